This design comes from an exercise in tuning for small area on the open sky130 flow, not from production work. At most, simulation tests tie the RTL to the original design; equivalence was not proved. Runs are listed by start time; runs that overlapped did not see each other's results, and the first one shown may already differ from the original design. Not every run is shown, and edits may drop behaviour that the tests do not exercise. For runs 1 to 3, only the layout was checked, not whether the RTL still works. No driver is modelled on the clock port, so clocking that relies on it looks cheaper here than on a real chip. Power is estimated from default activity; no workload was simulated.

File: flow/run.sh
#!/bin/bash
# synth_recipe.tcl (not shown) runs the flow's synth.tcl, then flattens the netlist and writes it again
# the make line also repeats each setting of config.mk as NAME=value (left out here)
make -C /OpenROAD-flow-scripts/flow DESIGN_CONFIG=/design/flow/config.mk WORK_HOME=/design/flow/orfs CLKGATE_MAP_FILE= SYNTH_SCRIPT=/design/flow/synth_recipe.tcl finish
File: flow/config.mk
export PLATFORM = sky130hd
export DESIGN_NAME = digital_voting_system_top
export DESIGN_NICKNAME = digital_voting_system_top
export VERILOG_FILES = /design/flow/design.v
export SDC_FILE = /design/flow/constraint.sdc
export NUM_CORES = 4
export LEC_CHECK = 0
export CAP_MARGIN = 20
export CORE_MARGIN = 2
export CORE_UTILIZATION = 40
export SLEW_MARGIN = 20
File: flow/constraint.sdc
create_clock -name core_clock -period 7.0 [get_ports {master_clk}]
set_input_delay 1.4000 -clock core_clock [delete_from_list [all_inputs] [get_ports {master_clk}]]
set_output_delay 1.4000 -clock core_clock [all_outputs]
set_load 0.01 [all_outputs]
File: flow/design.v
module voter_authentication(
    input wire clk,
    input wire reset,
    input wire [7:0] voter_id_input,
    input wire authenticate_voter,
    input wire system_enable,
    output reg authenticated,
    output reg already_voted,
    output reg valid_voter
);
    wire [7:0] registered_voters [0:15];
    reg voted [0:15];
    integer i;
    genvar g;
    generate
        for (g = 0; g < 16; g = g + 1) begin : g_ids
            assign registered_voters[g] = 8'h10 + g;
        end
    endgenerate
    always @(posedge clk or posedge reset) begin
        if (reset) begin
            authenticated <= 0;
            already_voted <= 0;
            valid_voter <= 0;
            for (i = 0; i < 16; i = i + 1)
                voted[i] <= 0;
        end else if (system_enable && authenticate_voter) begin
            valid_voter <= 0;
            already_voted <= 0;
            authenticated <= 0;
            for (i = 0; i < 16; i = i + 1) begin
                if (voter_id_input == registered_voters[i]) begin
                    valid_voter <= 1;
                    if (voted[i]) begin
                        already_voted <= 1;
                        authenticated <= 0;
                    end else begin
                        authenticated <= 1;
                        already_voted <= 0;
                        voted[i] <= 1;
                    end
                end
            end
        end
    end
endmodule
module vote_counter(
    input wire clk,
    input wire reset,
    input wire valid_vote,
    input wire [3:0] candidate,
    input wire result_request,
    output reg [15:0] total_votes_cast,
    output reg [3:0] winning_candidate_id,
    output reg [15:0] winning_candidate_votes,
    output reg results_available
);
    reg [15:0] votes [0:3];
    reg [15:0] best_votes;
    reg [3:0] best_id;
    integer i, j;
    always @(*) begin
        best_id = 0;
        best_votes = votes[0];
        for (j = 1; j < 4; j = j + 1) begin
            if (votes[j] > best_votes) begin
                best_votes = votes[j];
                best_id = j[3:0];
            end
        end
    end
    always @(posedge clk or posedge reset) begin
        if (reset) begin
            total_votes_cast <= 0;
            for (i = 0; i < 4; i = i + 1)
                votes[i] <= 0;
            winning_candidate_id <= 0;
            winning_candidate_votes <= 0;
            results_available <= 0;
        end else begin
            if (valid_vote && candidate < 4) begin
                votes[candidate] <= votes[candidate] + 1;
                total_votes_cast <= total_votes_cast + 1;
            end
            if (result_request) begin
                winning_candidate_id <= best_id;
                winning_candidate_votes <= best_votes;
                results_available <= 1;
            end else begin
                results_available <= 0;
            end
        end
    end
endmodule
module voting_system_controller(
    input wire clk,
    input wire reset,
    input wire [7:0] voter_id_input,
    input wire [3:0] candidate_selection,
    input wire submit_vote,
    input wire authenticate_voter,
    input wire display_results_request,
    input wire system_enable,
    output reg [7:0] system_status,
    output reg [7:0] current_voter_id,
    output reg [3:0] current_candidate,
    output reg vote_accepted,
    output reg vote_rejected,
    output reg system_ready,
    output wire [15:0] total_votes_cast,
    output wire [3:0] winning_candidate_id,
    output wire [15:0] winning_candidate_votes,
    output wire results_available,
    output reg [7:0] error_code
);
    wire authenticated, already_voted, valid_voter;
    reg allow_vote;
    reg result_request_pulse;
    voter_authentication auth (
        .clk(clk),
        .reset(reset),
        .voter_id_input(voter_id_input),
        .authenticate_voter(authenticate_voter),
        .system_enable(system_enable),
        .authenticated(authenticated),
        .already_voted(already_voted),
        .valid_voter(valid_voter)
    );
    vote_counter vcount (
        .clk(clk),
        .reset(reset),
        .valid_vote(allow_vote),
        .candidate(candidate_selection),
        .result_request(display_results_request),
        .total_votes_cast(total_votes_cast),
        .winning_candidate_id(winning_candidate_id),
        .winning_candidate_votes(winning_candidate_votes),
        .results_available(results_available)
    );
    always @(posedge clk or posedge reset) begin
        if (reset) begin
            system_status <= 0;
            current_voter_id <= 0;
            current_candidate <= 0;
            vote_accepted <= 0;
            vote_rejected <= 0;
            system_ready <= 0;
            error_code <= 0;
            allow_vote <= 0;
        end else begin
            system_ready <= system_enable;
            if (system_enable) begin
                if (authenticate_voter) begin
                    current_voter_id <= voter_id_input;
                    if (!valid_voter) begin
                        system_status <= 0;
                        error_code <= 8'h01;  
                        vote_accepted <= 0;
                        vote_rejected <= 1;
                        allow_vote <= 0;
                    end else if (already_voted) begin
                        system_status <= 0;
                        error_code <= 8'h02;  
                        vote_accepted <= 0;
                        vote_rejected <= 1;
                        allow_vote <= 0;
                    end else if (authenticated) begin
                        system_status <= 8'h01;
                        error_code <= 0;
                        vote_accepted <= 0;
                        vote_rejected <= 0;
                        allow_vote <= 0;
                    end
                end
                if (system_status == 8'h01 && submit_vote) begin
                    current_candidate <= candidate_selection;
                    if (candidate_selection < 4) begin
                        vote_accepted <= 1;
                        vote_rejected <= 0;
                        allow_vote <= 1;
                        error_code <= 0;
                    end else begin
                        vote_accepted <= 0;
                        vote_rejected <= 1;
                        error_code <= 8'h03;  
                        allow_vote <= 0;
                    end
                end else begin
                    vote_accepted <= 0;
                    vote_rejected <= 0;
                    allow_vote <= 0;
                end
            end else begin
                system_status <= 0;
                system_ready <= 0;
            end
        end
    end
endmodule
module digital_voting_system_top (
    input wire master_clk,
    input wire reset,
    input wire [7:0] voter_id_input,
    input wire [3:0] candidate_selection,
    input wire submit_vote,
    input wire authenticate_voter,
    input wire display_results_request,
    input wire system_enable,
    output wire [7:0] system_status,
    output wire [7:0] current_voter_id,
    output wire [3:0] current_candidate,
    output wire vote_accepted,
    output wire vote_rejected,
    output wire system_ready,
    output wire [15:0] total_votes_cast,
    output wire [3:0] winning_candidate_id,
    output wire [15:0] winning_candidate_votes,
    output wire results_available,
    output wire [7:0] error_code
);
    voting_system_controller voting_sys (
        .clk(master_clk),
        .reset(reset),
        .voter_id_input(voter_id_input),
        .candidate_selection(candidate_selection),
        .submit_vote(submit_vote),
        .authenticate_voter(authenticate_voter),
        .display_results_request(display_results_request),
        .system_enable(system_enable),
        .system_status(system_status),
        .current_voter_id(current_voter_id),
        .current_candidate(current_candidate),
        .vote_accepted(vote_accepted),
        .vote_rejected(vote_rejected),
        .system_ready(system_ready),
        .total_votes_cast(total_votes_cast),
        .winning_candidate_id(winning_candidate_id),
        .winning_candidate_votes(winning_candidate_votes),
        .results_available(results_available),
        .error_code(error_code)
    );
endmodule
==> results.json, run 1 <==
{
  "status": "complete, no violations",
  "gr-total-overflow": 0,
  "num-fill-cells": 1855,
  "ir_drop_uv": 146,
  "dieArea_um2": 21300,
  "synth-simple-area-share_pct": 13.8,
  "yosys.area.top_type": "dfrtp_1",
  "cp-end-kind": "flip-flop",
  "synthMuxAreaShare_pct": 12.2,
  "crit_buf_inv": 4,
  "vias": 6095,
  "worstHoldPathCells": 1,
  "first_global_vias": 6093,
  "r2r_start": "voting_sys.vcount.votes[0][14]",
  "fin_crit_ns": 6.21,
  "path_common_cell": "ha_1",
  "clk-insertion-delay-late_ns": 0.42,
  "cp.arrival_ns": 6.51,
  "drc": 0,
  "worstHoldStart": "voting_sys.auth.voted[9]",
  "synth_seq_area_share_pct": 42.3,
  "clock_path_buffers": 2,
  "seq_power_share_pct": 44.3,
  "combPwrFrac_pct": 8.1,
  "post_synth_num_cell_types": 67,
  "first_iter_violations": 348,
  "path_class": "flip-flop to flip-flop",
  "worstSetupPathDepth": 21,
  "synth_edf_count": 0,
  "tns_ns": 0,
  "initial_core_util_pct": 41.0,
  "cts_resized": 0,
  "cts_tree": "built",
  "die_height_um": 146,
  "syn_avg_cell_area_um2": 10.2,
  "wl_per_cell_um": 17.2,
  "synthAdderAreaFrac_pct": 7.78,
  "cp_max_fo": 19,
  "nets": 921,
  "tightestPinTransition_ns": 1.01,
  "clockPowerShare_pct": 47.7,
  "cp_data_required_time_ns": 7.30,
  "cp_top_family": "compound AO/OA/AOI/OAI gates",
  "synth-main-ff-cell": "dfrtp_1",
  "hp-class": "flip-flop to flip-flop",
  "p_leak_nw": 4.20,
  "synth_top_family_by_area": "compound AO/OA/AOI/OAI gates",
  "stdcell_count": 1131,
  "clockRootBuffer": "clkbuf_16",
  "slew_viol_final": 0,
  "swShare_pct": 24.3,
  "antenna_found_initial": 0,
  "n_antenna_cell": 0,
  "antenna_left": 0,
  "grt_pass1_wl_um": 32700,
  "coreArea_um2": 19600,
  "rr_endpoint": "voting_sys.vcount.winning_candidate_votes[5]",
  "final_cell_area_um2": 9520,
  "maxSlewHeadroom_pct": 32.5,
  "rows": 51,
  "post_dp_cell_area_um2": 8940,
  "syn-cell-area_um2": 8040,
  "drive_gt1_share_pct": 13.0,
  "switchingPower_w": 0.000452,
  "seqCellArea_um2": 3400,
  "crit_chain": "inv_1, ha_1, nand4_1, a2111o_1, a31oi_4, mux2_2, inv_1, ha_1, o211ai_1, a22oi_1, nand2_1, a311oi_4, buf_4, mux2_2, ha_1, nand4_1, nor4_1, o32ai_1, buf_4, a31oi_1, o221a_2",
  "drv_cap": 0,
  "viasPerCell": 5.39,
  "synth_compound_area_share_pct": 13.9,
  "max_stage_delay_ns": 0.82,
  "die_x_um": 146,
  "ys_ff_latch": 136,
  "worst_setup_path_start_kind": "flip-flop",
  "track_usage_pct": 19.0,
  "synth_xor_area_share_pct": 3.69,
  "synth_area_leaders": "dfrtp_1 42%, ha_1 7.8%, nand2_1 3.5%",
  "drt_wl_total_um": 19500,
  "fin_crit_sh_pct": 88.8,
  "clock_skew_ns": 0.00885,
  "ios": 86,
  "r2r.worst_path.cells": 21,
  "holdPathEnd": "voting_sys.auth.voted[9]",
  "synthCells": 790,
  "p_int_w": 0.00141,
  "yosysWarnings": 5,
  "dp.cells": 1099,
  "cellPowerDensity_nw_per_um2": 195,
  "syn_to_final_growth_pct": 18.4,
  "fmax_ghz": 0.161,
  "cts_buffers": 17,
  "setup_viol": 0,
  "gp_congestion": 0.901,
  "cts_setup_buffers": 0,
  "r2r_setup_slack_ns": 0.79,
  "clkTransAtPathRegs_ns": 0.06,
  "drtPass1Iterations": 5,
  "port_buffers": 70,
  "holdBufCountCts": 0,
  "hold_violations": 0,
  "multi_input_area_um2": 4210,
  "cts_sinks": 136,
  "rsz0062_at_grt": "no",
  "cp_slowest_cell": "o32ai_1",
  "grt_max_degree": 82,
  "dp_hpwl_um": 13700,
  "cts-htree-levels": 4,
  "async_reset_ff_share_pct": 100,
  "synth_top_area_share_pct": 42.3
}
flip-flops by register name, indices dropped and copies added, names as in the netlist, 2 cells and up:
register	cells
voting_sys.vcount.winning_candidate_votes	16
voting_sys.vcount.winning_candidate_id	2
voting_sys.error_code	2
voting_sys.auth.voted	16
voting_sys.vcount.votes	64
voting_sys.current_candidate	4
voting_sys.current_voter_id	8
voting_sys.vcount.total_votes_cast	16
cell usage after synthesis (10+ instances only):
cell        n
a21oi_1    39
o21ai_0    44
mux4_1     10
nand4_1    22
nand2_1    74
mux2_2     22
o221a_2    15
clkbuf_1   21
ha_1       50
buf_4      18
dfrtp_1   136
xnor2_1    16
a31oi_1    21
a21o_1     12
xor2_1     16
inv_1      58
nor2_1     70
nand3_1    16
mux2i_1    20
worst max-delay path by stage:
stage | slack [ns] | endpoint | start
after floorplan | 1.77 | voting_sys.vcount.winning_candidate_votes[0] | voting_sys.vcount.votes[1][1]
after CTS | 0.81 | voting_sys.vcount.winning_candidate_votes[5] | voting_sys.vcount.votes[0][7]
final | 0.79 | voting_sys.vcount.winning_candidate_votes[5] | voting_sys.vcount.votes[0][14]
after global placement | 0.96 | voting_sys.vcount.winning_candidate_votes[5] | voting_sys.vcount.votes[0][5]
after detailed placement | 0.86 | voting_sys.vcount.winning_candidate_votes[5] | voting_sys.vcount.votes[0][1]
after global routing | 0.35 | voting_sys.vcount.winning_candidate_votes[5] | voting_sys.vcount.votes[0][1]
power by group through the flow:
stage	Sequential (W)	Clock, W	Combinational, W
global placement	0.000835	0	0.000151
floorplan	0.000842	0	0.0000856
CTS	0.000822	0.000909	0.000152
detailed placement	0.000836	0	0.000151
global route	0.000825	0.000942	0.000165
finish	0.000822	0.000886	0.000150
cell type report:
type / count / share of cell area (%)
Timing Repair Buffer: 79 / 8.07
Clock inverter: 14 / 1.58
Tap cell: 265 / 3.48
Inverter: 58 / 2.34
Multi-Input combinational cell: 561 / 44.3
Clock buffer: 18 / 4.51
Sequential cell: 136 / 35.8
through the flow:
step	hold WS, ns	total power, W	util [%]	setup WS (ns)
2_1_floorplan	0.427	0.000928	-	1.77
3_3_place_gp	0.443	0.000986	45.6	0.964
3_5_place_dp	0.446	0.000988	45.6	0.857
4_1_cts	0.461	0.00188	48.6	0.813
5_1_grt	0.466	0.00193	48.6	0.349
6_report	0.458	0.00186	48.6	0.787
cell usage in the layout, fill, tap and decap left out, drive strengths merged, types with 22 or more instances in the layout:
master | synthesis | final
a21oi | 39 | 39
a31oi | 22 | 22
clkdlybuf4s50 | 0 | 70
dfrtp | 136 | 136
ha | 50 | 50
inv | 58 | 61
mux2 | 31 | 31
nand2 | 74 | 74
nand4 | 23 | 23
nor2 | 71 | 71
o21ai | 49 | 49
kinds of logic after synthesis:
family,after synthesis
AND/OR/NAND/NOR,228
AO/OA/AOI/OAI,168
flip-flops,136
buffers and inverters,107
multiplexers,67
adder cells (fa/ha/maj),50
XOR/XNOR,33
other,1
metal layers:
metal / vias up / GRT usage, % / routed length, µm / part of all wire [%]
met1: 2948 / 28.0 / 9280 / 48
met3: 13 / 4.64 / 1360 / 7.0
met5: - / 0 / 0 / 0
met4: 0 / 3.97 / 176 / 0.90
met2: 187 / 28.6 / 8630 / 44
li1: 2947 / - / - / -
==> inputs of run 2 (changes only) <==
==> flow/design.v (replaced) <==
module voter_authentication(
    input wire clk,
    input wire reset,
    input wire [7:0] voter_id_input,
    input wire authenticate_voter,
    input wire system_enable,
    input wire [7:0] current_voter_id,
    output wire authenticated,
    output reg already_voted,
    output wire valid_voter
);
    reg [15:0] voted;
    wire id_ok = (voter_id_input[7:4] == 4'h1);
    wire do_auth = system_enable & authenticate_voter;
    assign valid_voter = (current_voter_id[7:4] == 4'h1);
    assign authenticated = valid_voter & ~already_voted;
    always @(posedge clk or posedge reset) begin
        if (reset) begin
            already_voted <= 1'b0;
            voted <= 16'd0;
        end else if (do_auth) begin
            already_voted <= id_ok & voted[voter_id_input[3:0]];
            if (id_ok)
                voted[voter_id_input[3:0]] <= 1'b1;
        end
    end
endmodule
module vote_counter(
    input wire clk,
    input wire reset,
    input wire valid_vote,
    input wire [3:0] candidate,
    input wire result_request,
    output reg [15:0] total_votes_cast,
    output reg [3:0] winning_candidate_id,
    output reg [15:0] winning_candidate_votes,
    output reg results_available
);
    reg [15:0] v0, v1, v2, v3;
    function [15:0] inc16(input [15:0] q, input en);
        integer k;
        reg t;
        begin
            t = en;
            for (k = 0; k < 16; k = k + 1) begin
                inc16[k] = q[k] ^ t;
                t = t & q[k];
            end
        end
    endfunction
    wire vote = valid_vote & ~candidate[3] & ~candidate[2];
    reg [3:0] alive;
    reg [15:0] best_votes;
    reg [1:0] best_id;
    integer b;
    always @(*) begin
        alive = 4'b1111;
        for (b = 15; b >= 0; b = b - 1) begin
            best_votes[b] = (alive[0] & v0[b]) | (alive[1] & v1[b]) |
                            (alive[2] & v2[b]) | (alive[3] & v3[b]);
            if (best_votes[b])
                alive = alive & {v3[b], v2[b], v1[b], v0[b]};
        end
        best_id = alive[0] ? 2'd0 : alive[1] ? 2'd1 : alive[2] ? 2'd2 : 2'd3;
    end
    always @(posedge clk or posedge reset) begin
        if (reset) begin
            total_votes_cast <= 0;
            v0 <= 0; v1 <= 0; v2 <= 0; v3 <= 0;
            winning_candidate_id <= 0;
            winning_candidate_votes <= 0;
            results_available <= 0;
        end else begin
            total_votes_cast <= inc16(total_votes_cast, vote);
            v0 <= inc16(v0, vote & (candidate[1:0] == 2'd0));
            v1 <= inc16(v1, vote & (candidate[1:0] == 2'd1));
            v2 <= inc16(v2, vote & (candidate[1:0] == 2'd2));
            v3 <= inc16(v3, vote & (candidate[1:0] == 2'd3));
            results_available <= result_request;
            if (result_request) begin
                winning_candidate_id <= {2'b00, best_id};
                winning_candidate_votes <= best_votes;
            end
        end
    end
endmodule
module voting_system_controller(
    input wire clk,
    input wire reset,
    input wire [7:0] voter_id_input,
    input wire [3:0] candidate_selection,
    input wire submit_vote,
    input wire authenticate_voter,
    input wire display_results_request,
    input wire system_enable,
    output wire [7:0] system_status,
    output reg [7:0] current_voter_id,
    output reg [3:0] current_candidate,
    output reg vote_accepted,
    output reg vote_rejected,
    output reg system_ready,
    output wire [15:0] total_votes_cast,
    output wire [3:0] winning_candidate_id,
    output wire [15:0] winning_candidate_votes,
    output wire results_available,
    output wire [7:0] error_code
);
    wire authenticated, already_voted, valid_voter;
    reg status;
    reg [1:0] err;
    assign system_status = {7'd0, status};
    assign error_code = {6'd0, err};
    voter_authentication auth (
        .clk(clk),
        .reset(reset),
        .voter_id_input(voter_id_input),
        .authenticate_voter(authenticate_voter),
        .system_enable(system_enable),
        .current_voter_id(current_voter_id),
        .authenticated(authenticated),
        .already_voted(already_voted),
        .valid_voter(valid_voter)
    );
    vote_counter vcount (
        .clk(clk),
        .reset(reset),
        .valid_vote(vote_accepted),
        .candidate(candidate_selection),
        .result_request(display_results_request),
        .total_votes_cast(total_votes_cast),
        .winning_candidate_id(winning_candidate_id),
        .winning_candidate_votes(winning_candidate_votes),
        .results_available(results_available)
    );
    wire cand_ok = ~candidate_selection[3] & ~candidate_selection[2];
    always @(posedge clk or posedge reset) begin
        if (reset) begin
            status <= 0;
            current_voter_id <= 0;
            current_candidate <= 0;
            vote_accepted <= 0;
            vote_rejected <= 0;
            system_ready <= 0;
            err <= 0;
        end else begin
            system_ready <= system_enable;
            if (system_enable) begin
                if (authenticate_voter) begin
                    current_voter_id <= voter_id_input;
                    status <= authenticated;
                    err <= !valid_voter ? 2'd1 : already_voted ? 2'd2 : 2'd0;
                end
                if (status && submit_vote) begin
                    current_candidate <= candidate_selection;
                    vote_accepted <= cand_ok;
                    vote_rejected <= ~cand_ok;
                    err <= cand_ok ? 2'd0 : 2'd3;
                end else begin
                    vote_accepted <= 0;
                    vote_rejected <= 0;
                end
            end else begin
                status <= 0;
            end
        end
    end
endmodule
module digital_voting_system_top (
    input wire master_clk,
    input wire reset,
    input wire [7:0] voter_id_input,
    input wire [3:0] candidate_selection,
    input wire submit_vote,
    input wire authenticate_voter,
    input wire display_results_request,
    input wire system_enable,
    output wire [7:0] system_status,
    output wire [7:0] current_voter_id,
    output wire [3:0] current_candidate,
    output wire vote_accepted,
    output wire vote_rejected,
    output wire system_ready,
    output wire [15:0] total_votes_cast,
    output wire [3:0] winning_candidate_id,
    output wire [15:0] winning_candidate_votes,
    output wire results_available,
    output wire [7:0] error_code
);
    voting_system_controller voting_sys (
        .clk(master_clk),
        .reset(reset),
        .voter_id_input(voter_id_input),
        .candidate_selection(candidate_selection),
        .submit_vote(submit_vote),
        .authenticate_voter(authenticate_voter),
        .display_results_request(display_results_request),
        .system_enable(system_enable),
        .system_status(system_status),
        .current_voter_id(current_voter_id),
        .current_candidate(current_candidate),
        .vote_accepted(vote_accepted),
        .vote_rejected(vote_rejected),
        .system_ready(system_ready),
        .total_votes_cast(total_votes_cast),
        .winning_candidate_id(winning_candidate_id),
        .winning_candidate_votes(winning_candidate_votes),
        .results_available(results_available),
        .error_code(error_code)
    );
endmodule
==> run 2 against run 1 <==
Effect of this change: the layout now fails its checks (negative setup slack); via count rose by 12%; utilization rose by 9.3 points; global-route usage grew 2.1 points; area after synthesis shrank 3.0%; clock skew is 0.0016 ns higher; wire length rose by 10%; cell count rose by 8.8%; critical endpoint is now voting_sys.vcount.winning_candidate_id[1]; largest power group unchanged.
==> results.json, run 2 <==
{
  "antenna_found_initial": 0,
  "r2r_start": "voting_sys.vcount.v1[15]",
  "synth_xor_area_share_pct": 0.786,
  "dieArea_um2": 20600,
  "first_global_vias": 7069,
  "synth-main-ff-cell": "dfrtp_1",
  "crit_buf_inv": 4,
  "tightestPinTransition_ns": 0.944,
  "clkTransAtPathRegs_ns": 0.07,
  "cts_tree": "built",
  "track_usage_pct": 21.1,
  "synth_compound_area_share_pct": 22.6,
  "rsz0062_at_grt": "yes",
  "synthTopCellsByCount": "134 x dfrtp_1, 79 x ha_1, 53 x nor2_1",
  "drive_gt1_share_pct": 34.1,
  "cp_slowest_cell": "or4b_4",
  "fmax_ghz": 0.134,
  "drt_wl_total_um": 21400,
  "syn-cell-area_um2": 7800,
  "cellPowerDensity_nw_per_um2": 170,
  "clock_skew_ns": 0.0104,
  "clk-insertion-delay-late_ns": 0.43,
  "synth_seq_area_share_pct": 43.0,
  "drtPass1Iterations": 6,
  "synth_top_area_share_pct": 43.0,
  "final_cell_area_um2": 11100,
  "ios": 86,
  "synth-simple-area-share_pct": 13.0,
  "wl_per_cell_um": 17.4,
  "grt_pass1_wl_um": 34400,
  "path_class": "flip-flop to flip-flop",
  "synth_area_leaders": "dfrtp_1 43%, ha_1 13%, nor2_1 2.6%",
  "power_w": 0.00189,
  "worst_setup_path_start_kind": "flip-flop",
  "drv_cap": 0,
  "worst_slack_ns": -0.472,
  "coreArea_um2": 19300,
  "path_common_cell": "buf_4",
  "post_dp_cell_area_um2": 9430,
  "status": "finished with violations",
  "cp_max_fo": 7,
  "grt_max_degree": 75,
  "nets": 1050,
  "cts_buffers": 17,
  "first_iter_violations": 409,
  "yosys.area.top_type": "dfrtp_1",
  "maxSlewHeadroom_pct": 37.1,
  "die_x_um": 144,
  "check-failures": "negative setup slack",
  "syn_to_final_growth_pct": 42.9,
  "synth_edf_count": 0,
  "vias": 6855,
  "gr-total-overflow": 0,
  "async_reset_ff_share_pct": 100,
  "synthMuxAreaShare_pct": 2.87,
  "startpoint": "voting_sys.vcount.v1[15]",
  "seqCellArea_um2": 3360,
  "viasPerCell": 5.57,
  "post_synth_num_cell_types": 94,
  "fin_util_pct": 57.8,
  "cp_top_family": "compound AO/OA/AOI/OAI gates",
  "ir_drop_uv": 171,
  "port_buffers": 70,
  "ys_ff_latch": 134,
  "initial_core_util_pct": 40.5,
  "p_leak_nw": 5.43,
  "yosysWarnings": 3,
  "cts_sinks": 134,
  "die_height_um": 144,
  "synthCells": 722,
  "gp_congestion": 0.910,
  "final_common_cell": "buf_4",
  "slew_viol_final": 0,
  "antenna_left": 0,
  "tns_ns": -1.72,
  "n_antenna_cell": 0,
  "cts-htree-levels": 4,
  "worstHoldStart": "voting_sys.auth.voted[15]",
  "hp-class": "flip-flop to flip-flop",
  "cp-end-kind": "flip-flop",
  "holdBufCountCts": 0,
  "dp_hpwl_um": 14200,
  "fin_crit_sh_pct": 107,
  "most-common-layout-cells": "149 x buf_4, 132 x dfrtp_1, 79 x ha_1, 70 x clkdlybuf4s50_1, 48 x nor2_1",
  "fin_crit_ns": 7.47,
  "setup_viol": 5,
  "syn_avg_cell_area_um2": 10.8,
  "multi_input_area_um2": 4780,
  "synthAdderAreaFrac_pct": 13.3,
  "clock_path_buffers": 2,
  "max_stage_delay_ns": 0.54,
  "rows": 51,
  "hold_violations": 0,
  "cp_data_required_time_ns": 7.34,
  "cp.arrival_ns": 7.81,
  "num-fill-cells": 1607,
  "synth_most_common_cell": "dfrtp_1",
  "drc": 0,
  "synth_top_family_by_area": "compound AO/OA/AOI/OAI gates",
  "clockRootBuffer": "clkbuf_16"
}
-- run 2: cell count changes after synthesis, moves of 14 or more --
cell	change
mux2i_1	-19
ha_1	+29
nand4_1	-15
xnor2_1	-14
inv_1	-18
nor2_1	-17
o21ai_0	-22
o221a_2	-15
nand2_1	-35
-- run 2: power breakdown --
part           internal (W)  switching [W]
sequential         0.000802      0.0000172
clock              0.000535       0.000382
combinational     0.0000784      0.0000778
total               0.00142       0.000477
-- run 2: logic make-up (layout without fill, tap and decap cells) --
kind of cell,after synthesis,count (layout)
buffers and inverters,72,302
multiplexers,15,15
flip-flops,134,134
other,1,15
adder cells (fa/ha/maj),84,84
AND/OR/NAND/NOR,196,196
XOR/XNOR,7,7
AO/OA/AOI/OAI,213,213
-- run 2: layer usage --
metal / wire length, µm / GRT usage (%) / vias up
met5: 0 / 0 / -
met2: 11200 / 38.1 / 193
met3: 629 / 3.47 / 53
met4: 642 / 9.96 / 0
li1: - / - / 3173
met1: 8900 / 24.5 / 3436
-- run 2: path summary, 6_finish.rpt --
kind | endpoint | slack, ns | depth (start not counted)
min in group asynchronous | voting_sys.vcount.total_votes_cast[8] | 1.41 | 2
max in group asynchronous | voting_sys.vcount.v1[3] | 4.24 | 3
worst min register to register | voting_sys.auth.voted[15] | 0.45 | 1
worst max register to register | voting_sys.vcount.winning_candidate_id[1] | -0.47 | 30
worst max-delay path | voting_sys.vcount.winning_candidate_id[1] | -0.47 | 30
worst min-delay path | voting_sys.auth.voted[15] | 0.45 | 1
-- run 2: stage by stage --
| step | hold WS, ns | instances | worst slack, ns |
|---|---|---|---|
| after floorplan | 0.423 | 736 | 0.120 |
| after global placement | 0.435 | 1138 | -0.355 |
| after detailed placement | 0.443 | 1138 | -0.487 |
| after CTS | 0.458 | 1214 | -0.174 |
| after global routing | 0.473 | 1231 | -0.862 |
| final | 0.453 | 1231 | -0.472 |
-- run 2: area by class of cell --
cell class | instances | area share [%]
sequential | 134 | 30.1
clock inverter | 14 | 1.49
timing repair buffer | 228 | 17.2
clock buffer | 18 | 3.85
multi-input combinational | 530 | 42.9
inverter | 42 | 1.46
tap | 265 | 2.97
-- run 2: worst reg2reg max path, delay by kind of cell (launching register included) --
kind,cells,cell delay [ns]
AOI/OAI and AO/OA,21,4.94
buffers and inverters,4,0.49
DFF,1,0.40
and+or+nand+nor,5,1.54
-- run 2: repair_timing --
item / in CTS / in global routing
gates resized for setup: 90 / 36
pin swaps: 70 / 41
hold endpoints to repair: 0 / 0
setup endpoints to repair: 3 / 5
setup buffers: 45 / 17
cloned: 0 / 0
==> inputs of run 3 (changes only) <==
==> flow/flow/run.sh (new file) <==
#!/bin/bash
# Own layout flow: the standard synthesis, then an area-oriented re-mapping of
# the combinational logic (flip-flops, half adders and tie cells are kept as
# the standard synthesis made them), then the standard ORFS layout steps with
# small port buffers and a clock tree without dummy loads.
set -euo pipefail
W=$(pwd)
F=$W/flow
R=$W/orfs/results/${FLOW_PLATFORM}/digital_voting_system_top/base
LIB=$FLOW_HOME/platforms/${FLOW_PLATFORM}/lib/sky130_fd_sc_hd__tt_025C_1v80.lib

bash standard.sh synth > $W/synth.log 2>&1

cp $R/1_2_yosys.v $W/standard_1_2_yosys.v
REMAP_LIB=$LIB REMAP_TOP=$FLOW_TOP REMAP_IN=$W/standard_1_2_yosys.v \
REMAP_OUT=$W/remap.v REMAP_ABC=$F/abc_area.script \
    yosys -c $F/remap.tcl > $W/remap.log 2>&1
cp $W/remap.v $R/1_2_yosys.v
rm -f $R/1_synth.odb $R/1_synth.sdc

export BUFFER_PORTS_ARGS="-buffer_cell sky130_fd_sc_hd__buf_1"
export CTS_ARGS="-sink_clustering_enable -repair_clock_nets -dont_use_dummy_load"
bash standard.sh > $W/layout.log 2>&1
==> flow/flow/abc_area.script (new file) <==
strash
&get -n
&st
&dch
&nf -R 1000
&put
topo
==> flow/flow/remap.tcl (new file) <==
yosys -import
set lib $::env(REMAP_LIB)
set top $::env(REMAP_TOP)
read_liberty -wb -ignore_miss_func $lib
read_verilog $::env(REMAP_IN)
hierarchy -top $top
# keep sequential cells, adders and ties as they are
setattr -mod -set keep_hierarchy 1 =sky130_fd_sc_hd__df* =sky130_fd_sc_hd__ha_* =sky130_fd_sc_hd__fa_* =sky130_fd_sc_hd__conb_*
flatten -wb
opt_clean -purge
tee -o $::env(REMAP_OUT).pre.stat stat -liberty $lib
abc -script $::env(REMAP_ABC) -liberty $lib -dont_use sky130_fd_sc_hd__probe_p_8 -dont_use sky130_fd_sc_hd__probec_p_8 -dont_use sky130_fd_sc_hd__lpflow_*
opt_clean -purge
hilomap -singleton -hicell sky130_fd_sc_hd__conb_1 HI -locell sky130_fd_sc_hd__conb_1 LO
splitnets
opt_clean -purge
tee -o $::env(REMAP_OUT).stat stat -liberty $lib
select -module $top
write_verilog -noattr -noexpr -nohex -nodec -selected $::env(REMAP_OUT)
==> flow/standard.sh (new file) <==
#!/bin/bash
# synth_recipe.tcl (not shown) runs the flow's synth.tcl, then flattens the netlist and writes it again
# the make line also repeats each setting of config.mk as NAME=value (left out here)
make -C /OpenROAD-flow-scripts/flow DESIGN_CONFIG=/design/flow/config.mk WORK_HOME=/design/flow/orfs CLKGATE_MAP_FILE= SYNTH_SCRIPT=/design/flow/synth_recipe.tcl "${@:-finish}"
removed: flow/run.sh
==> run 3 against run 2 <==
Effect of this change: combinational power down 6%; wire length down 19%; maximum frequency down 13%; largest power group is now registers; via count down 18%; still fails the layout checks on negative setup slack; sequential power up 2%; setup slack worse by 1.1 ns.
==> results.json, run 3 <==
{
  "status": "finished with violations",
  "check-failures": "negative setup slack",
  "multi_input_area_um2": 3740,
  "antenna_left": 0,
  "tightestPinTransition_ns": 0.853,
  "cts-htree-levels": 4,
  "gr-total-overflow": 0,
  "cp_data_required_time_ns": 7.30,
  "p_leak_nw": 5.10,
  "seqCellArea_um2": 3350,
  "slew_viol_final": 0,
  "grt_pass1_wl_um": 26700,
  "initial_core_util_pct": 40.8,
  "cts_tree": "built",
  "final_common_cell": "buf_4",
  "drt_wl_total_um": 17300,
  "fin_util_pct": 60.9,
  "antenna_found_initial": 0,
  "cp.arrival_ns": 8.84,
  "stdcell_count": 1089,
  "drv_cap": 0,
  "cts_buffers": 17,
  "drtPass1Iterations": 4,
  "path_class": "flip-flop to flip-flop",
  "n_antenna_cell": 0,
  "syn_to_final_growth_pct": 49.3,
  "cts_sinks": 134,
  "worst_setup_path_start_kind": "flip-flop",
  "grt_max_degree": 87,
  "clock_path_buffers": 2,
  "nets": 972,
  "syn_avg_cell_area_um2": 11.0,
  "fin_crit_ns": 8.55,
  "ir_drop_uv": 147,
  "syn-cell-area_um2": 6460,
  "fmax_ghz": 0.117,
  "num-fill-cells": 1225,
  "viasPerCell": 5.19,
  "cellPowerDensity_nw_per_um2": 174,
  "dp_hpwl_um": 10600,
  "track_usage_pct": 19.9,
  "first_iter_violations": 323,
  "die_x_um": 131,
  "path_common_cell": "and2_4",
  "rows": 46,
  "clk-insertion-delay-late_ns": 0.42,
  "hold_violations": 0,
  "die_height_um": 131,
  "vias": 5654,
  "cp_max_fo": 3,
  "maxSlewHeadroom_pct": 43.1,
  "final_cell_area_um2": 9640,
  "clkTransAtPathRegs_ns": 0.05,
  "post_dp_cell_area_um2": 8000,
  "drc": 0,
  "dp.cells": 994,
  "first_global_vias": 5674,
  "worst_slack_ns": -1.55,
  "most-common-layout-cells": "163 x buf_4, 134 x dfrtp_1, 79 x ha_1, 69 x buf_1, 51 x nand2_1",
  "setup_viol": 6,
  "clockRootBuffer": "clkbuf_16",
  "cp_slowest_cell": "dfrtp_1",
  "hp-class": "flip-flop to flip-flop",
  "cp-end-kind": "flip-flop",
  "wl_per_cell_um": 15.9,
  "dieArea_um2": 17200,
  "drive_gt1_share_pct": 38.8,
  "ios": 86,
  "yosysWarnings": 3,
  "gp_congestion": 0.871,
  "rsz0062_at_grt": "yes",
  "max_stage_delay_ns": 0.40,
  "clock_skew_ns": 0.0129,
  "fin_crit_sh_pct": 122,
  "synthCells": 585,
  "coreArea_um2": 15800,
  "port_buffers": 70
}
[run 3: where the power goes]
part / switching, W / leakage [nW] / total, W / internal, W
clock network: 0.000282 / 0.209 / 0.000700 / 0.000418
registers: 0.0000220 / 1.80 / 0.000834 / 0.000812
logic: 0.0000908 / 3.09 / 0.000147 / 0.0000564
[run 3: layout make-up]
type                       count  share of cell area (%)
clock buffer                  17                    4.41
inverter                      22                    1.01
multi-input combinational    443                    38.8
sequential                   134                    34.8
tap                          216                    2.80
timing repair buffer         257                    18.2
[run 3: final timing paths]
path | from | endpoint | slack, ns | cells past startpoint
worst min-delay path | voting_sys.auth.voted[7] | voting_sys.auth.voted[7] | 0.45 | 1
worst max-delay path | voting_sys.vcount.v1[14] | voting_sys.vcount.winning_candidate_id[0] | -1.55 | 58
max in group asynchronous | reset | voting_sys.vcount.v2[7] | 4.84 | 3
min in group asynchronous | reset | voting_sys.vcount.v2[4] | 1.03 | 2
worst min register to register | voting_sys.auth.voted[7] | voting_sys.auth.voted[7] | 0.45 | 1
worst max register to register | voting_sys.vcount.v1[14] | voting_sys.vcount.winning_candidate_id[0] | -1.55 | 58
[run 3: worst max-delay path: cells and delay by family (launching register included)]
family | cells | cell delay (ns)
AO/OA/AOI/OAI | 17 | 2.71
AND/OR/NAND/NOR | 35 | 4.54
buffers and inverters | 6 | 0.76
flip-flops | 1 | 0.40
[run 3: timing repair]
item                                    4_1_cts  5_1_grt
setup buffers                                60       20
gates resized for setup                      76       78
pin swaps                                    63       34
hold buffers                                  0        0
endpoints found under the setup margin        5        6
[run 3: through the flow]
| step | setup WS, ns | hold WS [ns] | total power (W) | TNS, ns |
|---|---|---|---|---|
| 2_1_floorplan | -0.702 | 0.423 | 0.000921 | -1.80 |
| 3_3_place_gp | -1.11 | 0.437 | 0.000977 | -3.57 |
| 3_5_place_dp | -1.32 | 0.439 | 0.000983 | -4.48 |
| 4_1_cts | -0.955 | 0.450 | 0.00169 | -3.80 |
| 5_1_grt | -2.03 | 0.464 | 0.00175 | -9.89 |
| 6_report | -1.55 | 0.451 | 0.00168 | -7.19 |
[run 3: metal layers]
metal / wire [µm] / track usage, % / vias to the layer above
li1: - / - / 2669
met1: 7330 / 25.6 / 2787
met2: 8700 / 32.4 / 161
met3: 840 / 4.95 / 37
met4: 457 / 7.76 / 0
met5: 0 / 0 / -
==> inputs of run 4 (changes only) <==
--- a/flow/design.v
+++ b/flow/design.v
@@ -51,16 +51,19 @@
     wire vote = valid_vote & ~candidate[3] & ~candidate[2];
-    reg [3:0] alive;
-    reg [15:0] best_votes;
-    reg [1:0] best_id;
-    integer b;
-    always @(*) begin
-        alive = 4'b1111;
-        for (b = 15; b >= 0; b = b - 1) begin
-            best_votes[b] = (alive[0] & v0[b]) | (alive[1] & v1[b]) |
-                            (alive[2] & v2[b]) | (alive[3] & v3[b]);
-            if (best_votes[b])
-                alive = alive & {v3[b], v2[b], v1[b], v0[b]};
-        end
-        best_id = alive[0] ? 2'd0 : alive[1] ? 2'd1 : alive[2] ? 2'd2 : 2'd3;
-    end
+    function ge16(input [15:0] a, input [15:0] b);
+        integer k;
+        reg c;
+        begin
+            c = 1'b1;
+            for (k = 0; k < 16; k = k + 1)
+                c = (a[k] & ~b[k]) | ((a[k] | ~b[k]) & c);
+            ge16 = c;
+        end
+    endfunction
+    wire g01 = ge16(v0, v1);
+    wire g23 = ge16(v2, v3);
+    wire [15:0] m01 = g01 ? v0 : v1;
+    wire [15:0] m23 = g23 ? v2 : v3;
+    wire g = ge16(m01, m23);
+    wire [15:0] best_votes = g ? m01 : m23;
+    wire [1:0] best_id = g ? {1'b0, ~g01} : {1'b1, ~g23};
     always @(posedge clk or posedge reset) begin
==> flow/flow/abc_area.script (replaced) <==
strash
dch
map -D 5000
topo
stime -c
buffer -c
upsize -c -D 5000
dnsize -c -D 5000
--- a/flow/config.mk
+++ b/flow/config.mk
@@ -10,2 +10,3 @@
 export CORE_UTILIZATION = 40
+export CTS_BUF_LIST = sky130_fd_sc_hd__clkbuf_4 sky130_fd_sc_hd__clkbuf_8
 export SLEW_MARGIN = 20
==> run 4 against run 3 <==
Effect of this change: now clean on timing, DRC and antenna; wire length shrank 26%; die area barely moved; global-route usage fell by 3.7 points; clock power is 1% lower; register-to-register slack better by 3.8 ns; non-clock buffer count is 184 lower; first-iteration DRC count fell by 11%; highest routed layer unchanged.
==> results.json, run 4 <==
{
  "drc": 0,
  "first_global_vias": 4616,
  "swShare_pct": 25.0,
  "cp_top_family": "simple AND/OR/NAND/NOR gates",
  "cts_buffers": 17,
  "clock_skew_ns": 0.0192,
  "grt_max_degree": 84,
  "n_antenna_cell": 0,
  "cellPowerDensity_nw_per_um2": 228,
  "max_stage_delay_ns": 0.68,
  "clk-insertion-delay-late_ns": 0.42,
  "busiest_layer": "met2",
  "combPwrFrac_pct": 10.7,
  "die_height_um": 131,
  "cp_max_fo": 14,
  "port_buffers": 70,
  "rsz0062_at_grt": "no",
  "hp-class": "flip-flop to flip-flop",
  "cp_data_required_time_ns": 7.31,
  "yosysWarnings": 3,
  "status": "complete, no violations",
  "power_w": 0.00170,
  "tns_ns": 0,
  "most-common-layout-cells": "134 x dfrtp_1, 83 x nand2_1, 79 x ha_1, 75 x inv_1, 70 x buf_1",
  "drv_cap": 0,
  "first_iter_violations": 287,
  "coreArea_um2": 15800,
  "cts_sinks": 134,
  "p_int_w": 0.00128,
  "wl_per_cell_um": 13.4,
  "fmax_ghz": 0.210,
  "initial_core_util_pct": 40.8,
  "pre_cts_ws_ns": 2.18,
  "tightestPinTransition_ns": 0.890,
  "cts_tree": "built",
  "drt_wl_total_um": 12800,
  "worst_slack_ns": 2.24,
  "grtUsageMet3_pct": 4.97,
  "grt_pass1_wl_um": 21500,
  "path_common_cell": "nor2_1",
  "cts-htree-levels": 4,
  "syn_to_final_growth_pct": 15.6,
  "cts_setup_buffers": 0,
  "setup_viol": 0,
  "fin_crit_sh_pct": 68.0,
  "rows": 46,
  "slew_viol_final": 0,
  "use_met2_pct": 25.1,
  "ios": 86,
  "synthCells": 644,
  "path_class": "flip-flop to flip-flop",
  "drtPass1Iterations": 4,
  "clkTransAtPathRegs_ns": 0.06,
  "cp_slowest_cell": "nor2_1",
  "cts_resized": 0,
  "gr-total-overflow": 0,
  "final_cell_area_um2": 7460,
  "grt.met1_usage_pct": 21.2,
  "crit_chain": "inv_1, nor2_1, nor3_1, o21ai_0, o21ai_0, o21ai_0, nand3_1, a41oi_1, nor2_1, buf_4, clkinv_1, nor2_1, a21oi_1, inv_1, nor2_1, inv_1, o211ai_1, a21oi_1, o311ai_0, nand4_1, nand2_1, nor2_1, inv_1, o211ai_1",
  "cp.arrival_ns": 5.07,
  "switchingPower_w": 0.000426,
  "syn-cell-area_um2": 6450,
  "die_x_um": 131,
  "viasPerCell": 5.01,
  "track_usage_pct": 16.2,
  "clockPowerShare_pct": 40.6,
  "p_leak_nw": 3.92,
  "dp_hpwl_um": 9640,
  "gp_congestion": 0.858,
  "post_dp_cell_area_um2": 7030,
  "seq_power_share_pct": 48.7,
  "clock_path_buffers": 2,
  "worst_setup_path_start_kind": "flip-flop",
  "crit_buf_inv": 6,
  "holdBufCountCts": 0,
  "nets": 839,
  "vias": 4790,
  "cp-end-kind": "flip-flop",
  "antenna_left": 0,
  "maxSlewHeadroom_pct": 40.5,
  "ir_drop_uv": 177,
  "dieArea_um2": 17200,
  "r2r_setup_slack_ns": 2.24,
  "syn_avg_cell_area_um2": 10.0,
  "drive_gt1_share_pct": 3.51,
  "hold_violations": 0,
  "timing.hold.ws_ns": 0.459,
  "final_common_cell": "dfrtp_1",
  "clockRootBuffer": "clkbuf_16",
  "fin_crit_ns": 4.76,
  "antenna_found_initial": 0
}
## run 4: changes by cell type in the layout (fill, tap and decap cells not counted), sizes merged, moves of 7 or more
cell    delta
inv       +72
o22ai      +7
buf      -183
and2      -13
o21bai    +10
clkinv    -17
a31oi     -11
a22oi     +13
o21ai     +37
mux2      -10
a21o      -16
nor2b      -7
## run 4: routing by layer
metal  wire length [µm]  up-vias  part of all wire, %
met1               6020     2249                   47
met5                  0        -                    0
met2               5850      121                   46
met4                192        0                  1.5
met3                719       17                  5.6
li1                   -     2403                    -
## run 4: final timing paths
path,start,to,cells past startpoint
worst max register to register,voting_sys.vcount.v0[1],voting_sys.vcount.winning_candidate_votes[12],24
worst min-delay path,voting_sys.auth.voted[2],voting_sys.auth.voted[2],2
max in group asynchronous,reset,voting_sys.vcount.winning_candidate_votes[14],3
worst min register to register,voting_sys.auth.voted[2],voting_sys.auth.voted[2],2
min in group asynchronous,reset,voting_sys.vcount.v0[1],2
worst max-delay path,voting_sys.vcount.v0[1],voting_sys.vcount.winning_candidate_votes[12],24
## run 4: area by class of cell
| class | instances | area [µm²] |
|---|---|---|
| inverters | 77 | 294 |
| repair buffers | 73 | 285 |
| fillers | 1534 | 8370 |
| flip-flops and latches | 134 | 3350 |
| well taps | 216 | 270 |
| multi-input cells | 439 | 2830 |
| clock buffers | 17 | 425 |
## run 4: worst reg2reg max path: cells and delay by family, from the launching register on
kind / cells / cell delay, ns
and+or+nand+nor: 9 / 2.00
buffers and inverters: 6 / 1.11
DFF: 1 / 0.37
AOI/OAI and AO/OA: 9 / 1.15
## run 4: power by group through the flow
stage / Combinational [W] / Sequential (W) / Clock [W]
after floorplan: 0.000107 / 0.000850 / 0
after global placement: 0.000180 / 0.000841 / 0
after detailed placement: 0.000182 / 0.000842 / 0
after CTS: 0.000183 / 0.000830 / 0.000718
after global routing: 0.000208 / 0.000833 / 0.000753
final: 0.000183 / 0.000830 / 0.000691
## run 4: through the flow
stage               std cells  utilization, %
finish                    956            47.1
global route              956            47.1
CTS                       956            47.1
detailed placement        939            44.4
global placement          939            44.4
floorplan                 658               -
==> inputs of run 5 (changes only) <==
--- a/flow/config.mk
+++ b/flow/config.mk
@@ -10,3 +10,2 @@
 export CORE_UTILIZATION = 40
-export CTS_BUF_LIST = sky130_fd_sc_hd__clkbuf_4 sky130_fd_sc_hd__clkbuf_8
 export SLEW_MARGIN = 20
==> run 5 against run 4 <==
Effect of this change: utilization did not move; setup slack unchanged; combinational power hardly changed; largest cell class unchanged; critical path depth unchanged; die area stayed put; highest routed layer unchanged; via count is the same; area after synthesis stayed put; cell count unchanged; still clean on timing, DRC and antenna.
==> results.json, run 5 <==
{
  "slew_viol_final": 0,
  "r2r_start": "voting_sys.vcount.v0[1]",
  "path_class": "flip-flop to flip-flop",
  "num-fill-cells": 1534,
  "cts-htree-levels": 4,
  "yosysWarnings": 3,
  "dieArea_um2": 17200,
  "grt_pass1_wl_um": 21500,
  "fin_util_pct": 47.1,
  "worstHoldPathCells": 2,
  "tns_ns": 0,
  "status": "complete, no violations",
  "fin_crit_ns": 4.76,
  "clkTransAtPathRegs_ns": 0.06,
  "syn_to_final_growth_pct": 15.6,
  "gr-total-overflow": 0,
  "dp_hpwl_um": 9640,
  "rows": 46,
  "holdBufCountCts": 0,
  "r2r_setup_slack_ns": 2.24,
  "die_height_um": 131,
  "drt_wl_total_um": 12800,
  "setup_viol": 0,
  "syn_avg_cell_area_um2": 10.0,
  "clockRootBuffer": "clkbuf_16",
  "clock_path_buffers": 2,
  "crit_end": "voting_sys.vcount.winning_candidate_votes[12]",
  "first_global_vias": 4616,
  "final_common_cell": "dfrtp_1",
  "cp_data_required_time_ns": 7.31,
  "track_usage_pct": 16.2,
  "maxSlewHeadroom_pct": 40.5,
  "ir_drop_uv": 177,
  "most-common-layout-cells": "134 x dfrtp_1, 83 x nand2_1, 79 x ha_1, 75 x inv_1, 70 x buf_1",
  "drv_cap": 0,
  "viasPerCell": 5.01,
  "gp_congestion": 0.858,
  "drtPass1Iterations": 4,
  "cts_resized": 0,
  "coreArea_um2": 15800,
  "syn-cell-area_um2": 6450,
  "antenna_left": 0,
  "cp-end-kind": "flip-flop",
  "clock_skew_ns": 0.0192,
  "clk-insertion-delay-late_ns": 0.42,
  "drc": 0,
  "port_buffers": 70,
  "ios": 86,
  "wl_per_cell_um": 13.4,
  "r2r.worst_path.cells": 24,
  "hp-class": "flip-flop to flip-flop",
  "dp.cells": 939,
  "rsz0062_at_grt": "no",
  "cts_setup_buffers": 0,
  "timing.hold.ws_ns": 0.459,
  "tightestPinTransition_ns": 0.890,
  "nets": 839,
  "n_antenna_cell": 0,
  "worst_setup_path_start_kind": "flip-flop",
  "cts_sinks": 134,
  "multi_input_area_um2": 2830,
  "cts_buffers": 17,
  "power_w": 0.00170,
  "drive_gt1_share_pct": 3.51,
  "antenna_found_initial": 0,
  "die_x_um": 131,
  "rr_endpoint": "voting_sys.vcount.winning_candidate_votes[12]",
  "cp.arrival_ns": 5.07,
  "fmax_ghz": 0.210,
  "cellPowerDensity_nw_per_um2": 228,
  "vias": 4790,
  "first_iter_violations": 287,
  "p_leak_nw": 3.92,
  "stdcell_count": 956,
  "cts_tree": "built",
  "cp_max_fo": 14,
  "synthCells": 644,
  "seqCellArea_um2": 3350,
  "grt_max_degree": 84,
  "hold_violations": 0,
  "fin_crit_sh_pct": 68.0,
  "startpoint": "voting_sys.vcount.v0[1]",
  "worstHoldStart": "voting_sys.auth.voted[2]",
  "initial_core_util_pct": 40.8
}
-- run 5: report_power, final --
group          switching (W)  internal [W]
sequential         0.0000213      0.000809
clock               0.000273      0.000418
combinational       0.000131     0.0000516
-- run 5: area by class of cell --
type                            count  area share, %
Clock buffer                       17           5.70
Inverter                           77           3.94
Multi-Input combinational cell    439           38.0
Sequential cell                   134           44.9
Tap cell                          216           3.62
Timing Repair Buffer               73           3.82
-- run 5: critical path, stage by stage, from the launching register on --
cell      delay (ns)
dfrtp_1         0.37
inv_1           0.11
nor2_1          0.05
nor3_1          0.13
o21ai_0         0.10
o21ai_0         0.09
o21ai_0         0.12
nand3_1         0.12
a41oi_1         0.13
nor2_1          0.47
buf_4           0.30
clkinv_1        0.25
nor2_1          0.15
a21oi_1         0.05
inv_1           0.10
nor2_1          0.05
inv_1           0.09
o211ai_1        0.09
a21oi_1         0.13
o311ai_0        0.21
nand4_1         0.13
nand2_1         0.22
nor2_1          0.68
inv_1           0.26
o211ai_1        0.23
-- run 5: worst min-delay path by stage --
stage | end | slack [ns]
floorplan | voting_sys.auth.voted[9] | 0.42
global placement | voting_sys.auth.voted[10] | 0.44
detailed placement | voting_sys.auth.voted[2] | 0.45
CTS | voting_sys.auth.voted[2] | 0.46
global route | voting_sys.vcount.total_votes_cast[15] | 0.48
finish | voting_sys.auth.voted[2] | 0.46
-- run 5: metrics by stage --
step / cell area, µm² / setup slack (ns)
3_3_place_gp: 7030 / 2.24
5_1_grt: 7460 / 1.66
4_1_cts: 7460 / 2.35
6_report: 7460 / 2.24
2_1_floorplan: 6500 / 2.02
3_5_place_dp: 7030 / 2.18
-- run 5: metal layers --
| metal | vias to the layer above | GRT usage, % | wire [µm] | part of all wire, % |
|---|---|---|---|---|
| met5 | - | 0 | 0 | 0 |
| met4 | 0 | 6.70 | 192 | 1.5 |
| met3 | 17 | 4.97 | 719 | 5.6 |
| met2 | 121 | 25.1 | 5850 | 46 |
| met1 | 2249 | 21.2 | 6020 | 47 |
| li1 | 2403 | - | - | - |
==> inputs of run 6 (changes only) <==
--- a/flow/flow/run.sh
+++ b/flow/flow/run.sh
@@ -21,3 +21,3 @@
 export BUFFER_PORTS_ARGS="-buffer_cell sky130_fd_sc_hd__buf_1"
-export CTS_ARGS="-sink_clustering_enable -repair_clock_nets -dont_use_dummy_load"
+export CTS_ARGS="-sink_clustering_enable -repair_clock_nets -dont_use_dummy_load -buf_list {sky130_fd_sc_hd__clkbuf_4 sky130_fd_sc_hd__clkbuf_8} -root_buf sky130_fd_sc_hd__clkbuf_8"
 bash standard.sh > $W/layout.log 2>&1
==> run 6 against run 5 <==
Effect of this change: power down 14%; sequential power hardly changed; wire length fell by 0.34%; final area decreased by 2.6%; maximum frequency shrank 0.53%; die area unchanged; cell count unchanged; sequential share of layout area up 1.2 points; critical path depth unchanged; utilization shrank 1.2 points; critical endpoint unchanged; largest cell class unchanged; largest power group unchanged.
==> results.json, run 6 <==
{
  "cp_max_fo": 14,
  "gp_congestion": 0.858,
  "nets": 839,
  "vias": 4801,
  "track_usage_pct": 16.0,
  "fin_crit_ns": 4.78,
  "seqCellArea_um2": 3350,
  "cp.arrival_ns": 5.11,
  "cp_data_required_time_ns": 7.32,
  "hold_violations": 0,
  "coreArea_um2": 15800,
  "cts_buffers": 17,
  "drv_cap": 0,
  "drc": 0,
  "clock_path_buffers": 2,
  "cts_resized": 0,
  "gr-total-overflow": 0,
  "tightestPinTransition_ns": 0.896,
  "post_dp_cell_area_um2": 7030,
  "worstHoldStart": "voting_sys.auth.voted[2]",
  "drtPass1Iterations": 5,
  "ir_drop_uv": 156,
  "cts_setup_buffers": 0,
  "clock_skew_ns": 0.0263,
  "dp_hpwl_um": 9640,
  "wl_per_cell_um": 13.3,
  "max_stage_delay_ns": 0.68,
  "power_w": 0.00147,
  "first_global_vias": 4589,
  "final_cell_area_um2": 7270,
  "worst_setup_path_start_kind": "flip-flop",
  "hp-class": "flip-flop to flip-flop",
  "num-fill-cells": 1557,
  "yosysWarnings": 3,
  "rows": 46,
  "grt_max_degree": 84,
  "timing.hold.ws_ns": 0.464,
  "cp-end-kind": "flip-flop",
  "holdBufCountCts": 0,
  "multi_input_area_um2": 2830,
  "pre_cts_ws_ns": 2.18,
  "final_common_cell": "dfrtp_1",
  "ios": 86,
  "startpoint": "voting_sys.vcount.v0[1]",
  "syn-cell-area_um2": 6450,
  "tns_ns": 0,
  "cellPowerDensity_nw_per_um2": 202,
  "grt_pass1_wl_um": 21500,
  "slew_viol_final": 0,
  "first_iter_violations": 373,
  "clkTransAtPathRegs_ns": 0.08,
  "syn_avg_cell_area_um2": 10.0,
  "setup_viol": 0,
  "most-common-layout-cells": "134 x dfrtp_1, 83 x nand2_1, 79 x ha_1, 75 x inv_1, 70 x buf_1",
  "initial_core_util_pct": 40.8,
  "r2r_start": "voting_sys.vcount.v0[1]",
  "die_x_um": 131,
  "status": "complete, no violations",
  "cts-htree-levels": 4,
  "synthCells": 644,
  "cts_sinks": 134,
  "fmax_ghz": 0.209,
  "clockRootBuffer": "clkbuf_8",
  "path_common_cell": "nor2_1",
  "path_class": "flip-flop to flip-flop",
  "port_buffers": 70,
  "fin_crit_sh_pct": 68.3,
  "crit_chain": "inv_1, nor2_1, nor3_1, o21ai_0, o21ai_0, o21ai_0, nand3_1, a41oi_1, nor2_1, buf_4, clkinv_1, nor2_1, a21oi_1, inv_1, nor2_1, inv_1, o211ai_1, a21oi_1, o311ai_0, nand4_1, nand2_1, nor2_1, inv_1, o211ai_1",
  "clk-insertion-delay-late_ns": 0.43,
  "rsz0062_at_grt": "no",
  "maxSlewHeadroom_pct": 40.1,
  "dieArea_um2": 17200,
  "n_antenna_cell": 0,
  "cts_tree": "built",
  "antenna_found_initial": 0,
  "die_height_um": 131,
  "drt_wl_total_um": 12700,
  "drive_gt1_share_pct": 3.51,
  "viasPerCell": 5.02,
  "p_leak_nw": 3.83,
  "cp_slowest_cell": "nor2_1",
  "syn_to_final_growth_pct": 12.7,
  "worst_slack_ns": 2.22,
  "antenna_left": 0
}
==> run 6: routing by layer <==
metal	routed length, µm	track usage, %	part of all wire, %	vias to the layer above
li1	-	-	-	2403
met1	6060	21.5	48	2263
met2	5810	25.1	46	128
met3	734	5.33	5.8	7
met4	124	4.26	0.97	0
met5	0	0	0	-
==> run 6: final cells by class <==
type	count	area share [%]
clock buffer	17	3.22
inverter	77	4.04
multi-input combinational	439	39.0
sequential	134	46.1
tap	216	3.72
timing repair buffer	73	3.92
==> run 6: final timing paths <==
path	cells past startpoint	slack, ns	end
max in group asynchronous	3	4.72	voting_sys.vcount.winning_candidate_id[1]
worst min-delay path	2	0.46	voting_sys.auth.voted[2]
worst max register to register	24	2.22	voting_sys.vcount.winning_candidate_votes[12]
worst max-delay path	24	2.22	voting_sys.vcount.winning_candidate_votes[12]
min in group asynchronous	2	1.11	voting_sys.vcount.v0[1]
worst min register to register	2	0.46	voting_sys.auth.voted[2]
==> run 6: report_power, final <==
part	internal [W]	leakage, nW	switching [W]	total, W
registers	0.000807	1.81	0.0000214	0.000828
clock network	0.000213	0.122	0.000244	0.000457
logic	0.0000517	1.90	0.000131	0.000182
total	0.00107	3.83	0.000396	0.00147
==> run 6: stage by stage <==
step / utilization, % / std cells
after floorplan: - / 658
after global placement: 44.4 / 939
after detailed placement: 44.4 / 939
after CTS: 45.9 / 956
after global routing: 45.9 / 956
final: 45.9 / 956
==> run 6: worst max-delay path: cells and delay by family, from the launching register on <==
family	cells	cell delay, ns
AO/OA/AOI/OAI	9	1.15
buffers and inverters	6	1.11
flip-flops	1	0.38
AND/OR/NAND/NOR	9	2.01
==> inputs of run 7 (changes only) <==
--- a/flow/flow/run.sh
+++ b/flow/flow/run.sh
@@ -21,3 +21,3 @@
 export BUFFER_PORTS_ARGS="-buffer_cell sky130_fd_sc_hd__buf_1"
-export CTS_ARGS="-sink_clustering_enable -repair_clock_nets -dont_use_dummy_load -buf_list {sky130_fd_sc_hd__clkbuf_4 sky130_fd_sc_hd__clkbuf_8} -root_buf sky130_fd_sc_hd__clkbuf_8"
+export CTS_ARGS="-sink_clustering_enable -repair_clock_nets -dont_use_dummy_load -buf_list {sky130_fd_sc_hd__clkbuf_2 sky130_fd_sc_hd__clkbuf_4} -root_buf sky130_fd_sc_hd__clkbuf_4 -sink_clustering_size 20"
 bash standard.sh > $W/layout.log 2>&1
==> run 7 against run 6 <==
Effect of this change: critical endpoint unchanged; combinational power barely moved; critical path depth did not move; largest power group unchanged; die area did not move; sequential share of layout area rose by 0.67 points; still clean on timing, DRC and antenna; first-iteration DRC count rose by 4.8%; wire length fell by 0.29%.
==> results.json, run 7 <==
{
  "fmax_ghz": 0.209,
  "cts_sinks": 134,
  "worst_setup_path_start_kind": "flip-flop",
  "final_common_cell": "dfrtp_1",
  "cp.arrival_ns": 5.18,
  "gp_congestion": 0.858,
  "clock_skew_ns": 0.0442,
  "ir_drop_uv": 126,
  "status": "complete, no violations",
  "cp-end-kind": "flip-flop",
  "path_class": "flip-flop to flip-flop",
  "ios": 86,
  "path_common_cell": "nor2_1",
  "vias": 4806,
  "antenna_found_initial": 1,
  "clock_path_buffers": 2,
  "rr_endpoint": "voting_sys.vcount.winning_candidate_votes[12]",
  "hold_violations": 0,
  "drv_cap": 0,
  "crit_chain": "inv_1, nor2_1, nor3_1, o21ai_0, o21ai_0, o21ai_0, nand3_1, a41oi_1, nor2_1, buf_4, clkinv_1, nor2_1, a21oi_1, inv_1, nor2_1, inv_1, o211ai_1, a21oi_1, o311ai_0, nand4_1, nand2_1, nor2_1, inv_1, o211ai_1",
  "syn-cell-area_um2": 6450,
  "r2r.worst_path.cells": 24,
  "tns_ns": 0,
  "drtPass1Iterations": 5,
  "drt_wl_total_um": 12700,
  "grt_max_degree": 84,
  "cts_setup_buffers": 0,
  "clockRootBuffer": "clkbuf_4",
  "nets": 839,
  "slew_viol_final": 0,
  "viasPerCell": 5.02,
  "clkTransAtPathRegs_ns": 0.12,
  "setup_viol": 0,
  "max_stage_delay_ns": 0.67,
  "worstSetupPathDepth": 24,
  "dp.cells": 939,
  "drive_gt1_share_pct": 3.51,
  "stdcell_count": 957,
  "startpoint": "voting_sys.vcount.v0[1]",
  "die_height_um": 131,
  "power_w": 0.00135,
  "final_cell_area_um2": 7170,
  "r2r_setup_slack_ns": 2.22,
  "rows": 46,
  "drc": 0,
  "worstHoldPathCells": 2,
  "worstHoldStart": "voting_sys.auth.voted[2]",
  "port_buffers": 70,
  "cp_data_required_time_ns": 7.40,
  "tightestPinTransition_ns": 0.883,
  "cts_resized": 0,
  "hp-class": "flip-flop to flip-flop",
  "yosysWarnings": 3,
  "cp_slowest_cell": "nor2_1",
  "coreArea_um2": 15800,
  "post_dp_cell_area_um2": 7030,
  "holdBufCountCts": 0,
  "grt_pass1_wl_um": 21500,
  "dp_hpwl_um": 9640,
  "syn_to_final_growth_pct": 11.1,
  "wl_per_cell_um": 13.3,
  "crit_buf_inv": 6,
  "cts_buffers": 17,
  "clk-insertion-delay-late_ns": 0.52,
  "cts_tree": "built",
  "syn_avg_cell_area_um2": 10.0,
  "rsz0062_at_grt": "no",
  "gr-total-overflow": 0,
  "cellPowerDensity_nw_per_um2": 188,
  "cts-htree-levels": 4,
  "first_iter_violations": 391,
  "cp_max_fo": 14,
  "most-common-layout-cells": "134 x dfrtp_1, 83 x nand2_1, 79 x ha_1, 75 x inv_1, 70 x buf_1",
  "antenna_left": 0,
  "first_global_vias": 4595,
  "fin_util_pct": 45.3,
  "fin_crit_sh_pct": 68.3,
  "crit_end": "voting_sys.vcount.winning_candidate_votes[12]",
  "fin_crit_ns": 4.78,
  "dieArea_um2": 17200,
  "initial_core_util_pct": 40.8,
  "r2r_start": "voting_sys.vcount.v0[1]",
  "synthCells": 644,
  "die_x_um": 131,
  "cp_top_family": "simple AND/OR/NAND/NOR gates",
  "maxSlewHeadroom_pct": 41.0,
  "p_leak_nw": 3.79,
  "track_usage_pct": 16.0
}
run 7: final cells by class:
type / instances / area (µm²)
timing repair buffer: 73 / 285
tap: 216 / 270
fill: 1565 / 8660
multi-input combinational: 439 / 2830
clock buffer: 17 / 128
sequential: 134 / 3350
antenna: 1 / 2.50
inverter: 77 / 294
run 7: metrics by stage:
step                hold slack [ns]  setup slack [ns]
detailed placement            0.449              2.18
finish                        0.473              2.22
CTS                           0.477              2.30
global placement              0.445              2.24
floorplan                     0.424              2.02
global route                  0.494              1.58
run 7: how the worst min path moves through the flow:
stage	to	slack, ns
global placement	voting_sys.auth.voted[10]	0.44
global route	voting_sys.vcount.total_votes_cast[15]	0.49
CTS	voting_sys.auth.voted[2]	0.48
detailed placement	voting_sys.auth.voted[2]	0.45
floorplan	voting_sys.auth.voted[9]	0.42
finish	voting_sys.auth.voted[2]	0.47
run 7: worst min-delay path, cell delays in order, from the launching register on:
cell and delay [ns]:
dfrtp_1 0.34, inv_1 0.05, o21ai_0 0.06
run 7: metal layers:
layer  wire length, µm  track usage [%]  vias up
met5                 0                0        -
met4               126             4.63        0
met1              6110             21.5     2278
met3               695             5.46        7
li1                  -                -     2401
met2              5760             24.7      120
run 7: power breakdown:
group,switching [W],internal [W],total (W)
clock network,0.000228,0.000111,0.000339
logic,0.000130,0.0000516,0.000182
registers,0.0000214,0.000806,0.000827
total,0.000379,0.000968,0.00135
==> inputs of run 8 (changes only) <==
--- a/flow/flow/run.sh
+++ b/flow/flow/run.sh
@@ -21,3 +21,3 @@
 export BUFFER_PORTS_ARGS="-buffer_cell sky130_fd_sc_hd__buf_1"
-export CTS_ARGS="-sink_clustering_enable -repair_clock_nets -dont_use_dummy_load -buf_list {sky130_fd_sc_hd__clkbuf_2 sky130_fd_sc_hd__clkbuf_4} -root_buf sky130_fd_sc_hd__clkbuf_4 -sink_clustering_size 20"
+export CTS_ARGS="-sink_clustering_enable -repair_clock_nets -dont_use_dummy_load -buf_list {sky130_fd_sc_hd__clkbuf_4} -root_buf sky130_fd_sc_hd__clkbuf_8"
 bash standard.sh > $W/layout.log 2>&1
==> run 8 against run 7 <==
Effect of this change: final area barely moved; first-iteration DRC count fell by 11%; area after synthesis did not move; still clean; hold slack barely moved; sequential share of layout area barely moved; non-clock buffer count did not move; count of clock-buffer cells in the layout did not move; global-route usage barely moved; wire length fell by 0.32%.
==> results.json, run 8 <==
{
  "gp_congestion": 0.858,
  "final_cell_area_um2": 7170,
  "worst_setup_path_start_kind": "flip-flop",
  "dr_wl_met2_um": 5730,
  "clock_path_buffers": 2,
  "highest_layer": "met4",
  "clkTransAtPathRegs_ns": 0.12,
  "grt_max_degree": 84,
  "cp.arrival_ns": 5.10,
  "clock_skew_ns": 0.0436,
  "rows": 46,
  "drc": 0,
  "fin_crit_ns": 4.80,
  "final_common_cell": "dfrtp_1",
  "power_w": 0.00136,
  "cp_max_fo": 14,
  "syn_to_final_growth_pct": 11.1,
  "timing.hold.ws_ns": 0.473,
  "cts_setup_buffers": 0,
  "clk-insertion-delay-late_ns": 0.42,
  "drt-met1-wl_um": 6140,
  "cp-end-kind": "flip-flop",
  "die_x_um": 131,
  "yosysWarnings": 3,
  "grt_pass1_wl_um": 21500,
  "dp.cells": 939,
  "stdcell_count": 956,
  "tns_ns": 0,
  "dieArea_um2": 17200,
  "clockRootBuffer": "clkbuf_8",
  "n_antenna_cell": 0,
  "cts-htree-levels": 4,
  "antenna_found_initial": 0,
  "dp_hpwl_um": 9640,
  "cts_resized": 0,
  "first_global_vias": 4595,
  "p_leak_nw": 3.79,
  "port_buffers": 70,
  "synthCells": 644,
  "vias": 4780,
  "drtPass1Iterations": 5,
  "cellPowerDensity_nw_per_um2": 189,
  "syn_avg_cell_area_um2": 10.0,
  "cts_buffers": 17,
  "most-common-layout-cells": "134 x dfrtp_1, 83 x nand2_1, 79 x ha_1, 75 x inv_1, 70 x buf_1",
  "cts_tree": "built",
  "rsz0062_at_grt": "no",
  "ir_drop_uv": 126,
  "cts_sinks": 134,
  "fin_crit_sh_pct": 68.5,
  "antenna_left": 0,
  "first_iter_violations": 347,
  "r2r_setup_slack_ns": 2.20,
  "initial_core_util_pct": 40.8,
  "drv_cap": 0,
  "wl_per_cell_um": 13.2,
  "path_class": "flip-flop to flip-flop",
  "hold_violations": 0,
  "post_dp_cell_area_um2": 7030,
  "drive_gt1_share_pct": 3.51,
  "hp-class": "flip-flop to flip-flop",
  "track_usage_pct": 16.0,
  "holdBufCountCts": 0,
  "slew_viol_final": 0,
  "cp_data_required_time_ns": 7.30,
  "tightestPinTransition_ns": 0.881,
  "ios": 86,
  "gr-total-overflow": 0,
  "drt_wl_total_um": 12700,
  "nets": 839,
  "coreArea_um2": 15800,
  "route.met3.wl_um": 657,
  "setup_viol": 0,
  "status": "complete, no violations",
  "die_height_um": 131,
  "syn-cell-area_um2": 6450,
  "viasPerCell": 5.00,
  "fmax_ghz": 0.208,
  "maxSlewHeadroom_pct": 41.1
}
-- run 8: critical path, cell delays in order (launching register included) --
cell and delay, ns:
dfrtp_1 0.40, inv_1 0.11, nor2_1 0.05, nor3_1 0.12, o21ai_0 0.10, o21ai_0 0.09
o21ai_0 0.12, nand3_1 0.12, a41oi_1 0.12, nor2_1 0.48, buf_4 0.30, clkinv_1 0.25
nor2_1 0.15, a21oi_1 0.05, inv_1 0.10, nor2_1 0.05, inv_1 0.10, o211ai_1 0.09
a21oi_1 0.13, o311ai_0 0.21, nand4_1 0.13, nand2_1 0.23, nor2_1 0.68, inv_1 0.26
o211ai_1 0.23
-- run 8: through the flow --
step	setup slack [ns]	utilization (%)
5_1_grt	1.60	45.3
4_1_cts	2.30	45.3
2_1_floorplan	2.02	-
6_report	2.20	45.3
3_5_place_dp	2.18	44.4
3_3_place_gp	2.24	44.4
-- run 8: final timing paths --
kind / start / to / cells past startpoint
max in group asynchronous: reset / voting_sys.vcount.winning_candidate_votes[14] / 3
setup / recovery: voting_sys.vcount.v0[1] / voting_sys.vcount.winning_candidate_votes[12] / 24
min in group asynchronous: reset / voting_sys.vcount.v0[1] / 2
hold / removal: voting_sys.auth.voted[2] / voting_sys.auth.voted[2] / 2
hold reg to reg: voting_sys.auth.voted[2] / voting_sys.auth.voted[2] / 2
setup reg to reg: voting_sys.vcount.v0[1] / voting_sys.vcount.winning_candidate_votes[12] / 24
-- run 8: layout make-up --
type	count	area, µm²
well taps	216	270
clock buffers	17	134
fillers	1563	8660
flip-flops and latches	134	3350
repair buffers	73	285
inverters	77	294
multi-input cells	439	2830
-- run 8: report_power, final --
group          leakage [nW]  switching [W]  internal, W  total (W)
logic                  1.90       0.000131    0.0000516   0.000183
clock network        0.0808       0.000228     0.000119   0.000347
registers              1.81      0.0000213     0.000806   0.000827
total                  3.79       0.000380     0.000977    0.00136
-- run 8: routing by layer --
| layer | vias up | GRT usage [%] |
|---|---|---|
| li1 | 2404 | - |
| met5 | - | 0 |
| met3 | 7 | 5.33 |
| met1 | 2261 | 21.5 |
| met4 | 0 | 4.63 |
| met2 | 108 | 24.7 |
==> inputs of run 9 (changes only) <==
--- a/flow/flow/run.sh
+++ b/flow/flow/run.sh
@@ -21,3 +21,3 @@
 export BUFFER_PORTS_ARGS="-buffer_cell sky130_fd_sc_hd__buf_1"
-export CTS_ARGS="-sink_clustering_enable -repair_clock_nets -dont_use_dummy_load -buf_list {sky130_fd_sc_hd__clkbuf_4} -root_buf sky130_fd_sc_hd__clkbuf_8"
+export CTS_ARGS="-sink_clustering_enable -repair_clock_nets -dont_use_dummy_load -buf_list {sky130_fd_sc_hd__clkbuf_2 sky130_fd_sc_hd__clkbuf_4} -root_buf sky130_fd_sc_hd__clkbuf_4 -sink_clustering_size 20"
 bash standard.sh > $W/layout.log 2>&1
--- a/flow/config.mk
+++ b/flow/config.mk
@@ -9,3 +9,3 @@
 export CORE_MARGIN = 2
-export CORE_UTILIZATION = 40
+export CORE_UTILIZATION = 65
 export SLEW_MARGIN = 20
==> run 9 against run 8 <==
Effect of this change: maximum frequency increased by 2.0%; area after synthesis unchanged; largest power group unchanged; still clean; wire length down 0.96%; critical endpoint is now voting_sys.vcount.winning_candidate_votes[4]; largest cell class unchanged; non-clock buffer count fell by 1; count of clock-buffer cells in the layout did not move.
==> results.json, run 9 <==
{
  "antenna_left": 0,
  "cts_resized": 0,
  "status": "complete, no violations",
  "port_buffers": 70,
  "drtPass1Iterations": 4,
  "multi_input_area_um2": 2830,
  "gp_congestion": 0.843,
  "ios": 86,
  "tns_ns": 0,
  "cp-end-kind": "flip-flop",
  "dp_hpwl_um": 9590,
  "path_class": "flip-flop to flip-flop",
  "gr-total-overflow": 0,
  "initial_core_util_pct": 66.6,
  "fin_crit_ns": 4.70,
  "nets": 838,
  "cts-htree-levels": 4,
  "most-common-layout-cells": "134 x dfrtp_1, 83 x nand2_1, 79 x ha_1, 75 x inv_1, 70 x buf_1",
  "seqCellArea_um2": 3350,
  "dieArea_um2": 10700,
  "syn_avg_cell_area_um2": 10.0,
  "timing.hold.ws_ns": 0.466,
  "clkTransAtPathRegs_ns": 0.09,
  "drc": 0,
  "fmax_ghz": 0.213,
  "coreArea_um2": 9680,
  "rsz0062_at_grt": "no",
  "die_height_um": 104,
  "first_global_vias": 4848,
  "wl_per_cell_um": 14.4,
  "synthCells": 644,
  "final_common_cell": "dfrtp_1",
  "holdBufCountCts": 0,
  "tightestPinTransition_ns": 0.920,
  "n_antenna_cell": 0,
  "num-fill-cells": 790,
  "drive_gt1_share_pct": 3.38,
  "hold_violations": 0,
  "grt_max_degree": 71,
  "rows": 36,
  "cts_buffers": 17,
  "cp_max_fo": 30,
  "syn_to_final_growth_pct": 9.25,
  "clock_path_buffers": 2,
  "syn-cell-area_um2": 6450,
  "drt_wl_total_um": 12500,
  "clock_skew_ns": 0.0289,
  "antenna_found_initial": 0,
  "maxSlewHeadroom_pct": 38.5,
  "drv_cap": 0,
  "die_x_um": 104,
  "first_iter_violations": 263,
  "yosysWarnings": 3,
  "clk-insertion-delay-late_ns": 0.53,
  "p_leak_nw": 3.78,
  "worst_setup_path_start_kind": "flip-flop",
  "viasPerCell": 5.61,
  "track_usage_pct": 25.1,
  "grt_pass1_wl_um": 21500,
  "cp.arrival_ns": 5.14,
  "cts_tree": "built",
  "cellPowerDensity_nw_per_um2": 190,
  "stdcell_count": 872,
  "hp-class": "flip-flop to flip-flop",
  "setup_viol": 0,
  "vias": 4891,
  "clockRootBuffer": "clkbuf_4",
  "fin_crit_sh_pct": 67.2,
  "cp_data_required_time_ns": 7.43,
  "slew_viol_final": 0,
  "ir_drop_uv": 134,
  "dp.cells": 855,
  "cts_setup_buffers": 0,
  "cts_sinks": 134
}
-- run 9: area by class of cell --
cell class                 count  area share, %
clock buffer                  17           1.81
inverter                      77           4.14
multi-input combinational    439           40.2
sequential                   134           47.6
tap                          133           2.36
timing repair buffer          72           3.94
-- run 9: report_power, final --
part	switching (W)	internal [W]	leakage, nW	total [W]
logic	0.000131	0.0000513	1.90	0.000182
registers	0.0000197	0.000806	1.81	0.000825
clock network	0.000224	0.000111	0.0782	0.000335
-- run 9: final timing paths --
kind                                                           endpoint  slack, ns  cells after the start                              startpoint
setup / recovery           voting_sys.vcount.winning_candidate_votes[4]       2.30                     18                 voting_sys.vcount.v3[3]
hold / removal                   voting_sys.vcount.total_votes_cast[15]       0.47                      1  voting_sys.vcount.total_votes_cast[15]
setup reg to reg           voting_sys.vcount.winning_candidate_votes[4]       2.30                     18                 voting_sys.vcount.v3[3]
hold reg to reg                  voting_sys.vcount.total_votes_cast[15]       0.47                      1  voting_sys.vcount.total_votes_cast[15]
max in group asynchronous                       voting_sys.vcount.v3[6]       4.63                      3                                   reset
min in group asynchronous                      voting_sys.vcount.v0[10]       1.01                      2                                   reset
-- run 9: per-stage QoR --
step                setup slack (ns)  power (W)  area (µm²)  utilization (%)
CTS                             2.36    0.00135        7050             72.8
global placement                2.24    0.00102        6920             71.5
finish                          2.30    0.00134        7050             72.8
detailed placement              2.16    0.00102        6920             71.5
floorplan                       2.02   0.000957        6500                -
global route                    1.74    0.00142        7050             72.8
-- run 9: critical path, cell delays in order, from the launching register on --
cell      delay (ns)
dfrtp_1         0.44
nand2_1         0.09
o21ai_0         0.09
a31o_2          0.23
o221ai_1        0.07
nand3_1         0.13
nand4_1         0.11
nand3_1         0.64
o21ai_0         0.67
nor2_1          0.13
a31oi_1         0.15
o211ai_1        0.12
a21oi_1         0.14
o311ai_0        0.20
nand4_1         0.13
nand2_1         0.20
nor2_1          0.64
inv_1           0.23
o211ai_1        0.21
-- run 9: routing by layer --
metal	routed length, µm	GRT usage [%]	vias to the layer above
li1	-	-	2405
met1	5150	29.0	2349
met2	6580	44.7	114
met3	606	6.61	23
met4	197	9.56	0
met5	0	0	-
==> inputs of run 10 (changes only) <==
--- a/flow/flow/run.sh
+++ b/flow/flow/run.sh
@@ -21,3 +21,3 @@
 export BUFFER_PORTS_ARGS="-buffer_cell sky130_fd_sc_hd__buf_1"
-export CTS_ARGS="-sink_clustering_enable -repair_clock_nets -dont_use_dummy_load -buf_list {sky130_fd_sc_hd__clkbuf_2 sky130_fd_sc_hd__clkbuf_4} -root_buf sky130_fd_sc_hd__clkbuf_4 -sink_clustering_size 20"
+export CTS_ARGS="-sink_clustering_enable -repair_clock_nets -dont_use_dummy_load -buf_list {sky130_fd_sc_hd__clkbuf_8} -root_buf sky130_fd_sc_hd__clkbuf_8 -sink_clustering_size 40 -sink_clustering_max_diameter 200"
 bash standard.sh > $W/layout.log 2>&1
--- a/flow/config.mk
+++ b/flow/config.mk
@@ -9,3 +9,3 @@
 export CORE_MARGIN = 2
-export CORE_UTILIZATION = 65
+export CORE_UTILIZATION = 40
 export SLEW_MARGIN = 20
==> run 10 against run 9 <==
Effect of this change: combinational power is essentially flat; cell count increased by 9.6%; maximum frequency is 1.7% lower; die area is 60% higher; critical endpoint is now voting_sys.vcount.winning_candidate_votes[12]; register-to-register slack worse by 0.08 ns; synthesized cell count unchanged.
==> results.json, run 10 <==
{
  "syn_to_final_growth_pct": 12.7,
  "drc": 0,
  "hold_violations": 0,
  "first_global_vias": 4589,
  "cellPowerDensity_nw_per_um2": 202,
  "first_iter_violations": 373,
  "fmax_ghz": 0.209,
  "p_leak_nw": 3.83,
  "initial_core_util_pct": 40.8,
  "synthCells": 644,
  "maxSlewHeadroom_pct": 40.1,
  "cp.arrival_ns": 5.11,
  "clkTransAtPathRegs_ns": 0.08,
  "tightestPinTransition_ns": 0.896,
  "antenna_found_initial": 0,
  "cts_tree": "built",
  "grt_pass1_wl_um": 21500,
  "vias": 4801,
  "path_common_cell": "nor2_1",
  "drive_gt1_share_pct": 3.51,
  "cts_setup_buffers": 0,
  "fin_util_pct": 45.9,
  "r2r_setup_slack_ns": 2.22,
  "cp_data_required_time_ns": 7.32,
  "cts-htree-levels": 4,
  "r2r.worst_path.cells": 24,
  "clock_skew_ns": 0.0263,
  "rsz0062_at_grt": "no",
  "gr-total-overflow": 0,
  "setup_viol": 0,
  "rr_endpoint": "voting_sys.vcount.winning_candidate_votes[12]",
  "ios": 86,
  "path_class": "flip-flop to flip-flop",
  "startpoint": "voting_sys.vcount.v0[1]",
  "die_height_um": 131,
  "crit_chain": "inv_1, nor2_1, nor3_1, o21ai_0, o21ai_0, o21ai_0, nand3_1, a41oi_1, nor2_1, buf_4, clkinv_1, nor2_1, a21oi_1, inv_1, nor2_1, inv_1, o211ai_1, a21oi_1, o311ai_0, nand4_1, nand2_1, nor2_1, inv_1, o211ai_1",
  "ir_drop_uv": 156,
  "nets": 839,
  "crit_end": "voting_sys.vcount.winning_candidate_votes[12]",
  "cp_slowest_cell": "nor2_1",
  "most-common-layout-cells": "134 x dfrtp_1, 83 x nand2_1, 79 x ha_1, 75 x inv_1, 70 x buf_1",
  "clock_path_buffers": 2,
  "worst_setup_path_start_kind": "flip-flop",
  "max_stage_delay_ns": 0.68,
  "tns_ns": 0,
  "coreArea_um2": 15800,
  "wl_per_cell_um": 13.3,
  "drtPass1Iterations": 5,
  "port_buffers": 70,
  "status": "complete, no violations",
  "fin_crit_sh_pct": 68.3,
  "syn_avg_cell_area_um2": 10.0,
  "cts_sinks": 134,
  "drv_cap": 0,
  "clockRootBuffer": "clkbuf_8",
  "cts_buffers": 17,
  "dp_hpwl_um": 9640,
  "syn-cell-area_um2": 6450,
  "r2r_start": "voting_sys.vcount.v0[1]",
  "final_common_cell": "dfrtp_1",
  "yosysWarnings": 3,
  "slew_viol_final": 0,
  "cp-end-kind": "flip-flop",
  "gp_congestion": 0.858,
  "drt_wl_total_um": 12700,
  "dieArea_um2": 17200,
  "hp-class": "flip-flop to flip-flop",
  "antenna_left": 0,
  "rows": 46,
  "track_usage_pct": 16.0,
  "n_antenna_cell": 0,
  "cts_resized": 0,
  "die_x_um": 131,
  "viasPerCell": 5.02,
  "cp_max_fo": 14,
  "clk-insertion-delay-late_ns": 0.43,
  "holdBufCountCts": 0,
  "fin_crit_ns": 4.78,
  "grt_max_degree": 84
}
[run 10: how the worst min path moves through the flow]
stage                                      startpoint                                     end  depth (start not counted)
4_1_cts                      voting_sys.auth.voted[2]                voting_sys.auth.voted[2]                          2
5_1_grt        voting_sys.vcount.total_votes_cast[15]  voting_sys.vcount.total_votes_cast[15]                          1
6_report                     voting_sys.auth.voted[2]                voting_sys.auth.voted[2]                          2
2_1_floorplan                voting_sys.auth.voted[9]                voting_sys.auth.voted[9]                          2
3_3_place_gp                voting_sys.auth.voted[10]               voting_sys.auth.voted[10]                          2
3_5_place_dp                 voting_sys.auth.voted[2]                voting_sys.auth.voted[2]                          2
[run 10: area by class of cell]
cell class                      count  area [µm²]
Inverter                           77         294
Sequential cell                   134        3350
Clock buffer                       17         234
Fill cell                        1557        8560
Multi-Input combinational cell    439        2830
Timing Repair Buffer               73         285
Tap cell                          216         270
[run 10: power by group]
group	internal (W)	switching [W]	leakage, nW
clock network	0.000213	0.000244	0.122
logic	0.0000517	0.000131	1.90
registers	0.000807	0.0000214	1.81
[run 10: worst max-delay path: cells and delay by family, from the launching register on]
family,cells,cell delay (ns)
flops,1,0.38
buf+inv,6,1.11
compound gates,9,1.15
simple gates,9,2.01
[run 10: stage by stage]
step / total power [W] / instances / hold WS [ns] / setup WS, ns / cell area [µm²]
finish: 0.00147 / 956 / 0.464 / 2.22 / 7270
global route: 0.00156 / 956 / 0.488 / 1.62 / 7270
CTS: 0.00149 / 956 / 0.467 / 2.30 / 7270
detailed placement: 0.00102 / 939 / 0.449 / 2.18 / 7030
global placement: 0.00102 / 939 / 0.445 / 2.24 / 7030
floorplan: 0.000957 / 658 / 0.424 / 2.02 / 6500
[run 10: metal layers]
metal	share of wire [%]	wire (µm)	track usage, %	vias up
met3	5.8	734	5.33	7
met5	0	0	0	-
met4	0.97	124	4.26	0
met1	48	6060	21.5	2263
met2	46	5810	25.1	128
li1	-	-	-	2403
==> inputs of run 11 (changes only) <==
--- a/flow/flow/run.sh
+++ b/flow/flow/run.sh
@@ -21,3 +21,3 @@
 export BUFFER_PORTS_ARGS="-buffer_cell sky130_fd_sc_hd__buf_1"
-export CTS_ARGS="-sink_clustering_enable -repair_clock_nets -dont_use_dummy_load -buf_list {sky130_fd_sc_hd__clkbuf_8} -root_buf sky130_fd_sc_hd__clkbuf_8 -sink_clustering_size 40 -sink_clustering_max_diameter 200"
+export CTS_ARGS="-sink_clustering_enable -repair_clock_nets -dont_use_dummy_load -buf_list {sky130_fd_sc_hd__clkbuf_4} -root_buf sky130_fd_sc_hd__clkbuf_8"
 bash standard.sh > $W/layout.log 2>&1
--- a/flow/config.mk
+++ b/flow/config.mk
@@ -9,3 +9,3 @@
 export CORE_MARGIN = 2
-export CORE_UTILIZATION = 40
+export CORE_UTILIZATION = 65
 export SLEW_MARGIN = 20
==> run 11 against run 10 <==
Effect of this change: critical path depth fell by 6; largest power group unchanged; die area fell by 37%; via count rose by 2.7%.
==> results.json, run 11 <==
{
  "viasPerCell": 5.66,
  "first_global_vias": 4863,
  "fin_crit_ns": 4.68,
  "worst_slack_ns": 2.32,
  "num-fill-cells": 792,
  "grt_pass1_wl_um": 21600,
  "dp_hpwl_um": 9590,
  "switchingPower_w": 0.000375,
  "cts_sinks": 134,
  "syn-cell-area_um2": 6450,
  "port_buffers": 70,
  "cellPowerDensity_nw_per_um2": 191,
  "wl_per_cell_um": 14.4,
  "yosysWarnings": 3,
  "worstHoldStart": "voting_sys.vcount.total_votes_cast[15]",
  "cts_setup_buffers": 0,
  "clockPowerShare_pct": 25.4,
  "p_int_w": 0.000976,
  "cts-htree-levels": 4,
  "tightestPinTransition_ns": 0.932,
  "r2r_setup_slack_ns": 2.32,
  "fin_crit_sh_pct": 66.9,
  "tns_ns": 0,
  "drv_cap": 0,
  "hp-class": "flip-flop to flip-flop",
  "vias": 4933,
  "drtPass1Iterations": 5,
  "clk-insertion-delay-late_ns": 0.42,
  "max_stage_delay_ns": 0.66,
  "syn_to_final_growth_pct": 9.35,
  "pre_cts_ws_ns": 2.16,
  "synthCells": 644,
  "clock_path_buffers": 2,
  "cp_slowest_cell": "o21ai_0",
  "cts_tree": "built",
  "initial_core_util_pct": 66.6,
  "r2r.worst_path.cells": 18,
  "rr_endpoint": "voting_sys.vcount.winning_candidate_votes[4]",
  "clkTransAtPathRegs_ns": 0.09,
  "drive_gt1_share_pct": 3.38,
  "status": "complete, no violations",
  "worstHoldPathCells": 1,
  "holdPathEnd": "voting_sys.vcount.total_votes_cast[15]",
  "p_leak_nw": 3.79,
  "fmax_ghz": 0.214,
  "cp-end-kind": "flip-flop",
  "post_dp_cell_area_um2": 6920,
  "holdBufCountCts": 0,
  "die_x_um": 104,
  "crit_buf_inv": 1,
  "coreArea_um2": 9680,
  "die_height_um": 104,
  "rsz0062_at_grt": "no",
  "track_usage_pct": 25.1,
  "setup_viol": 0,
  "cp_max_fo": 30,
  "most-common-layout-cells": "134 x dfrtp_1, 83 x nand2_1, 79 x ha_1, 75 x inv_1, 70 x buf_1",
  "grt_max_degree": 71,
  "gr-total-overflow": 0,
  "ios": 86,
  "combPwrFrac_pct": 13.5,
  "gp_congestion": 0.843,
  "dieArea_um2": 10700,
  "antenna_left": 0,
  "cp.arrival_ns": 5.00,
  "first_iter_violations": 273,
  "crit_chain": "nand2_1, o21ai_0, a31o_2, o221ai_1, nand3_1, nand4_1, nand3_1, o21ai_0, nor2_1, a31oi_1, o211ai_1, a21oi_1, o311ai_0, nand4_1, nand2_1, nor2_1, inv_1, o211ai_1",
  "drt_wl_total_um": 12500,
  "clockRootBuffer": "clkbuf_8",
  "final_cell_area_um2": 7060,
  "syn_avg_cell_area_um2": 10.0,
  "ir_drop_uv": 134,
  "antenna_found_initial": 0,
  "swShare_pct": 27.7,
  "power_w": 0.00135,
  "seq_power_share_pct": 61.1,
  "cp_top_family": "simple AND/OR/NAND/NOR gates",
  "maxSlewHeadroom_pct": 37.7,
  "worst_setup_path_start_kind": "flip-flop",
  "n_antenna_cell": 0,
  "r2r_start": "voting_sys.vcount.v3[3]",
  "nets": 838,
  "cts_resized": 0,
  "cts_buffers": 17,
  "clock_skew_ns": 0.0334,
  "cp_data_required_time_ns": 7.32,
  "path_class": "flip-flop to flip-flop",
  "drc": 0,
  "rows": 36,
  "final_common_cell": "dfrtp_1",
  "slew_viol_final": 0,
  "hold_violations": 0
}
run 11: worst register-to-register path, cell delays in order, from the launching register on:
cell	delay (ns)
dfrtp_1	0.44
nand2_1	0.09
o21ai_0	0.09
a31o_2	0.23
o221ai_1	0.07
nand3_1	0.13
nand4_1	0.11
nand3_1	0.65
o21ai_0	0.66
nor2_1	0.13
a31oi_1	0.15
o211ai_1	0.12
a21oi_1	0.14
o311ai_0	0.18
nand4_1	0.12
nand2_1	0.21
nor2_1	0.64
inv_1	0.23
o211ai_1	0.21
run 11: final cells by class:
class | instances | area (µm²) | share of cell area (%)
Multi-Input combinational cell | 439 | 2830 | 40.1
Timing Repair Buffer | 72 | 278 | 3.94
Inverter | 77 | 292 | 4.13
Clock buffer | 17 | 134 | 1.90
Tap cell | 133 | 166 | 2.36
Sequential cell | 134 | 3350 | 47.5
run 11: worst max-delay path by stage:
stage	startpoint	end	slack, ns	cells past startpoint
final	voting_sys.vcount.v3[3]	voting_sys.vcount.winning_candidate_votes[4]	2.32	18
after global routing	voting_sys.vcount.v0[1]	voting_sys.vcount.winning_candidate_id[0]	1.75	24
after CTS	voting_sys.vcount.v3[3]	voting_sys.vcount.winning_candidate_votes[4]	2.36	18
after detailed placement	candidate_selection[3]	voting_sys.vcount.total_votes_cast[15]	2.16	20
after global placement	candidate_selection[3]	voting_sys.vcount.total_votes_cast[15]	2.24	20
after floorplan	reset	voting_sys.auth.already_voted	2.02	1
run 11: power groups by stage:
stage | Clock, W | Sequential, W | Combinational (W)
floorplan | 0 | 0.000850 | 0.000107
CTS | 0.000354 | 0.000826 | 0.000182
finish | 0.000343 | 0.000825 | 0.000182
global placement | 0 | 0.000840 | 0.000176
global route | 0.000395 | 0.000830 | 0.000206
detailed placement | 0 | 0.000840 | 0.000181
run 11: metal layers:
metal  global-route usage, %  vias to the layer above  wire [µm]
li1                        -                     2403          -
met1                    29.1                     2378       5070
met2                    44.7                      126       6590
met3                    6.99                       26        663
met4                    8.98                        0        218
met5                       0                        -          0
run 11: through the flow:
step                hold WS, ns  utilization [%]  cells
floorplan                 0.424                -    658
global placement          0.445             71.5    855
CTS                       0.469             72.9    872
finish                    0.465             72.9    872
detailed placement        0.454             71.5    855
global route              0.502             72.9    872
==> inputs of run 12 (changes only) <==
--- a/flow/design.v
+++ b/flow/design.v
@@ -14,2 +14,9 @@
     wire do_auth = system_enable & authenticate_voter;
+    wire [15:0] sel;
+    genvar g;
+    generate
+        for (g = 0; g < 16; g = g + 1) begin : g_sel
+            assign sel[g] = (voter_id_input[3:0] == g);
+        end
+    endgenerate
     assign valid_voter = (current_voter_id[7:4] == 4'h1);
@@ -20,6 +27,6 @@
             voted <= 16'd0;
-        end else if (do_auth) begin
-            already_voted <= id_ok & voted[voter_id_input[3:0]];
-            if (id_ok)
-                voted[voter_id_input[3:0]] <= 1'b1;
+        end else begin
+            if (do_auth)
+                already_voted <= id_ok & |(voted & sel);
+            voted <= voted | ({16{do_auth & id_ok}} & sel);
         end
--- a/flow/flow/run.sh
+++ b/flow/flow/run.sh
@@ -21,3 +21,3 @@
 export BUFFER_PORTS_ARGS="-buffer_cell sky130_fd_sc_hd__buf_1"
-export CTS_ARGS="-sink_clustering_enable -repair_clock_nets -dont_use_dummy_load -buf_list {sky130_fd_sc_hd__clkbuf_4} -root_buf sky130_fd_sc_hd__clkbuf_8"
+export CTS_ARGS="-sink_clustering_enable -repair_clock_nets -dont_use_dummy_load -buf_list {sky130_fd_sc_hd__clkbuf_2 sky130_fd_sc_hd__clkbuf_4} -root_buf sky130_fd_sc_hd__clkbuf_4 -sink_clustering_size 20"
 bash standard.sh > $W/layout.log 2>&1
==> flow/flow/abc_area.script (replaced) <==
strash
dc2
&get -n
&st
&dch -f
&nf -p -F 8 -A 4 -R 1000
&put
topo
==> run 12 against run 11 <==
Effect of this change: sequential power about the same; sequential share of layout area up 1.3 points; wire length down 12%; clock skew down 0.00084 ns; final area down 2.6%; count of clock-buffer cells in the layout unchanged; critical endpoint is now voting_sys.vcount.winning_candidate_id[0]; area after synthesis down 4.0%; maximum frequency down 11%; largest power group unchanged; clock power down 2%; flip-flop and latch count unchanged.
==> results.json, run 12 <==
{
  "final_common_cell": "dfrtp_1",
  "coreArea_um2": 9240,
  "cts_sinks": 134,
  "p_leak_nw": 3.59,
  "clk-insertion-delay-late_ns": 0.50,
  "num-fill-cells": 658,
  "cts_setup_buffers": 0,
  "final_cell_area_um2": 6870,
  "tightestPinTransition_ns": 1.06,
  "port_buffers": 70,
  "status": "complete, no violations",
  "first_global_vias": 4265,
  "combPwrFrac_pct": 12.2,
  "tns_ns": 0,
  "cp-end-kind": "flip-flop",
  "clkTransAtPathRegs_ns": 0.10,
  "post_dp_cell_area_um2": 6730,
  "ir_drop_uv": 155,
  "fin_crit_sh_pct": 75.0,
  "clockPowerShare_pct": 25.4,
  "drive_gt1_share_pct": 4.16,
  "holdBufCountCts": 0,
  "track_usage_pct": 23.6,
  "ios": 86,
  "antenna_left": 0,
  "cp.arrival_ns": 5.62,
  "fin_crit_ns": 5.25,
  "cts-htree-levels": 4,
  "cp_max_fo": 19,
  "worst_setup_path_start_kind": "flip-flop",
  "hp-class": "flip-flop to flip-flop",
  "grt_max_degree": 84,
  "hold_violations": 0,
  "most-common-layout-cells": "134 x dfrtp_1, 75 x ha_1, 70 x buf_1, 50 x clkinv_1, 36 x nand2_1",
  "switchingPower_w": 0.000352,
  "grt_pass1_wl_um": 18900,
  "clock_path_buffers": 2,
  "synthCells": 520,
  "rsz0062_at_grt": "no",
  "drc": 0,
  "initial_core_util_pct": 67.1,
  "nets": 720,
  "path_class": "flip-flop to flip-flop",
  "wl_per_cell_um": 14.6,
  "p_int_w": 0.000974,
  "gp_congestion": 0.853,
  "yosysWarnings": 3,
  "vias": 4347,
  "gr-total-overflow": 0,
  "dieArea_um2": 10300,
  "timing.hold.ws_ns": 0.462,
  "clock_skew_ns": 0.0325,
  "rows": 35,
  "slew_viol_final": 0,
  "cp_data_required_time_ns": 7.37,
  "worstHoldPathCells": 1,
  "clockRootBuffer": "clkbuf_4",
  "fmax_ghz": 0.191,
  "r2r.worst_path.cells": 20,
  "viasPerCell": 5.77,
  "syn-cell-area_um2": 6200,
  "die_x_um": 102,
  "power_w": 0.00133,
  "swShare_pct": 26.6,
  "cellPowerDensity_nw_per_um2": 193,
  "dp_hpwl_um": 8190,
  "cts_tree": "built",
  "setup_viol": 0,
  "first_iter_violations": 182,
  "cts_resized": 0,
  "syn_avg_cell_area_um2": 11.9,
  "drt_wl_total_um": 11000,
  "die_height_um": 102,
  "antenna_found_initial": 0,
  "seq_power_share_pct": 62.4,
  "drv_cap": 0,
  "syn_to_final_growth_pct": 10.8,
  "cts_buffers": 17,
  "drtPass1Iterations": 6,
  "n_antenna_cell": 0,
  "maxSlewHeadroom_pct": 29.3
}
## run 12: path summary, 6_finish.rpt
kind / startpoint / endpoint / slack, ns
worst max register to register: voting_sys.vcount.v1[0] / voting_sys.vcount.winning_candidate_id[0] / 1.75
worst min-delay path: voting_sys.auth.voted[1] / voting_sys.auth.voted[1] / 0.46
min in group asynchronous: reset / voting_sys.vcount.total_votes_cast[6] / 0.97
worst min register to register: voting_sys.auth.voted[1] / voting_sys.auth.voted[1] / 0.46
worst max-delay path: voting_sys.vcount.v1[0] / voting_sys.vcount.winning_candidate_id[0] / 1.75
max in group asynchronous: reset / voting_sys.vcount.v2[8] / 4.83
## run 12: area by class of cell
class	count	area (µm²)	share of cell area, %
inverters	51	194	2.82
well taps	129	161	2.35
clock buffers	17	128	1.86
multi-input cells	349	2740	39.8
repair buffers	74	297	4.32
flip-flops and latches	134	3350	48.8
## run 12: per-layer routing
layer  wire length [µm]  vias to the layer above  GRT usage [%]
met5                  0                        -              0
met4                149                        0           9.15
met3                564                       20           6.07
met2               5560                      136           39.8
met1               4710                     2099           29.3
li1                   -                     2092              -
## run 12: stage by stage
step                std cells  worst slack, ns  util, %
floorplan                 534             1.19        -
global placement          737             1.89     72.9
detailed placement        737             1.84     72.9
CTS                       754             1.81     74.2
global route              754             1.37     74.3
finish                    754             1.75     74.3
## run 12: power by group through the flow
stage,Clock [W],Sequential (W),Combinational [W]
floorplan,0,0.000851,0.0000925
detailed placement,0,0.000844,0.000162
global route,0.000378,0.000832,0.000182
CTS,0.000348,0.000829,0.000162
finish,0.000337,0.000828,0.000161
global placement,0,0.000842,0.000157
## run 12: critical path, stage by stage (launching register included)
cell and delay, ns:
dfrtp_1 0.40, nor2b_1 0.14, maj3_1 0.36, maj3_1 0.36, maj3_1 0.36, a21oi_1 0.12, o22ai_1 0.10, maj3_1 0.36
a21oi_1 0.12, o21ai_0 0.15, a31oi_2 0.15, buf_4 0.30, mux2i_1 0.38, a211oi_1 0.13, a211o_1 0.29, a211oi_1 0.23
a21oi_1 0.12, nor2_1 0.46, nand2_1 0.32, o22ai_1 0.19, a21oi_1 0.07
==> inputs of run 13 (changes only) <==
--- a/flow/flow/run.sh
+++ b/flow/flow/run.sh
@@ -4,3 +4,5 @@
 # the standard synthesis made them), then the standard ORFS layout steps with
-# small port buffers and a clock tree without dummy loads.
+# small port buffers, one tie cell per constant, a clock tree of small buffers
+# without dummy loads, and the leaf clock buffers upsized where their
+# flip-flops would see a slow clock slew.
 set -euo pipefail
@@ -21,3 +23,9 @@
 export BUFFER_PORTS_ARGS="-buffer_cell sky130_fd_sc_hd__buf_1"
+export SKIP_REPAIR_TIE_FANOUT=1
 export CTS_ARGS="-sink_clustering_enable -repair_clock_nets -dont_use_dummy_load -buf_list {sky130_fd_sc_hd__clkbuf_2 sky130_fd_sc_hd__clkbuf_4} -root_buf sky130_fd_sc_hd__clkbuf_4 -sink_clustering_size 20"
+bash standard.sh cts > $W/layout_to_cts.log 2>&1
+
+FIXCLK_RESULTS=$R FIXCLK_SLEW=0.095 FIXCLK_CELL=sky130_fd_sc_hd__clkbuf_8 \
+    openroad -no_init -exit $F/fix_clk.tcl > $W/fix_clk.log 2>&1
+
 bash standard.sh > $W/layout.log 2>&1
==> flow/flow/fix_clk.tcl (new file) <==
# Upsize the clock tree's leaf buffers whose flip-flop clock pins see a slow
# slew, then legalise the placement again.
set P $::env(FLOW_HOME)/platforms/$::env(FLOW_PLATFORM)
set R $::env(FIXCLK_RESULTS)
read_db $R/4_cts.odb
read_liberty $P/lib/sky130_fd_sc_hd__tt_025C_1v80.lib
read_sdc $R/4_cts.sdc
source $P/setRC.tcl
set_propagated_clock [all_clocks]
estimate_parasitics -placement
set thr $::env(FIXCLK_SLEW)
set big $::env(FIXCLK_CELL)
set n 0
foreach inst [get_cells clkbuf_*] {
  set worst 0
  foreach pin [get_pins -of_objects [get_nets -of_objects [get_pins -of_objects $inst -filter "direction == output"]] -filter "direction == input"] {
    set s [get_property $pin slew_max]
    if {$s > $worst} { set worst $s }
  }
  if {$worst > $thr} {
    puts "upsize [get_property $inst name] [get_property $inst ref_name] slew $worst"
    replace_cell $inst $big
    incr n
  }
}
puts "upsized $n clock buffers"
if {$n > 0} {
  detailed_placement
  check_placement -verbose
  estimate_parasitics -placement
}
set worst 0
foreach pin [get_pins -hierarchical */CLK] {
  set s [get_property $pin slew_max]
  if {$s > $worst} { set worst $s }
}
puts "worst clock pin slew after: $worst"
write_db $R/4_cts.odb
==> run 13 against run 12 <==
Effect of this change: still clean on timing, DRC and antenna; power rose by 3.5%; register-to-register slack got worse by 0.07 ns; count of clock-buffer cells in the layout unchanged; flip-flop and latch count stayed put; first-iteration DRC count fell by 25%; hold slack better by 0.00097 ns; final area down 0.15%; via count decreased by 2.3%; combinational power about the same; setup slack worse by 0.072 ns; critical path depth increased by 1; wire length rose by 1.5%; critical endpoint is now voting_sys.vcount.winning_candidate_votes[8].
==> results.json, run 13 <==
{
  "status": "complete, no violations",
  "rows": 35,
  "max_stage_delay_ns": 0.51,
  "grt_max_degree": 91,
  "most-common-layout-cells": "134 x dfrtp_1, 75 x ha_1, 70 x buf_1, 50 x clkinv_1, 36 x nand2_1",
  "fin_crit_ns": 5.32,
  "hp-class": "flip-flop to flip-flop",
  "n_antenna_cell": 0,
  "cts_resized": 0,
  "cts-htree-levels": 4,
  "nets": 706,
  "syn_to_final_growth_pct": 10.7,
  "cp_data_required_time_ns": 7.27,
  "first_global_vias": 4289,
  "cp_max_fo": 19,
  "antenna_found_initial": 0,
  "path_common_cell": "maj3_1",
  "gp_congestion": 0.860,
  "clock_path_buffers": 2,
  "multi_input_area_um2": 2680,
  "slew_viol_final": 0,
  "timing.hold.ws_ns": 0.463,
  "fin_crit_sh_pct": 76.0,
  "dr_wl_met2_um": 5780,
  "cp_slowest_cell": "o21ai_0",
  "cts_setup_buffers": 0,
  "cts_tree": "built",
  "dp.cells": 723,
  "cp.arrival_ns": 5.59,
  "port_buffers": 70,
  "grt_pass1_wl_um": 19100,
  "antenna_left": 0,
  "pre_cts_ws_ns": 1.78,
  "drive_gt1_share_pct": 4.26,
  "syn_avg_cell_area_um2": 11.9,
  "drt-met1-wl_um": 4670,
  "cp_top_family": "compound AO/OA/AOI/OAI gates",
  "clkTransAtPathRegs_ns": 0.09,
  "crit_buf_inv": 3,
  "wl_per_cell_um": 15.1,
  "die_x_um": 102,
  "clk-insertion-delay-late_ns": 0.41,
  "first_iter_violations": 136,
  "initial_core_util_pct": 67.1,
  "route.met3.wl_um": 491,
  "holdBufCountCts": 0,
  "worst_setup_path_start_kind": "flip-flop",
  "hold_violations": 0,
  "cp-end-kind": "flip-flop",
  "track_usage_pct": 23.9,
  "clock_skew_ns": 0.0293,
  "drc": 0,
  "dieArea_um2": 10300,
  "syn-cell-area_um2": 6200,
  "setup_viol": 0,
  "final_common_cell": "dfrtp_1",
  "dp_hpwl_um": 8300,
  "rsz0062_at_grt": "no",
  "seqCellArea_um2": 3350,
  "tightestPinTransition_ns": 1.03,
  "highest_layer": "met4",
  "worstSetupPathDepth": 21,
  "viasPerCell": 5.74,
  "worstHoldPathCells": 1,
  "stdcell_count": 740,
  "cts_sinks": 134,
  "drtPass1Iterations": 4,
  "cellPowerDensity_nw_per_um2": 200,
  "drt_wl_total_um": 11200,
  "crit_chain": "nor2b_1, maj3_1, maj3_1, maj3_1, a21oi_1, o22ai_1, maj3_1, a21oi_1, o21ai_0, a31oi_2, buf_4, mux2i_1, a211oi_1, a211o_1, a211oi_1, a21oi_1, o21ai_0, buf_4, clkinv_1, nand2_1, o221ai_1",
  "path_class": "flip-flop to flip-flop",
  "maxSlewHeadroom_pct": 31.2,
  "r2r.worst_path.cells": 21,
  "r2r_setup_slack_ns": 1.68,
  "clockRootBuffer": "clkbuf_4",
  "vias": 4247,
  "num-fill-cells": 666,
  "worst_slack_ns": 1.68,
  "ios": 86,
  "die_height_um": 102,
  "synthCells": 520,
  "p_leak_nw": 3.56,
  "fmax_ghz": 0.188,
  "ir_drop_uv": 157,
  "tns_ns": 0,
  "coreArea_um2": 9240,
  "gr-total-overflow": 0,
  "cts_buffers": 17,
  "yosysWarnings": 3,
  "drv_cap": 0
}
-- run 13: final timing paths --
check                                                        from                                      endpoint
max                                       voting_sys.vcount.v1[0]  voting_sys.vcount.winning_candidate_votes[8]
min                        voting_sys.vcount.total_votes_cast[15]        voting_sys.vcount.total_votes_cast[15]
max reg2reg                               voting_sys.vcount.v1[0]  voting_sys.vcount.winning_candidate_votes[8]
min reg2reg                voting_sys.vcount.total_votes_cast[15]        voting_sys.vcount.total_votes_cast[15]
max in group asynchronous                                   reset  voting_sys.vcount.winning_candidate_votes[6]
min in group asynchronous                                   reset        voting_sys.vcount.total_votes_cast[15]
-- run 13: routing by layer --
| layer | GRT usage (%) | vias up |
|---|---|---|
| met2 | 41.1 | 107 |
| met4 | 9.67 | 0 |
| met1 | 28.3 | 2044 |
| met5 | 0 | - |
| met3 | 6.83 | 25 |
| li1 | - | 2071 |
-- run 13: through the flow --
step / total power (W) / util, % / cell area, µm²
2_1_floorplan: 0.000944 / - / 6200
3_3_place_gp: 0.000996 / 72.3 / 6680
3_5_place_dp: 0.00100 / 72.3 / 6680
4_1_cts: 0.00134 / 73.7 / 6810
5_1_grt: 0.00144 / 74.2 / 6860
6_report: 0.00137 / 74.2 / 6860
-- run 13: layout make-up --
cell class / instances / share of cell area (%)
flip-flops and latches: 134 / 48.9
multi-input cells: 335 / 39.1
repair buffers: 74 / 4.27
inverters: 51 / 2.86
clock buffers: 17 / 2.50
well taps: 129 / 2.35
-- run 13: power breakdown --
part | internal (W) | total [W] | switching, W
Clock | 0.000155 | 0.000385 | 0.000230
Sequential | 0.000807 | 0.000828 | 0.0000215
Combinational | 0.0000566 | 0.000160 | 0.000103
Total | 0.00102 | 0.00137 | 0.000355
==> inputs of run 14 (changes only) <==
--- a/flow/config.mk
+++ b/flow/config.mk
@@ -7,5 +7,5 @@
 export LEC_CHECK = 0
-export CAP_MARGIN = 20
+export CAP_MARGIN = 5
 export CORE_MARGIN = 2
 export CORE_UTILIZATION = 65
-export SLEW_MARGIN = 20
+export SLEW_MARGIN = 5
==> run 14 against run 13 <==
Effect of this change: combinational power about the same; register-to-register slack about the same; count of clock-buffer cells in the layout unchanged; critical endpoint unchanged; sequential power about the same; area after synthesis unchanged; power about the same; setup slack worse by 0.012 ns; still clean on timing, DRC and antenna; non-clock buffer count unchanged; largest cell class unchanged; via count about the same.
==> results.json, run 14 <==
{
  "cp_max_fo": 19,
  "cts_resized": 0,
  "first_iter_violations": 150,
  "rows": 35,
  "fmax_ghz": 0.188,
  "yosysWarnings": 3,
  "vias": 4248,
  "cts_tree": "built",
  "grt_max_degree": 91,
  "r2r.worst_path.cells": 21,
  "initial_core_util_pct": 67.1,
  "first_global_vias": 4289,
  "dieArea_um2": 10300,
  "cp_data_required_time_ns": 7.26,
  "die_height_um": 102,
  "fin_crit_sh_pct": 76.2,
  "syn_to_final_growth_pct": 10.5,
  "p_leak_nw": 3.56,
  "status": "complete, no violations",
  "most-common-layout-cells": "134 x dfrtp_1, 75 x ha_1, 70 x buf_1, 50 x clkinv_1, 36 x nand2_1",
  "setup_viol": 0,
  "clkTransAtPathRegs_ns": 0.09,
  "hp-class": "flip-flop to flip-flop",
  "drc": 0,
  "clock_skew_ns": 0.0292,
  "path_class": "flip-flop to flip-flop",
  "maxSlewHeadroom_pct": 27.2,
  "coreArea_um2": 9240,
  "dp.cells": 723,
  "port_buffers": 70,
  "num-fill-cells": 663,
  "clockRootBuffer": "clkbuf_4",
  "slew_viol_final": 0,
  "cts_setup_buffers": 0,
  "wl_per_cell_um": 15.1,
  "rsz0062_at_grt": "no",
  "synthCells": 520,
  "hold_violations": 0,
  "holdPathEnd": "voting_sys.vcount.total_votes_cast[15]",
  "cts_sinks": 134,
  "timing.hold.ws_ns": 0.463,
  "dp_hpwl_um": 8300,
  "ios": 86,
  "drv_cap": 0,
  "cts_buffers": 17,
  "gp_congestion": 0.860,
  "worstHoldPathCells": 1,
  "n_antenna_cell": 0,
  "cp.arrival_ns": 5.59,
  "tightestPinTransition_ns": 1.08,
  "stdcell_count": 740,
  "fin_crit_ns": 5.33,
  "final_common_cell": "dfrtp_1",
  "drtPass1Iterations": 4,
  "nets": 706,
  "track_usage_pct": 23.9,
  "grt_pass1_wl_um": 19100,
  "r2r_start": "voting_sys.vcount.v1[0]",
  "holdBufCountCts": 0,
  "drt_wl_total_um": 11200,
  "antenna_found_initial": 0,
  "cts-htree-levels": 4,
  "clk-insertion-delay-late_ns": 0.41,
  "clock_path_buffers": 2,
  "rr_endpoint": "voting_sys.vcount.winning_candidate_votes[8]",
  "viasPerCell": 5.74,
  "gr-total-overflow": 0,
  "tns_ns": 0,
  "cellPowerDensity_nw_per_um2": 200,
  "ir_drop_uv": 157,
  "drive_gt1_share_pct": 4.09,
  "worst_setup_path_start_kind": "flip-flop",
  "cp-end-kind": "flip-flop",
  "antenna_left": 0,
  "syn_avg_cell_area_um2": 11.9,
  "die_x_um": 102,
  "worstHoldStart": "voting_sys.vcount.total_votes_cast[15]",
  "r2r_setup_slack_ns": 1.67,
  "syn-cell-area_um2": 6200
}
==> run 14: layer usage <==
layer,vias up,global-route usage [%],wire length [µm]
met1,2051,28.3,4710
li1,2072,-,-
met5,-,0,0
met3,18,6.83,479
met4,0,9.67,187
met2,107,41.1,5780
==> run 14: how the worst max path moves through the flow <==
stage / from / depth (start not counted) / endpoint / slack, ns
floorplan: voting_sys.vcount.v1[0] / 19 / voting_sys.vcount.winning_candidate_votes[8] / 1.19
global placement: voting_sys.vcount.v1[0] / 21 / voting_sys.vcount.winning_candidate_votes[8] / 2.06
detailed placement: voting_sys.vcount.v1[0] / 21 / voting_sys.vcount.winning_candidate_votes[5] / 1.78
CTS: voting_sys.vcount.v1[0] / 21 / voting_sys.vcount.winning_candidate_votes[8] / 1.66
global route: voting_sys.vcount.v1[0] / 21 / voting_sys.vcount.winning_candidate_votes[8] / 1.32
finish: voting_sys.vcount.v1[0] / 21 / voting_sys.vcount.winning_candidate_votes[8] / 1.67
==> run 14: cell type report <==
class,instances,area (µm²),share of cell area [%]
flip-flops and latches,134,3350,48.9
repair buffers,74,293,4.27
multi-input cells,335,2680,39.1
well taps,129,161,2.36
clock buffers,17,171,2.50
inverters,51,194,2.83
==> run 14: report_power, final <==
part | internal (W) | total [W] | switching [W]
registers | 0.000807 | 0.000828 | 0.0000214
logic | 0.0000565 | 0.000160 | 0.000103
clock network | 0.000155 | 0.000384 | 0.000229
total | 0.00102 | 0.00137 | 0.000354
==> run 14: worst max-delay path, stage by stage (launching register included) <==
cell and delay [ns]:
dfrtp_1 0.39, nor2b_1 0.13, maj3_1 0.35, maj3_1 0.36
maj3_1 0.35, a21oi_1 0.12, o22ai_1 0.11, maj3_1 0.37
a21oi_1 0.11, o21ai_0 0.12, a31oi_2 0.14, buf_4 0.30
mux2i_1 0.41, a211oi_1 0.17, a211o_1 0.31, a211oi_1 0.25
a21oi_1 0.11, o21ai_0 0.52, buf_4 0.28, clkinv_1 0.12
nand2_1 0.08, o221ai_1 0.10
==> run 14: stage by stage <==
stage / utilization [%] / worst slack (ns) / cell area, µm² / power [W]
CTS: 73.7 / 1.66 / 6810 / 0.00134
global placement: 72.3 / 2.06 / 6680 / 0.000996
floorplan: - / 1.19 / 6200 / 0.000944
detailed placement: 72.3 / 1.78 / 6680 / 0.00100
finish: 74.1 / 1.67 / 6850 / 0.00137
global route: 74.1 / 1.32 / 6850 / 0.00144
==> inputs of run 15 (changes only) <==
--- a/flow/config.mk
+++ b/flow/config.mk
@@ -7,5 +7,5 @@
 export LEC_CHECK = 0
-export CAP_MARGIN = 5
+export CAP_MARGIN = 20
 export CORE_MARGIN = 2
-export CORE_UTILIZATION = 65
-export SLEW_MARGIN = 5
+export CORE_UTILIZATION = 80
+export SLEW_MARGIN = 20
==> run 15 against run 14 <==
Effect of this change: count of clock-buffer cells in the layout did not move; combinational power rose by 7%; first-iteration DRC count rose to 2.7 times the previous value; flip-flop and latch count did not move; clock power rose by 2%.
==> results.json, run 15 <==
{
  "drc": 0,
  "die_x_um": 92.0,
  "antenna_left": 0,
  "clockRootBuffer": "clkbuf_4",
  "tightestPinTransition_ns": 0.828,
  "n_antenna_cell": 0,
  "r2r.worst_path.cells": 21,
  "worst_slack_ns": 0.927,
  "drtPass1Iterations": 5,
  "dieArea_um2": 8470,
  "viasPerCell": 6.62,
  "cp.arrival_ns": 6.33,
  "fin_crit_sh_pct": 86.8,
  "yosysWarnings": 3,
  "syn_to_final_growth_pct": 10.2,
  "ios": 86,
  "holdPathEnd": "voting_sys.auth.voted[11]",
  "die_height_um": 92.0,
  "maxSlewHeadroom_pct": 44.2,
  "cts-htree-levels": 4,
  "port_buffers": 70,
  "fin_crit_ns": 6.07,
  "most-common-layout-cells": "134 x dfrtp_1, 75 x ha_1, 70 x buf_1, 50 x clkinv_1, 36 x nand2_1",
  "cts_setup_buffers": 0,
  "gr-total-overflow": 0,
  "cts_sinks": 134,
  "r2r_start": "voting_sys.vcount.v1[0]",
  "r2r_setup_slack_ns": 0.93,
  "tns_ns": 0,
  "grt_pass1_wl_um": 23400,
  "p_leak_nw": 3.56,
  "pre_cts_ws_ns": 1.30,
  "final_cell_area_um2": 6830,
  "slew_viol_final": 0,
  "multi_input_area_um2": 2680,
  "first_global_vias": 4981,
  "clk-insertion-delay-late_ns": 0.43,
  "status": "complete, no violations",
  "drt_wl_total_um": 14000,
  "worstHoldPathCells": 1,
  "clock_skew_ns": 0.0334,
  "seqCellArea_um2": 3350,
  "cts_resized": 0,
  "hold_violations": 0,
  "gp_congestion": 0.883,
  "rsz0062_at_grt": "no",
  "syn-cell-area_um2": 6200,
  "cp_max_fo": 12,
  "holdBufCountCts": 0,
  "drive_gt1_share_pct": 4.41,
  "initial_core_util_pct": 81.5,
  "cp-end-kind": "flip-flop",
  "clock_path_buffers": 2,
  "worstHoldStart": "voting_sys.auth.voted[11]",
  "wl_per_cell_um": 19.6,
  "coreArea_um2": 7610,
  "clkTransAtPathRegs_ns": 0.08,
  "ir_drop_uv": 152,
  "cts_tree": "built",
  "path_class": "flip-flop to flip-flop",
  "cp_data_required_time_ns": 7.26,
  "drv_cap": 0,
  "first_iter_violations": 401,
  "grt_max_degree": 85,
  "setup_viol": 0,
  "post_dp_cell_area_um2": 6650,
  "syn_avg_cell_area_um2": 11.9,
  "worst_setup_path_start_kind": "flip-flop",
  "nets": 707,
  "fmax_ghz": 0.165,
  "synthCells": 520,
  "hp-class": "flip-flop to flip-flop",
  "vias": 4729,
  "cellPowerDensity_nw_per_um2": 204,
  "antenna_found_initial": 0,
  "rr_endpoint": "voting_sys.vcount.winning_candidate_votes[5]",
  "cts_buffers": 17,
  "num-fill-cells": 333,
  "final_common_cell": "dfrtp_1",
  "track_usage_pct": 36.1,
  "dp_hpwl_um": 9480,
  "rows": 32
}
## run 15: how the worst max path moves through the flow
stage	start	endpoint	slack, ns	cells past startpoint
after floorplan	voting_sys.vcount.v1[0]	voting_sys.vcount.winning_candidate_votes[8]	1.19	19
after global routing	voting_sys.vcount.v1[0]	voting_sys.vcount.winning_candidate_votes[5]	0.80	21
after detailed placement	voting_sys.vcount.v1[0]	voting_sys.vcount.winning_candidate_votes[5]	1.30	21
after global placement	voting_sys.vcount.v1[0]	voting_sys.vcount.winning_candidate_votes[8]	1.75	21
after CTS	voting_sys.vcount.v1[0]	voting_sys.vcount.winning_candidate_votes[5]	1.11	21
final	voting_sys.vcount.v1[0]	voting_sys.vcount.winning_candidate_votes[5]	0.93	21
## run 15: where the power goes
group / total, W / internal, W / leakage, nW / switching [W]
Clock: 0.000390 / 0.000149 / 0.0937 / 0.000241
Sequential: 0.000829 / 0.000807 / 1.82 / 0.0000228
Combinational: 0.000172 / 0.0000581 / 1.65 / 0.000114
## run 15: worst max-delay path, stage by stage (launching register included)
cell and delay (ns):
dfrtp_1 0.40, nor2b_1 0.14, maj3_1 0.35, maj3_1 0.36, maj3_1 0.35, a21oi_1 0.13, o22ai_1 0.12, maj3_1 0.37
a21oi_1 0.11, o21ai_0 0.14, a31oi_2 0.47, buf_4 0.32, mux2i_1 0.38, a211oi_1 0.15, a211o_1 0.30, a211oi_1 0.31
a21oi_1 0.15, o21ai_0 0.67, buf_4 0.29, clkinv_1 0.15, nand2_1 0.12, o221ai_1 0.12
## run 15: cell type report
| cell class | count | share of cell area [%] |
|---|---|---|
| inverter | 51 | 2.88 |
| clock buffer | 17 | 2.42 |
| sequential | 134 | 49.1 |
| multi-input combinational | 335 | 39.3 |
| timing repair buffer | 75 | 4.45 |
| tap | 102 | 1.87 |
## run 15: per-stage QoR
stage	hold WS (ns)	power (W)	instances	utilization, %
2_1_floorplan	0.428	0.000944	520	-
3_3_place_gp	0.439	0.000993	696	87.4
3_5_place_dp	0.450	0.00101	696	87.4
4_1_cts	0.469	0.00135	713	89.0
5_1_grt	0.480	0.00145	714	89.8
6_report	0.464	0.00139	714	89.8
## run 15: routing by layer
metal	GRT usage (%)	share of wire, %
met5	0	0
met4	22.5	5.4
met3	8.71	6.3
met2	63.4	53
met1	39.1	35
==> inputs of run 16 (changes only) <==
--- a/flow/flow/run.sh
+++ b/flow/flow/run.sh
@@ -27,3 +27,3 @@
 
-FIXCLK_RESULTS=$R FIXCLK_SLEW=0.095 FIXCLK_CELL=sky130_fd_sc_hd__clkbuf_8 \
+FIXCLK_RESULTS=$R FIXCLK_SLEW=0.105 FIXCLK_CELL=sky130_fd_sc_hd__clkbuf_8 \
     openroad -no_init -exit $F/fix_clk.tcl > $W/fix_clk.log 2>&1
--- a/flow/config.mk
+++ b/flow/config.mk
@@ -9,3 +9,3 @@
 export CORE_MARGIN = 2
-export CORE_UTILIZATION = 80
+export CORE_UTILIZATION = 65
 export SLEW_MARGIN = 20
==> run 16 against run 15 <==
Effect of this change: largest cell class unchanged; wire length is 20% lower; clock power is 6.7% lower; cell count is 3.6% higher; area after synthesis stayed put.
==> results.json, run 16 <==
{
  "port_buffers": 70,
  "path_class": "flip-flop to flip-flop",
  "initial_core_util_pct": 67.1,
  "die_height_um": 102,
  "cp_slowest_cell": "o21ai_0",
  "slew_viol_final": 0,
  "fin_crit_sh_pct": 76.8,
  "first_global_vias": 4294,
  "tns_ns": 0,
  "fmax_ghz": 0.186,
  "grt_max_degree": 91,
  "clkTransAtPathRegs_ns": 0.10,
  "drc": 0,
  "cts_setup_buffers": 0,
  "most-common-layout-cells": "134 x dfrtp_1, 75 x ha_1, 70 x buf_1, 50 x clkinv_1, 36 x nand2_1",
  "cp-end-kind": "flip-flop",
  "drt_wl_total_um": 11200,
  "nets": 706,
  "syn-cell-area_um2": 6200,
  "r2r_setup_slack_ns": 1.63,
  "cp.arrival_ns": 5.63,
  "cp_top_family": "compound AO/OA/AOI/OAI gates",
  "r2r_start": "voting_sys.vcount.v1[0]",
  "dp.cells": 723,
  "holdBufCountCts": 0,
  "r2r.worst_path.cells": 21,
  "wl_per_cell_um": 15.1,
  "drv_cap": 0,
  "maxSlewHeadroom_pct": 31.3,
  "antenna_found_initial": 0,
  "coreArea_um2": 9240,
  "worstHoldStart": "voting_sys.vcount.total_votes_cast[15]",
  "die_x_um": 102,
  "rr_endpoint": "voting_sys.vcount.winning_candidate_votes[8]",
  "drive_gt1_share_pct": 4.26,
  "tightestPinTransition_ns": 1.03,
  "worstHoldPathCells": 1,
  "cts_buffers": 17,
  "first_iter_violations": 141,
  "clock_skew_ns": 0.0323,
  "final_common_cell": "dfrtp_1",
  "vias": 4252,
  "cts_resized": 0,
  "antenna_left": 0,
  "stdcell_count": 740,
  "syn_avg_cell_area_um2": 11.9,
  "path_common_cell": "maj3_1",
  "yosysWarnings": 3,
  "cp_data_required_time_ns": 7.26,
  "n_antenna_cell": 0,
  "p_leak_nw": 3.55,
  "max_stage_delay_ns": 0.52,
  "grt_pass1_wl_um": 19100,
  "cts_sinks": 134,
  "clk-insertion-delay-late_ns": 0.41,
  "syn_to_final_growth_pct": 10.4,
  "status": "complete, no violations",
  "dp_hpwl_um": 8300,
  "fin_crit_ns": 5.37,
  "fin_util_pct": 74.0,
  "ir_drop_uv": 157,
  "drtPass1Iterations": 4,
  "clockRootBuffer": "clkbuf_4",
  "holdPathEnd": "voting_sys.vcount.total_votes_cast[15]",
  "cts-htree-levels": 4,
  "viasPerCell": 5.75,
  "crit_buf_inv": 3,
  "hold_violations": 0,
  "timing.hold.ws_ns": 0.463,
  "gr-total-overflow": 0,
  "ios": 86,
  "cellPowerDensity_nw_per_um2": 198,
  "setup_viol": 0,
  "synthCells": 520,
  "gp_congestion": 0.860,
  "cts_tree": "built",
  "cp_max_fo": 19,
  "track_usage_pct": 23.9,
  "rows": 35,
  "crit_chain": "nor2b_1, maj3_1, maj3_1, maj3_1, a21oi_1, o22ai_1, maj3_1, a21oi_1, o21ai_0, a31oi_2, buf_4, mux2i_1, a211oi_1, a211o_1, a211oi_1, a21oi_1, o21ai_0, buf_4, clkinv_1, nand2_1, o221ai_1",
  "worst_setup_path_start_kind": "flip-flop",
  "hp-class": "flip-flop to flip-flop",
  "dieArea_um2": 10300,
  "clock_path_buffers": 2,
  "rsz0062_at_grt": "no"
}
## run 16: worst max-delay path by stage
stage | end | startpoint | cells after the start
detailed placement | voting_sys.vcount.winning_candidate_votes[5] | voting_sys.vcount.v1[0] | 21
global route | voting_sys.vcount.winning_candidate_votes[8] | voting_sys.vcount.v1[0] | 21
floorplan | voting_sys.vcount.winning_candidate_votes[8] | voting_sys.vcount.v1[0] | 19
finish | voting_sys.vcount.winning_candidate_votes[8] | voting_sys.vcount.v1[0] | 21
CTS | voting_sys.vcount.winning_candidate_votes[8] | voting_sys.vcount.v1[0] | 21
global placement | voting_sys.vcount.winning_candidate_votes[8] | voting_sys.vcount.v1[0] | 21
## run 16: per-stage QoR
step | worst slack, ns | power, W | area (µm²)
2_1_floorplan | 1.19 | 0.000944 | 6200
3_3_place_gp | 2.06 | 0.000996 | 6680
3_5_place_dp | 1.78 | 0.00100 | 6680
4_1_cts | 1.66 | 0.00134 | 6810
5_1_grt | 1.27 | 0.00142 | 6840
6_report | 1.63 | 0.00135 | 6840
## run 16: final cells by class
class                   instances  area (µm²)
multi-input cells             335        2680
fillers                       668        2400
clock buffers                  17         153
inverters                      51         196
well taps                     129         161
repair buffers                 74         293
flip-flops and latches        134        3350
## run 16: report_power, final
group / switching (W) / internal, W
sequential: 0.0000215 / 0.000806
combinational: 0.000104 / 0.0000567
clock: 0.000227 / 0.000137
total: 0.000353 / 0.00100
## run 16: layer usage
metal / vias up / GRT usage [%] / wire length, µm
met4: 0 / 9.67 / 218
met5: - / 0 / 0
met2: 107 / 41.1 / 5780
li1: 2076 / - / -
met1: 2046 / 28.2 / 4730
met3: 23 / 6.83 / 473
==> inputs of run 17 (changes only) <==
--- a/flow/config.mk
+++ b/flow/config.mk
@@ -7,5 +7,5 @@
 export LEC_CHECK = 0
-export CAP_MARGIN = 20
+export CAP_MARGIN = 5
 export CORE_MARGIN = 2
 export CORE_UTILIZATION = 65
-export SLEW_MARGIN = 20
+export SLEW_MARGIN = 5
==> run 17 against run 16 <==
Effect of this change: die area unchanged; power about the same; register-to-register slack about the same; combinational power about the same; maximum frequency decreased by 0.15%; critical endpoint unchanged; largest power group unchanged.
==> results.json, run 17 <==
{
  "tns_ns": 0,
  "dp_hpwl_um": 8300,
  "gp_congestion": 0.860,
  "track_usage_pct": 23.9,
  "synthCells": 520,
  "cp_slowest_cell": "o21ai_0",
  "seq_power_share_pct": 61.3,
  "clk-insertion-delay-late_ns": 0.41,
  "tightestPinTransition_ns": 1.06,
  "cp.arrival_ns": 5.63,
  "initial_core_util_pct": 67.1,
  "port_buffers": 70,
  "slew_viol_final": 0,
  "drc": 0,
  "timing.hold.ws_ns": 0.463,
  "drtPass1Iterations": 5,
  "combPwrFrac_pct": 11.8,
  "nets": 706,
  "final_cell_area_um2": 6830,
  "wl_per_cell_um": 15.1,
  "path_common_cell": "maj3_1",
  "clockRootBuffer": "clkbuf_4",
  "cts-htree-levels": 4,
  "post_dp_cell_area_um2": 6680,
  "rr_endpoint": "voting_sys.vcount.winning_candidate_votes[8]",
  "cts_resized": 0,
  "crit_end": "voting_sys.vcount.winning_candidate_votes[8]",
  "hold_violations": 0,
  "clockPowerShare_pct": 26.9,
  "hp-class": "flip-flop to flip-flop",
  "cts_tree": "built",
  "die_height_um": 102,
  "fmax_ghz": 0.186,
  "max_stage_delay_ns": 0.51,
  "p_leak_nw": 3.55,
  "final_common_cell": "dfrtp_1",
  "viasPerCell": 5.75,
  "r2r_setup_slack_ns": 1.62,
  "syn_to_final_growth_pct": 10.2,
  "first_global_vias": 4294,
  "fin_crit_sh_pct": 76.9,
  "worstSetupPathDepth": 21,
  "n_antenna_cell": 0,
  "grt_pass1_wl_um": 19100,
  "cts_setup_buffers": 0,
  "drt_wl_total_um": 11100,
  "drv_cap": 0,
  "cellPowerDensity_nw_per_um2": 198,
  "cp_top_family": "compound AO/OA/AOI/OAI gates",
  "rows": 35,
  "dieArea_um2": 10300,
  "syn-cell-area_um2": 6200,
  "clock_skew_ns": 0.0315,
  "clock_path_buffers": 2,
  "gr-total-overflow": 0,
  "grt_max_degree": 91,
  "setup_viol": 0,
  "fin_util_pct": 73.9,
  "holdBufCountCts": 0,
  "swShare_pct": 26.0,
  "coreArea_um2": 9240,
  "startpoint": "voting_sys.vcount.v1[0]",
  "drive_gt1_share_pct": 4.09,
  "ir_drop_uv": 157,
  "antenna_left": 0,
  "syn_avg_cell_area_um2": 11.9,
  "cp-end-kind": "flip-flop",
  "die_x_um": 102,
  "crit_buf_inv": 3,
  "crit_chain": "nor2b_1, maj3_1, maj3_1, maj3_1, a21oi_1, o22ai_1, maj3_1, a21oi_1, o21ai_0, a31oi_2, buf_4, mux2i_1, a211oi_1, a211o_1, a211oi_1, a21oi_1, o21ai_0, buf_4, clkinv_1, nand2_1, o221ai_1",
  "maxSlewHeadroom_pct": 28.5,
  "worst_setup_path_start_kind": "flip-flop",
  "ios": 86,
  "first_iter_violations": 151,
  "r2r.worst_path.cells": 21,
  "status": "complete, no violations",
  "yosysWarnings": 3,
  "most-common-layout-cells": "134 x dfrtp_1, 75 x ha_1, 70 x buf_1, 50 x clkinv_1, 36 x nand2_1",
  "path_class": "flip-flop to flip-flop",
  "rsz0062_at_grt": "no",
  "clkTransAtPathRegs_ns": 0.10,
  "cp_max_fo": 19,
  "cp_data_required_time_ns": 7.25,
  "fin_crit_ns": 5.38,
  "cts_buffers": 17,
  "p_int_w": 0.00100,
  "cts_sinks": 134,
  "r2r_start": "voting_sys.vcount.v1[0]",
  "vias": 4254,
  "switchingPower_w": 0.000351,
  "antenna_found_initial": 0
}
run 17: power groups by stage:
stage	clock [W]	combinational, W	sequential [W]
finish	0.000364	0.000160	0.000828
global route	0.000408	0.000178	0.000833
CTS	0.000347	0.000161	0.000828
detailed placement	0	0.000160	0.000843
global placement	0	0.000155	0.000841
floorplan	0	0.0000925	0.000851
run 17: final cells by class:
cell class | instances | area, µm²
Fill cell | 665 | 2410
Clock buffer | 17 | 153
Timing Repair Buffer | 74 | 293
Tap cell | 129 | 161
Multi-Input combinational cell | 335 | 2680
Sequential cell | 134 | 3350
Inverter | 51 | 194
run 17: worst min-delay path by stage:
stage                                           start                                      to  slack [ns]  depth (start not counted)
2_1_floorplan                voting_sys.auth.voted[7]                voting_sys.auth.voted[7]        0.43                          1
3_3_place_gp                 voting_sys.auth.voted[3]                voting_sys.auth.voted[3]        0.44                          1
3_5_place_dp   voting_sys.vcount.total_votes_cast[15]  voting_sys.vcount.total_votes_cast[15]        0.45                          1
4_1_cts        voting_sys.vcount.total_votes_cast[15]  voting_sys.vcount.total_votes_cast[15]        0.47                          1
5_1_grt                     voting_sys.auth.voted[15]               voting_sys.auth.voted[15]        0.48                          1
6_report       voting_sys.vcount.total_votes_cast[15]  voting_sys.vcount.total_votes_cast[15]        0.46                          1
run 17: metal layers:
layer / share of wire (%) / track usage, % / wire (µm) / vias to the layer above
li1: - / - / - / 2075
met2: 51 / 41.1 / 5720 / 106
met1: 42 / 28.2 / 4690 / 2042
met5: 0 / 0 / 0 / -
met4: 2.2 / 9.67 / 248 / 0
met3: 4.3 / 6.83 / 481 / 31
run 17: through the flow:
step / setup WS (ns) / instances / power [W]
after detailed placement: 1.78 / 723 / 0.00100
final: 1.62 / 740 / 0.00135
after global routing: 1.27 / 740 / 0.00142
after floorplan: 1.19 / 520 / 0.000944
after global placement: 2.06 / 723 / 0.000996
after CTS: 1.66 / 740 / 0.00134
==> inputs of run 18 (changes only) <==
--- a/flow/design.v
+++ b/flow/design.v
@@ -14,9 +14,14 @@
     wire do_auth = system_enable & authenticate_voter;
-    wire [15:0] sel;
+    wire [3:0] lo = 4'b0001 << voter_id_input[1:0];
+    wire [3:0] hi = 4'b0001 << voter_id_input[3:2];
+    wire hit = do_auth & id_ok;
+    wire [3:0] lo_hit = lo & {4{hit}};
+    wire [3:0] grp;
     genvar g;
     generate
-        for (g = 0; g < 16; g = g + 1) begin : g_sel
-            assign sel[g] = (voter_id_input[3:0] == g);
+        for (g = 0; g < 4; g = g + 1) begin : g_grp
+            assign grp[g] = |(voted[4*g +: 4] & lo);
         end
     endgenerate
+    wire seen = |(grp & hi);
     assign valid_voter = (current_voter_id[7:4] == 4'h1);
@@ -29,4 +34,5 @@
             if (do_auth)
-                already_voted <= id_ok & |(voted & sel);
-            voted <= voted | ({16{do_auth & id_ok}} & sel);
+                already_voted <= id_ok & seen;
+            voted <= voted | {{4{hi[3]}} & lo_hit, {4{hi[2]}} & lo_hit,
+                              {4{hi[1]}} & lo_hit, {4{hi[0]}} & lo_hit};
         end
==> run 18 against run 17 <==
Effect of this change: hold slack improved by 0.0038 ns; non-clock buffer count grew 1; count of clock-buffer cells in the layout unchanged; cell count shrank 1.5%; synthesized cell count decreased by 2.3%; via count shrank 0.80%; sequential power hardly changed; first-iteration DRC count is 15% lower; flip-flop and latch count is the same; final area fell by 0.59%; area after synthesis down 0.52%.
==> results.json, run 18 <==
{
  "hold_violations": 0,
  "gp_congestion": 0.907,
  "r2r_start": "voting_sys.vcount.v3[1]",
  "worstHoldStart": "voting_sys.vcount.total_votes_cast[15]",
  "holdBufCountCts": 0,
  "tightestPinTransition_ns": 0.991,
  "cp-end-kind": "flip-flop",
  "drive_gt1_share_pct": 4.17,
  "most-common-layout-cells": "134 x dfrtp_1, 75 x ha_1, 70 x buf_1, 43 x clkinv_1, 32 x nand2_1",
  "status": "complete, no violations",
  "fin_crit_sh_pct": 79.1,
  "cts_sinks": 134,
  "drc": 0,
  "cp.arrival_ns": 5.83,
  "n_antenna_cell": 0,
  "first_global_vias": 4194,
  "cp_max_fo": 26,
  "cellPowerDensity_nw_per_um2": 201,
  "wl_per_cell_um": 15.4,
  "drtPass1Iterations": 4,
  "cts_resized": 0,
  "cp_data_required_time_ns": 7.30,
  "ios": 86,
  "max_stage_delay_ns": 0.51,
  "drv_cap": 0,
  "grt_pass1_wl_um": 19200,
  "rows": 35,
  "dieArea_um2": 10300,
  "syn_to_final_growth_pct": 10.2,
  "track_usage_pct": 24.0,
  "num-fill-cells": 661,
  "dp.cells": 712,
  "die_x_um": 101,
  "syn_avg_cell_area_um2": 12.1,
  "path_class": "flip-flop to flip-flop",
  "p_leak_nw": 3.48,
  "cts_buffers": 17,
  "slew_viol_final": 0,
  "setup_viol": 0,
  "rr_endpoint": "voting_sys.vcount.winning_candidate_votes[0]",
  "rsz0062_at_grt": "no",
  "synthCells": 508,
  "antenna_found_initial": 0,
  "ir_drop_uv": 161,
  "worst_setup_path_start_kind": "flip-flop",
  "clk-insertion-delay-late_ns": 0.40,
  "clockRootBuffer": "clkbuf_4",
  "gr-total-overflow": 0,
  "clkTransAtPathRegs_ns": 0.10,
  "fmax_ghz": 0.181,
  "nets": 695,
  "cp_slowest_cell": "o32ai_1",
  "maxSlewHeadroom_pct": 33.9,
  "clock_path_buffers": 2,
  "port_buffers": 70,
  "die_height_um": 101,
  "hp-class": "flip-flop to flip-flop",
  "coreArea_um2": 9240,
  "antenna_left": 0,
  "cts_setup_buffers": 0,
  "r2r_setup_slack_ns": 1.47,
  "dp_hpwl_um": 8480,
  "stdcell_count": 729,
  "drt_wl_total_um": 11200,
  "cts-htree-levels": 4,
  "cts_tree": "built",
  "clock_skew_ns": 0.0239,
  "worstHoldPathCells": 1,
  "vias": 4220,
  "r2r.worst_path.cells": 29,
  "tns_ns": 0,
  "grt_max_degree": 87,
  "path_common_cell": "a21oi_1",
  "fin_crit_ns": 5.53,
  "final_common_cell": "dfrtp_1",
  "first_iter_violations": 128,
  "yosysWarnings": 3,
  "viasPerCell": 5.79,
  "initial_core_util_pct": 66.7,
  "syn-cell-area_um2": 6160,
  "holdPathEnd": "voting_sys.vcount.total_votes_cast[15]"
}
[run 18: critical path, delay by kind of cell (launching register included)]
kind | cells | cell delay, ns
buffers and inverters | 2 | 0.33
adder cells (fa/ha/maj) | 3 | 0.91
flip-flops | 1 | 0.37
multiplexers | 1 | 0.17
AO/OA/AOI/OAI | 20 | 2.96
AND/OR/NAND/NOR | 3 | 0.68
[run 18: layout make-up]
type                       instances  area [µm²]  area share, %
timing repair buffer              75         300           4.42
sequential                       134        3350           49.4
clock buffer                      17         153           2.25
multi-input combinational        330        2660           39.1
tap                              129         161           2.38
inverter                          44         168           2.47
[run 18: routing by layer]
metal	vias to the layer above	GRT usage, %	wire length (µm)
met1	2056	30.8	5040
met4	0	7.80	106
li1	2055	-	-
met5	-	0	0
met2	99	40.8	5580
met3	10	5.31	515
[run 18: worst max path at each step]
stage | start | end | slack [ns] | cells after the start
after floorplan | voting_sys.vcount.v1[1] | voting_sys.vcount.winning_candidate_votes[7] | 1.58 | 25
after global placement | voting_sys.vcount.v1[1] | voting_sys.vcount.winning_candidate_votes[12] | 1.74 | 26
after detailed placement | voting_sys.vcount.v1[1] | voting_sys.vcount.winning_candidate_votes[0] | 1.61 | 26
after CTS | voting_sys.vcount.v3[1] | voting_sys.vcount.winning_candidate_votes[0] | 1.54 | 29
after global routing | voting_sys.vcount.v3[1] | voting_sys.vcount.winning_candidate_votes[11] | 0.87 | 29
final | voting_sys.vcount.v3[1] | voting_sys.vcount.winning_candidate_votes[0] | 1.47 | 29
[run 18: power by group]
group          switching, W  internal [W]  leakage [nW]
registers         0.0000218      0.000807          1.82
logic              0.000110     0.0000614          1.57
clock network      0.000226      0.000137        0.0886
total              0.000358       0.00101          3.48
[run 18: stage by stage]
step	area [µm²]	hold slack, ns	setup WS [ns]	total power, W	util, %
4_1_cts	6770	0.474	1.54	0.00135	73.2
3_3_place_gp	6640	0.449	1.74	0.00101	71.8
6_report	6790	0.467	1.47	0.00136	73.5
5_1_grt	6790	0.487	0.871	0.00144	73.5
2_1_floorplan	6160	0.437	1.58	0.000956	-
3_5_place_dp	6640	0.455	1.61	0.00102	71.8

-- afterwards: timing with drivers on the ports --
Ports are ideal in the flow. The routed layouts listed here were re-timed in OpenROAD.
Step 1: set_driving_cell puts a clkbuf_16 on master_clk and a buf_2 on each other input, an assumption about the parent block.
Step 2 also shifts input and output timing later by t, the mid clock arrival at the registers, as if the neighbouring blocks saw the same clock.
a / b / c = ideal ports / drivers / drivers and shift; a / b = the first two.
run	t, ns	slack for setup (ns)	hold slack, ns	latest minus earliest clock arrival (ns)	worst slew at a driven data input, ns
run 1	0.460	0.787 / 0.787 / 0.787	0.458 / 0.458 / 0.458	0.009 / 0.009	0.04
run 2	0.472	-0.472 / -0.472 / -0.472	0.453 / 0.453 / 0.453	0.011 / 0.011	0.05
run 3	0.453	-1.545 / -1.545 / -1.545	0.451 / 0.451 / 0.451	0.013 / 0.014	0.04
run 4	0.453	2.242 / 2.242 / 2.192	0.459 / 0.459 / 0.459	0.021 / 0.021	0.04
run 5	0.453	2.242 / 2.242 / 2.192	0.459 / 0.459 / 0.459	0.021 / 0.021	0.04
run 6	0.456	2.217 / 2.217 / 2.193	0.464 / 0.464 / 0.464	0.026 / 0.027	0.04
run 7	0.540	2.222 / 2.222 / 2.202	0.473 / 0.473 / 0.473	0.044 / 0.045	0.04
run 8	0.435	2.203 / 2.203 / 2.203	0.473 / 0.473 / 0.473	0.044 / 0.044	0.04
run 9	0.546	2.296 / 2.296 / 2.164	0.466 / 0.466 / 0.466	0.032 / 0.031	0.04
run 10	0.456	2.217 / 2.217 / 2.193	0.464 / 0.464 / 0.464	0.026 / 0.027	0.04
run 11	0.437	2.319 / 2.319 / 2.166	0.465 / 0.465 / 0.465	0.034 / 0.034	0.04
run 12	0.518	1.752 / 1.752 / 1.752	0.462 / 0.462 / 0.462	0.035 / 0.035	0.03
run 13	0.429	1.680 / 1.680 / 1.680	0.463 / 0.463 / 0.463	0.029 / 0.030	0.03
run 14	0.428	1.668 / 1.668 / 1.668	0.463 / 0.463 / 0.463	0.030 / 0.030	0.03
run 15	0.443	0.927 / 0.927 / 0.927	0.464 / 0.464 / 0.464	0.033 / 0.033	0.04
run 16	0.424	1.627 / 1.627 / 1.627	0.463 / 0.463 / 0.463	0.032 / 0.032	0.03
run 17	0.423	1.619 / 1.619 / 1.619	0.463 / 0.463 / 0.463	0.031 / 0.031	0.03
run 18	0.424	1.466 / 1.466 / 1.466	0.467 / 0.467 / 0.467	0.024 / 0.024	0.03
The setup slack of run 11, which loses most, moves by 0.000 ns with the drivers and by -0.153 ns with both steps.
